This design comes from an exercise in tuning for small area on the open sky130 flow, not from production work. Only simulation tests tie the RTL to the original design; equivalence was not proved. Runs are listed by start time; runs that overlapped did not see each other's results, and the first one shown may already differ from the original design. Some runs may be left out. An edit can pass the tests and still lose a function that they never use. Power figures rest on the tool's default switching activity, not on a simulated workload.

==> flow/run.sh <==
#!/bin/bash
# synth_recipe.tcl (not shown) runs the flow's synth.tcl, then flattens the netlist and writes it again
# the make line also repeats each setting of config.mk as NAME=value (left out here)
make -C /OpenROAD-flow-scripts/flow DESIGN_CONFIG=/design/flow/config.mk WORK_HOME=/design/flow/orfs CLKGATE_MAP_FILE= SYNTH_SCRIPT=/design/flow/synth_recipe.tcl finish
==> flow/config.mk <==
export PLATFORM = sky130hd
export DESIGN_NAME = SonarOnChip
export DESIGN_NICKNAME = SonarOnChip
export VERILOG_FILES = /design/flow/design.v
export SDC_FILE = /design/flow/constraint.sdc
export NUM_CORES = 4
export LEC_CHECK = 0
export CAP_MARGIN = 20
export CORE_MARGIN = 2
export CORE_UTILIZATION = 45
export PLACE_DENSITY = 0.6
export SLEW_MARGIN = 20
==> flow/constraint.sdc <==
create_clock -name core_clock -period 15.0 [get_ports {wb_clk_i}]
set_input_delay 3.0000 -clock core_clock [delete_from_list [all_inputs] [get_ports {wb_clk_i}]]
set_output_delay 3.0000 -clock core_clock [all_outputs]
set_load 0.01 [all_outputs]
==> flow/design.v <==
module SonarOnChip
   (
    input wire wb_clk_i,
    input wire wb_rst_i,
    input wire wb_valid_i,
    input wire  [3:0] wbs_adr_i,
    input wire  [16-1:0] wbs_dat_i,
    input  wire  wbs_strb_i,
    output                    wbs_ack_o,
    output   [16-1:0] wbs_dat_o,
    input wire  ce_pdm,
    input wire  ce_pcm,
    input wire  pdm_data_i,
    input wire  mclear,
    output wire  cmp
	);
  localparam  CONTROL_ADDR 		=  'd0;
  localparam  A0_ADDR 			=  'd1;
  localparam  A1_ADDR 			=  'd2; 
  localparam  A2_ADDR 			=  'd3; 
  localparam  B1_ADDR 			=  'd4; 
  localparam  B2_ADDR 			=  'd5; 
  localparam  AMP_ADDR 			=  'd6; 
  localparam  THRESHOLD_ADDR 	=  'd7;
  localparam  TIMER_ADDR 	    =  'd8;
  localparam  PCM_ADDR 	        =  'd9;
  localparam  PCM_LOAD_ADDR     =  'd10;
  localparam  FB0_ADDR 	 	    =  'd11;
  localparam  FB1_ADDR	    	=  'd12;
  wire clk;
  wire rst;
  wire we_pcm;  
  wire [16-1:0] maf_o;
  wire compare_out;
  wire [16-1:0] pcm_reg_i;
  wire [16-1:0] pcm_abs;
  wire [16-1:0] mul_o;
  reg wbs_done;
  wire wb_valid;
  wire [3:0] wstrb;
  reg [7:0] control;
  reg [7:0] amp;
  reg signed [16-1:0] pcm;
  reg signed [16-1:0] pcm_load;
  reg [16-1:0] timer;
  reg signed [16-1:0] a0;
  reg signed [16-1:0] a1;
  reg signed [16-1:0] a2;
  reg signed [16-1:0] b1;
  reg signed [16-1:0] b2;
  reg signed [16-1:0] fb0;
  reg signed [16-1:0] fb1;
  reg [16-1:0] threshold;
  wire timer_we;
  wire srlatchQ;
  wire srlatchQbar;
  reg [16-1:0] rdata;
  wire [11:0] cic_out;
  wire [16-1:0] fir_out;
  wire [16-1:0] fir_in;
  wire  [16-1:0] mul_i;
  wire  [16-1:0] iir_data;
  assign wbs_ack_o = wbs_done;
  assign wbs_dat_o =  rdata;
  assign clk = wb_clk_i;
  assign rst = wb_rst_i;
	always@(posedge clk) begin
		if(rst) begin
        wbs_done <= 0;
		a0 <= 16'h0000;
		a1 <= 16'h0000;
		a2 <= 16'h0000;
		b1 <= 16'h0000;
		b2 <= 16'h0000;
        fb0 <= 0;
        fb1 <= 0;
		fb0 <= 16'h0FFF;
		fb1 <= 16'h7FFF; 
        amp <= 8'h00;
        threshold <= 0;
        control   <= 0; 
        threshold <= 16'h0400;
        control   <= 16'h04; 
		pcm_load <= 16'h0000;
        rdata <= 16'h0000;
		end
		else begin
            wbs_done <= 0;
			if (wb_valid_i) begin     
				case(wbs_adr_i)   
					CONTROL_ADDR: 
 						begin
                  rdata <= control;
                   		if(wbs_strb_i)
       						      control <= wbs_dat_i;
                      end
					A0_ADDR:
 						begin
                  rdata <= a0;
                   	if(wbs_strb_i)
       						    a0 <= wbs_dat_i;
            end
					A1_ADDR:
 						begin
                  rdata <= a1;
                   	if(wbs_strb_i)
       						    a1 <= wbs_dat_i;
            end
					A2_ADDR:
 						begin
                  rdata <= a2;
                   		if(wbs_strb_i)
       						a2 <= wbs_dat_i;
                        end
					B1_ADDR:
 						begin
                  rdata <= b1;
                   	if(wbs_strb_i)
       						    b1 <= wbs_dat_i;
            end
					B2_ADDR:
 						begin
                  rdata <= b2;
                   		if(wbs_strb_i)
       						      b2 <= wbs_dat_i;
            end
					FB0_ADDR:
 						begin
                   	         rdata <= fb0;
                   		if(wbs_strb_i)
       						fb0 <= wbs_dat_i;
                        end
					FB1_ADDR:
 						begin
                   	         rdata <= fb1;
                   		if(wbs_strb_i)
       						fb1 <= wbs_dat_i;
                        end
					PCM_ADDR:
 						begin
                   	         rdata <= pcm;
                        end
					TIMER_ADDR:
 						begin
                   	         rdata <= timer;
                        end
					PCM_LOAD_ADDR:
 						begin
                   	         rdata <= pcm_load;
                   		if(wbs_strb_i)
       						 pcm_load <= wbs_dat_i;
                        end
					AMP_ADDR:
 						begin
                   	         rdata <= amp;
                   		if(wbs_strb_i)
       						amp <= wbs_dat_i;
                        end
					THRESHOLD_ADDR:
 						begin
                   	         rdata <= threshold;
                   		if(wbs_strb_i)
       						threshold <= wbs_dat_i;
                        end
                    default:   rdata <= 0; 
				endcase
                wbs_done  <= 1;
			end
		end
   end 
  always @(posedge clk)
    begin
      if (rst)
            timer <= 0;
        else if (mclear)
            timer <= 0;
        else if (timer_we)
            timer <= timer + 1'b1;
    end
   assign  timer_we = we_pcm & (srlatchQbar); 
  assign we_pcm = ce_pcm; 
  cic  cicmodule(clk, rst, ce_pdm, pdm_data_i, cic_out);
  assign fir_in = {{4{cic_out[11]}}, cic_out };
  assign pcm_reg_i = control[3] ? pcm_load :fir_out;
  always@(posedge clk) begin
  	if(rst) 
		pcm <= 0;
    else if (we_pcm)
        pcm <= pcm_reg_i;
  end
  assign mul_i = control[2] ? pcm : iir_data; 
  multiplier mul(mul_i, amp, mul_o);
  Abs  abs(mul_o, pcm_abs);
  comparator comp(maf_o, threshold, compare_out);
  SR_latch sr(clk, rst, mclear, compare_out, srlatchQ, srlatchQbar);
  assign cmp = srlatchQ;
 Filters  filt( .clk(clk),
                .rst(rst),
                .en(we_pcm),
                .X_fir(fir_in),
                .b0_fir(fb0),
                .b1_fir(fb1),
                .Y_fir(fir_out),  
                .X_iir(pcm), 
                .a0_iir(a0),
                .a1_iir(a1), 
                .a2_iir(a2), 
                .b1_iir(b1), 
                .b2_iir(b2), 
                .Y_iir(iir_data),
                .X_maf(pcm_abs),
                .Y_maf(maf_o)
);
endmodule
module cic #(parameter N =- 2)(
  input clk, rst, we,
  input                       data_in,
  output wire signed [11:0] data_out2
);
  integer i;
  wire signed [6:0] sum1; 
  wire signed [1:0] data_1_in;
  reg         [1:0] ff1[0:32-1];
  wire        [1:0] ff1_last;
  reg         [6:0] ff1out;
  wire        [6:0] dinext1;
  wire        [6:0] ffext1;
  wire signed [11:0] sum2;   
  reg         [6:0] ff2[0:32-1];
  wire        [6:0] ff2_last;
  reg         [11:0] ff2out;
  wire        [11:0] dinext2;
  wire        [11:0] ffext2;
   assign data_1_in = (data_in == 1'b0) ? 2'b11 : 2'b01;
   assign dinext1 =  {{6{data_1_in[1]}},data_1_in};
   assign ff1_last = ff1[32-1];
   assign ffext1 =  {{5{ff1_last[1]}}, ff1_last };
   assign sum1 = dinext1-ffext1;
   assign dinext2 =  {{5{ff1out[6]}},ff1out};
   assign ff2_last =ff2[32-1];
   assign ffext2 =  {{5{ff2_last[6]}}, ff2_last };
   assign sum2 = dinext2 - ffext2;
   assign data_out2 = ff2out;
   always @(posedge clk) begin
      if (rst) begin
         ff1out <=0;
         ff2out <=0;
		 for(i = 0; i<32; i=i+1 ) begin
		     ff1[i] <= 0;
		     ff2[i] <= 0;
		 end
      end  
      else if (we) begin
    	ff1[0] <= data_1_in;   
		ff2[0] <= ff1out; 	
		for(i = 1; i<32; i=i+1 ) begin
			ff1[i] <= ff1[i-1];       
            ff2[i] <= ff2[i-1];    
        end
        ff1out <= ff1out + sum1;
        ff2out <= ff2out + sum2;   
      end
   end
endmodule
module Filters  #(parameter N  = 16)
  ( 
    input         clk,
    input         rst,
    input          en,
    input signed [N-1:0] X_fir,
    input signed [N-1:0] b0_fir,
    input signed [N-1:0] b1_fir,
    output signed [N-1:0]   Y_fir,
    input signed [N-1:0] X_iir,
    input signed [N-1:0] a0_iir,
    input signed [N-1:0] a1_iir,
    input signed [N-1:0] a2_iir,
    input signed [N-1:0] b1_iir,
    input signed [N-1:0] b2_iir,
    output signed  [N-1:0] Y_iir,
    input [N-1:0] X_maf,
    output [N-1:0] Y_maf 
    );
reg signed [N-1:0] mux_coeff;
reg signed [N-1:0] mux_xy;
wire signed [2*N-1:0] product;
wire [N-1:0] aritmetic_shift;
reg signed [N-1:0] add1;
reg signed [N-1:0] result;
reg signed [N-1:0] X1_fir, X2_fir, X3_fir, Yt_fir;
reg signed [N-1:0] X1_iir, X2_iir;
reg signed [N-1:0] Yt_iir, Y1_iir, Y2_iir;
reg  [N-1:0] X1_maf, X2_maf, X3_maf, Yt_maf;
assign Y_fir = Yt_fir;
assign Y_iir = Yt_iir;
assign Y_maf = (Yt_maf >> 2);
always@(posedge clk) begin
    if(rst) begin
        Yt_fir <= 0;
        Yt_iir <= 0;
        Yt_maf <= 0;
        X1_fir <= 0;
        X2_fir <= 0;
        X3_fir <= 0;
        Y1_iir <= 0;
        Y2_iir <= 0;
        X1_iir <= 0;
        X2_iir <= 0;
        X1_maf <= 0;
        X2_maf <= 0;
        X3_maf <= 0;
    end
    else if(en == 1) begin
        X1_fir <= X_fir;
        X2_fir <= X1_fir;
        X3_fir <= X2_fir;
        Y1_iir <= Yt_iir; 
        Y2_iir <= Y1_iir;
        X1_iir <= X_iir;
        X2_iir <= X1_iir;
        X1_maf <= X_maf;
        X2_maf <= X1_maf;
        X3_maf <= X2_maf;
    end
   else if(phase == phase4)
        Yt_fir <= result;
   else if(phase == phase10)
        Yt_iir <= result;
   else if(phase == phase15)
        Yt_maf <= result; 
end
reg [4:0] phase;  
reg [4:0] next_phase;  
parameter phase0 = 0; parameter phase1 = 1;
parameter phase2 = 2; parameter phase3 = 3;
parameter phase4 = 4; parameter phase5 = 5;
parameter phase6 = 6; parameter phase7 = 7;
parameter phase8 = 8; parameter phase9 = 9;
parameter phase10 = 10; parameter phase11 = 11;
parameter phase12 = 12; parameter phase13 = 13;
parameter phase14 = 14;
parameter phase15 = 15;
parameter phase16 = 16;
always @(posedge clk) begin 
        if (rst) 
         phase <= phase0;
        else if(en == 1 )
           phase <= phase0;
        else 
           phase <= next_phase;
end
always @(*) begin
        mux_coeff = 0;
        mux_xy = 0;
        add1 = 0;
        next_phase = phase16;
        case(phase)
            phase0    : begin
                mux_coeff = b0_fir;
                mux_xy = X_fir;
                add1 = aritmetic_shift;
                next_phase = phase1;
            end
            phase1    : begin
                mux_coeff = b1_fir;
                mux_xy = X1_fir;
                add1 = aritmetic_shift; 
                next_phase = phase2;
            end
            phase2    : begin
                mux_coeff = b1_fir;
                mux_xy = X2_fir;
                add1 = aritmetic_shift;
                next_phase = phase3;   
            end
            phase3    : begin
                mux_coeff = b0_fir;
                mux_xy = X3_fir;
                add1 = aritmetic_shift;
                next_phase = phase4;
            end
            phase4    : begin 
                next_phase = phase5;
            end
            phase5    : begin
                mux_coeff = a0_iir;
                mux_xy = X_iir;
                add1 = aritmetic_shift; 
                next_phase = phase6;
            end
            phase6    : begin
                mux_coeff = a1_iir;
                mux_xy = X1_iir;
                add1 = aritmetic_shift;
                next_phase = phase7;
            end  	
            phase7     : begin
                mux_coeff = a2_iir;
                mux_xy = X2_iir;
                add1 = aritmetic_shift;
                next_phase = phase8;
            end
            phase8    : begin
                mux_coeff = b1_iir;
                mux_xy = -Y1_iir;
                add1 = aritmetic_shift;
                next_phase = phase9;
            end
            phase9    : begin
                mux_coeff = b2_iir;
                mux_xy = -Y2_iir;
                add1 = aritmetic_shift;
                next_phase = phase10; 
            end
            phase10    : begin
                next_phase = phase11; 
            end
            phase11    : begin
                add1 = X_maf;
                next_phase = phase12;
            end
            phase12    : begin
                add1 = X1_maf;
                next_phase = phase13;
            end
            phase13    : begin
                add1 = X2_maf;
                next_phase = phase14;
            end
            phase14    : begin
                add1 = X3_maf;
                next_phase = phase15;
            end
            phase15    : begin
                next_phase = phase16;
            end
             default : begin
                add1 = aritmetic_shift;                
             end  
        endcase
end
assign product = mux_coeff * mux_xy;
assign aritmetic_shift = product >>> 15;
always @(posedge clk) begin
    if(rst ==1'b1) 
        begin
            result <= 0;
        end
    else  if (en == 1)
            result <= 0;
    else  if (phase == phase4) 
            result <= 0;
    else  if (phase == phase10) 
            result <= 0;
    else
    	result <= result + add1;   
end
endmodule
module multiplier   #(parameter n =16)  (data_i, amplify, multiplier_o);
  input   wire [n-1:0]   data_i;
  input   wire [7:0]     amplify; 
  output  wire [n-1:0]   multiplier_o;
  assign multiplier_o = data_i <<< amplify; 
endmodule
module Abs
  #(  parameter n=16)( 
  input signed  [n-1:0] data_in,
  output        [n-1:0] data_out);
  assign data_out = ~data_in[n-1] ? data_in : ~data_in; 
endmodule
module comparator #(parameter n=16) (data_i,threshold,compare_o);
  input wire    [n-1:0] data_i, threshold;  
  output wire           compare_o;  
  assign compare_o = (data_i > threshold) ? 1'b1:1'b0;
endmodule
module SR_latch(
	input clk, 
	input rst, 
	input r, 
	input s, 
	output reg q, 
	output reg qbar); 
always@(posedge clk) begin
    if(rst)	begin
		q <= 0;
		qbar <= 1;
	end
	else if(s)	begin
		q <= 1;
		qbar <= 0;
	end
	else if(r) begin
		q <= 0;
		qbar <= 1;
	end
	else if(s == 0 & r == 0) begin
			q <= q;
			qbar <= qbar;
	end
	end
endmodule 
==> flow_summary.yaml, run 1 <==
power:
  p_sw_w: 0.00349
  power_frac_seq: 0.246
  clkPwrFrac: 0.239
  sw_frac_of_total: 0.418
  internal_power_w: 0.00486
  power.density_mw_per_mm2: 184
  p_leak_nw: 19.5
  ir_drop_v: 0.000276
  combPwrFrac: 0.515
global_route:
  grt_pass1_wl_um: 182000
  grt_use_total: 0.247
  grt_max_degree: 197
  antenna_found_initial: 1
  grt_pass1_vias: 30900
  grt_remaining_overflow: 0
placed_design:
  placed_area_mm2: 0.0425
  dp_worst_setup_slack_ns: 3.40
  gp_congestion: 0.973
  port_buffers: 45
  dpl.hpwl_um: 82300
setup_path:
  crit_top_cell: "fa_1"
  max_stage_delay_ns: 0.70
  arrival_ns: 11.99
  crit_start: "filt.phase[2]"
  cp-end-kind: "register"
  r2r_start: "filt.phase[2]"
  cp.required_ns: 15.55
  critical_path.max_fanout: 20
  slowest_stage: "dfxtp_1"
  startpoint_type: "register"
  worst-setup-path-type: "reg2reg"
timing:
  fin_crit_sh: 0.763
  max_slew_margin: 0.245
  fmax_mhz: 87.4
  setup_viol: 0
  tns_ns: 0
  min_period_ns: 11.45
  hold_viol: 0
  tightest_slew_ns: 1.13
  fin_skew_ns: 0.0357
  timing.final.ws_setup_ns: 3.55
  rsz0062_at_grt: "false"
  report.final.slew_viol_count: 0
job:
  maxCapViolations: 0
cells_and_area:
  nets: 4930
  final_util: 0.501
  drive_above_1_share: 0.0573
  finalInstanceArea_mm2: 0.0452
  diodes: 0
  syn_to_final_growth_pct: 10.0
clocking:
  post_cts_buffers: 0
  ctsResizeCount: 0
  cts_buffers: 79
  ctsHoldBuffers: 0
  tritoncts: "yes"
  max-clock-path-buffers: 3
  htreeDepth: 3
  clk_latency_ns: 0.66
  path_clk_slew_ns: 0.06
  cts-root-buf: "clkbuf_16"
  clkSinkCount: 730
synthesis:
  synth-seq-cells: 730
  synth_edf_count: 0
  syn_inst: 4613
  synth_area_per_cell_um2: 8.92
  syn_nets: 5036
  synth_warnings: 6
  yosys.area.top_type_share: 0.355
  synth_ff_type: "dfxtp_1"
  netlist_area_mm2: 0.0411
  synthDistinctLibCells: 79
  yosysTopAreaCell: "dfxtp_1"
  synth.area.top_cells: "dfxtp_1, fa_1, mux2i_1, nor2_1, nand2_1"
  yosysSeqAreaShare: 0.355
  async_flop_share: 0
min_path:
  worstHoldStart: "filt.Yt_fir[12]"
  hp-class: "reg2reg"
die:
  die_area_mm2: 0.0938
  rows: 110
  initial_core_util: 0.456
  die_y_um: 306
  pin_count: 46
  core_area_mm2: 0.0903
  die_w_um: 306
detailed_routing:
  ant_nets: 0
  via_per_inst: 5.56
  dr.pass1.iters: 14
  drtIter0Drc: 2895
  wl_per_cell_um: 20.2
  drt-total-wl_um: 116000
  route.detailed.drc: 0
  via_count: 31900
run_status:
  status: "complete, no violations"
-- synth_stat cells, types with 6 or more instances --
cell type	n
nor2_1	745
dfxtp_1	730
nand2_1	574
mux2i_1	500
inv_1	347
fa_1	259
a21oi_1	256
clkbuf_1	232
ha_1	136
xnor2_1	72
a22oi_1	64
buf_1	51
a221oi_1	47
xor2_1	42
o21ai_0	39
a211oi_1	36
nor3_1	36
nand2b_1	35
nor2b_1	31
a222oi_1	30
a22o_1	29
a211o_1	27
nand3_1	26
a21o_1	21
nand3b_1	20
a31oi_1	19
and2_1	19
and3_1	16
or2_2	14
mux2_2	12
nand4_1	12
o21a_1	12
buf_2	10
nor4_1	10
o21bai_1	10
a221o_1	9
and4_1	8
or3_1	7
mux4_2	6
-- power groups by stage --
stage | Sequential, W | Combinational (W) | Clock, W
floorplan | 0.00206 | 0.00298 | 0
global placement | 0.00210 | 0.00421 | 0
detailed placement | 0.00210 | 0.00424 | 0
CTS | 0.00205 | 0.00429 | 0.00203
global route | 0.00206 | 0.00482 | 0.00211
finish | 0.00206 | 0.00430 | 0.00199
-- placed cells by master (no fill, tap or decap), drive strengths merged, types with 49 or more instances in the layout --
| cell type | Yosys | routed |
|---|---|---|
| nor2 | 745 | 745 |
| a221oi | 49 | 49 |
| inv | 348 | 353 |
| buf | 63 | 66 |
| fa | 259 | 259 |
| xnor2 | 72 | 72 |
| a22oi | 64 | 64 |
| mux2i | 500 | 500 |
| dfxtp | 730 | 730 |
| ha | 136 | 136 |
| clkbuf | 232 | 118 |
| a21oi | 258 | 258 |
| nand2 | 574 | 574 |
-- flip-flops by register name, summed over array words and instances, names as in the netlist, 16 cells and up --
| register | flops |
|---|---|
| filt.Yt_fir | 16 |
| a2 | 16 |
| filt.Yt_iir | 16 |
| b1 | 16 |
| filt.X2_iir | 16 |
| threshold | 16 |
| filt.result | 16 |
| rdata | 16 |
| cicmodule.ff2 | 224 |
| fb1 | 16 |
| pcm_load | 16 |
| timer | 16 |
| filt.X1_iir | 16 |
| b2 | 16 |
| filt.Y2_iir | 16 |
| a0 | 16 |
| pcm | 16 |
| filt.Y1_iir | 16 |
| cicmodule.ff1 | 64 |
| fb0 | 16 |
| a1 | 16 |
-- layer usage --
metal  share of wire  GRT usage  routed length (um)
met1            0.43      0.332               50200
met2            0.45      0.386               51800
met3           0.068     0.0382                7950
met4           0.054      0.123                6230
met5               0          0                   0
-- through the flow --
stage | power (W) | hold slack, ns | cells
2_1_floorplan | 0.00505 | 0.433 | 4613
3_3_place_gp | 0.00631 | 0.440 | 5602
3_5_place_dp | 0.00634 | 0.447 | 5602
4_1_cts | 0.00838 | 0.456 | 5745
5_1_grt | 0.00899 | 0.475 | 5745
6_report | 0.00835 | 0.456 | 5745
-- logic make-up after synthesis --
logic type	Yosys count	share of synthesized area
AND/OR/NAND/NOR	1576	0.160
buffers and inverters	644	0.0593
multiplexers	518	0.128
XOR/XNOR	114	0.0243
adder cells (fa/ha/maj)	395	0.167
AO/OA/AOI/OAI	636	0.105
flip-flops	730	0.355
-- worst max-delay path: cells and delay by family, from the launching register on --
kind / cells / cell delay (ns)
adders and majority gates: 8 / 3.70
and+or+nand+nor: 8 / 1.45
AOI/OAI and AO/OA: 18 / 4.57
xor gates and xnor gates: 2 / 0.47
buffers and inverters: 5 / 0.41
DFF: 1 / 0.70
-- path summary, 6_finish.rpt --
check	slack [ns]	endpoint	depth (start not counted)
max	3.55	filt.result[14]	41
max reg2reg	3.55	filt.result[14]	41
min	0.46	filt.Yt_fir[12]	2
min reg2reg	0.46	filt.Yt_fir[12]	2
-- final cells by class --
| cell class | count | area, um2 |
|---|---|---|
| Fill cell | 8524 | 45000 |
| Multi-Input combinational cell | 3239 | 24200 |
| Sequential cell | 730 | 14600 |
| Clock buffer | 118 | 2360 |
| Tap cell | 1176 | 1470 |
| Inverter | 349 | 1310 |
| Timing Repair Buffer | 108 | 963 |
| Clock inverter | 25 | 328 |
==> run 2, diff against run 1 <==
==> flow/design.v (replaced) <==
module SonarOnChip (
    input  wire        wb_clk_i,
    input  wire        wb_rst_i,
    input  wire        wb_valid_i,
    input  wire [3:0]  wbs_adr_i,
    input  wire [15:0] wbs_dat_i,
    input  wire        wbs_strb_i,
    output             wbs_ack_o,
    output      [15:0] wbs_dat_o,
    input  wire        ce_pdm,
    input  wire        ce_pcm,
    input  wire        pdm_data_i,
    input  wire        mclear,
    output wire        cmp
);
  wire clk = wb_clk_i;
  wire rst = wb_rst_i;
  wire en  = ce_pcm;
  reg        ack;
  reg [15:0] rdata;
  reg [7:0]  control, amp;
  reg [15:0] a0, a1, a2, b1, b2, fb0, fb1, threshold, pcm_load;
  reg [15:0] timer, pcm;
  reg        q;
  assign wbs_ack_o = ack;
  assign wbs_dat_o = rdata;
  assign cmp = q;
  reg [15:0] rd;
  always @(*) begin
    case (wbs_adr_i)
      4'd0:  rd = {8'd0, control};
      4'd1:  rd = a0;
      4'd2:  rd = a1;
      4'd3:  rd = a2;
      4'd4:  rd = b1;
      4'd5:  rd = b2;
      4'd6:  rd = {8'd0, amp};
      4'd7:  rd = threshold;
      4'd8:  rd = timer;
      4'd9:  rd = pcm;
      4'd10: rd = pcm_load;
      4'd11: rd = fb0;
      4'd12: rd = fb1;
      default: rd = 16'd0;
    endcase
  end
  wire wr = wb_valid_i & wbs_strb_i;
  always @(posedge clk) begin
    if (rst) begin
      ack <= 1'b0;
      rdata <= 16'd0;
      control <= 8'h04;
      a0 <= 16'd0; a1 <= 16'd0; a2 <= 16'd0; b1 <= 16'd0; b2 <= 16'd0;
      amp <= 8'd0;
      threshold <= 16'h0400;
      pcm_load <= 16'd0;
      fb0 <= 16'h0FFF;
      fb1 <= 16'h7FFF;
    end else begin
      ack <= wb_valid_i;
      if (wb_valid_i) rdata <= rd;
      if (wr) begin
        case (wbs_adr_i)
          4'd0:  control <= wbs_dat_i[7:0];
          4'd1:  a0 <= wbs_dat_i;
          4'd2:  a1 <= wbs_dat_i;
          4'd3:  a2 <= wbs_dat_i;
          4'd4:  b1 <= wbs_dat_i;
          4'd5:  b2 <= wbs_dat_i;
          4'd6:  amp <= wbs_dat_i[7:0];
          4'd7:  threshold <= wbs_dat_i;
          4'd10: pcm_load <= wbs_dat_i;
          4'd11: fb0 <= wbs_dat_i;
          4'd12: fb1 <= wbs_dat_i;
          default: ;
        endcase
      end
    end
  end
  reg [63:0] h;
  reg [6:0]  cnt;
  reg signed [6:0]  sa, sc;
  reg signed [11:0] sb;
  wire v32 = cnt[6] | cnt[5];
  wire v64 = cnt[6];
  wire signed [6:0] xn  = pdm_data_i ? 7'sd1 : -7'sd1;
  wire signed [6:0] x32 = v32 ? (h[31] ? 7'sd1 : -7'sd1) : 7'sd0;
  wire signed [6:0] x64 = v64 ? (h[63] ? 7'sd1 : -7'sd1) : 7'sd0;
  always @(posedge clk) begin
    if (ce_pdm) h <= {h[62:0], pdm_data_i};
  end
  always @(posedge clk) begin
    if (rst) begin
      cnt <= 7'd0;
      sa <= 7'sd0;
      sc <= 7'sd0;
      sb <= 12'sd0;
    end else if (ce_pdm) begin
      if (!v64) cnt <= cnt + 7'd1;
      sa <= sa + xn - x32;
      sc <= sc + x32 - x64;
      sb <= sb + {{5{sa[6]}}, sa} - {{5{sc[6]}}, sc};
    end
  end
  reg [3:0]  ph;
  reg [15:0] acc;         
  reg [15:0] yfir;        
  reg [15:0] yiir;        
  reg [15:0] yprev;       
  reg [11:0] xf1, xf2, xf3;
  reg [15:0] xi1, xi2;
  reg [14:0] xm1, xm2, xm3;
  reg [13:0] ymaf;        
  wire [15:0] gin  = control[2] ? pcm : yiir;
  wire [15:0] gout = gin << amp;
  wire [14:0] xmaf = gout[15] ? ~gout[14:0] : gout[14:0];
  reg [15:0] mc, md;
  reg        neg;
  always @(*) begin
    mc = 16'd0;
    md = 16'd0;
    neg = 1'b0;
    case (ph)
      4'd0: begin mc = fb0; md = {{4{sb[11]}}, sb}; end
      4'd1: begin mc = fb1; md = {{4{xf1[11]}}, xf1}; end
      4'd2: begin mc = fb1; md = {{4{xf2[11]}}, xf2}; end
      4'd3: begin mc = fb0; md = {{4{xf3[11]}}, xf3}; end
      4'd5: begin mc = a0;  md = pcm; end
      4'd6: begin mc = a1;  md = xi1; end
      4'd7: begin mc = a2;  md = xi2; end
      4'd8: begin mc = b1;  md = -yiir; end
      4'd9: begin mc = b2;  md = -yprev; end
      default: ;
    endcase
  end
  wire signed [15:0] mcs = mc;
  wire signed [15:0] mds = md;
  wire signed [31:0] prod = mcs * mds;
  reg [15:0] addend;
  always @(*) begin
    case (ph)
      4'd11: addend = {1'b0, xmaf};
      4'd12: addend = {1'b0, xm1};
      4'd13: addend = {1'b0, xm2};
      4'd14: addend = {1'b0, xm3};
      default: addend = prod[30:15];
    endcase
  end
  always @(posedge clk) begin
    if (rst) begin
      ph <= 4'd0;
      acc <= 16'd0;
      yfir <= 16'd0;
      yiir <= 16'd0;
      yprev <= 16'd0;
      ymaf <= 14'd0;
      xf1 <= 12'd0; xf2 <= 12'd0; xf3 <= 12'd0;
      xi1 <= 16'd0; xi2 <= 16'd0;
      xm1 <= 15'd0; xm2 <= 15'd0; xm3 <= 15'd0;
      pcm <= 16'd0;
    end else if (en) begin
      ph <= 4'd0;
      acc <= 16'd0;
      xf1 <= sb; xf2 <= xf1; xf3 <= xf2;
      xi1 <= pcm; xi2 <= xi1;
      xm1 <= xmaf; xm2 <= xm1; xm3 <= xm2;
      pcm <= control[3] ? pcm_load : yfir;
    end else begin
      if (ph != 4'd15) ph <= ph + 4'd1;
      case (ph)
        4'd4:  begin yfir <= acc; acc <= 16'd0; end
        4'd10: begin yiir <= acc; yprev <= yiir; acc <= 16'd0; end
        4'd15: ymaf <= acc[15:2];
        default: acc <= acc + addend;
      endcase
    end
  end
  wire over = {2'b00, ymaf} > threshold;
  always @(posedge clk) begin
    if (rst) q <= 1'b0;
    else if (over) q <= 1'b1;
    else if (mclear) q <= 1'b0;
  end
  always @(posedge clk) begin
    if (rst | mclear) timer <= 16'd0;
    else if (en & ~q) timer <= timer + 16'd1;
  end
endmodule
==> run 2 against run 1 <==
Compared with the run above: flip-flop and latch count fell by 228; critical path depth is 4 lower; utilization decreased by 0.35 points; clock skew increased by 0.0098 ns; clock-buffer cell count shrank 39; sequential power shrank 27%; largest power group unchanged; clock power down 23%; setup slack gained 0.35 ns; highest routed layer unchanged; register-to-register slack improved by 0.35 ns; final cell count down 16%; largest cell class unchanged; via count decreased by 13%.
==> flow_summary.yaml, run 2 <==
run_status:
  status: "complete, no violations"
clocking:
  htreeDepth: 2
  clk_latency_ns: 0.65
  cts_buffers: 56
  post_cts_buffers: 0
  ctsHoldBuffers: 0
  tritoncts: "yes"
  cts-root-buf: "clkbuf_16"
  ctsResizeCount: 0
  max-clock-path-buffers: 3
  path_clk_slew_ns: 0.06
  clkSinkCount: 502
cells_and_area:
  diodes: 0
  largest_register_ffs: 64
  final_cell_mix: "nand2_1, dfxtp_1, nor2_1"
  syn_to_final_growth_pct: 9.87
  drive_above_1_share: 0.0544
  nets: 4246
  final_common_cell: "nand2_1"
  largest_register: "h"
timing:
  report.final.slew_viol_count: 0
  max_slew_margin: 0.176
  rsz0062_at_grt: "false"
  whs_ns: 0.418
  hold_viol: 0
  tightest_slew_ns: 1.23
  tns_ns: 0
  fin_crit_sh: 0.739
  fmax_mhz: 90.2
  fin_skew_ns: 0.0454
  min_period_ns: 11.09
  setup_viol: 0
setup_path:
  path_buf_inv: 6
  startpoint_type: "register"
  path_depth: 37
  reg2regPathDepth: 37
  critical_path.max_fanout: 16
  cp.required_ns: 15.58
  crit_family: "adder cells"
  arrival_ns: 11.67
  worst-setup-path-type: "reg2reg"
  max_stage_delay_ns: 0.83
  cp-end-kind: "register"
  slowest_stage: "nor3b_2"
power:
  clkPwrFrac: 0.199
  power.density_mw_per_mm2: 208
  internal_power_w: 0.00433
  combPwrFrac: 0.604
  power_frac_seq: 0.197
  ir_drop_v: 0.000305
  sw_frac_of_total: 0.437
  p_sw_w: 0.00337
  p_leak_nw: 15.6
synthesis:
  synth-seq-cells: 502
  yosys.area.top_type_share: 0.261
  netlist_area_mm2: 0.0336
  syn_nets: 4330
  synth.most_common_cell: "nand2_1"
  yosysSeqAreaShare: 0.318
  synth.area.top_cells: "dfxtp_1, fa_1, nand2_1, edfxtp_1, ha_1"
  synthDistinctLibCells: 78
  synth_ff_type: "dfxtp_1"
  synthAdderAreaFrac: 0.219
  yosys.area_share.xor_xnor: 0.0287
  synthMuxAreaShare: 0.0583
  synth_warnings: 1
  async_flop_share: 0
  synth_compound_area_frac: 0.135
  yosysTopAreaCell: "dfxtp_1"
  synthTopCellsByCount: "nand2_1, dfxtp_1, nor2_1"
  synth_top_family_by_area: "adder cells"
  synth_edf_count: 64
  synth-simple-area-share: 0.167
  syn_inst: 3881
  synth_area_per_cell_um2: 8.66
die:
  core_area_mm2: 0.0742
  die_w_um: 277
  pin_count: 46
  die_area_mm2: 0.0769
  die_y_um: 277
  initial_core_util: 0.453
  rows: 100
global_route:
  grt_pass1_wl_um: 166000
  grt_max_degree: 89
  grt_pass1_vias: 26800
  grt_use_total: 0.279
  antenna_found_initial: 0
  grt_remaining_overflow: 0
min_path:
  hp-class: "reg2reg"
  hold_depth: 0
detailed_routing:
  dr.pass1.iters: 10
  route.detailed.drc: 0
  via_count: 27600
  via_per_inst: 5.74
  drt-total-wl_um: 107000
  ant_nets: 0
  drtIter0Drc: 3182
  wl_per_cell_um: 22.3
placed_design:
  dpl.hpwl_um: 77800
  port_buffers: 45
  gp_congestion: 0.963
job:
  maxCapViolations: 0
run 2: cell types whose count changed after synthesis, moves of 57 or more:
cell,previous run,this run
dfxtp_1,730,438
mux2i_1,500,171
edfxtp_1,0,64
inv_1,347,404
nor2_1,745,419
nand2_1,574,647
run 2: power by group through the flow:
stage,registers [W],clock network [W],logic [W]
after CTS,0.00151,0.00155,0.00465
after detailed placement,0.00154,0,0.00461
final,0.00151,0.00153,0.00465
after global placement,0.00154,0,0.00456
after floorplan,0.00149,0,0.00348
after global routing,0.00152,0.00161,0.00532
run 2: worst paths after layout:
check,from,to,slack (ns)
worst min-delay path,h[14],h[15],0.42
worst min register to register,h[14],h[15],0.42
worst max-delay path,ph[0],acc[12],3.91
worst max register to register,ph[0],acc[12],3.91
run 2: routing by layer:
| layer | part of all wire | routed length [um] | GRT usage | vias to the layer above |
|---|---|---|---|---|
| met5 | 0 | 0 | 0 | - |
| met2 | 0.44 | 47100 | 0.429 | 1195 |
| met3 | 0.086 | 9210 | 0.0443 | 252 |
| met1 | 0.43 | 46100 | 0.391 | 13400 |
| li1 | - | - | - | 12700 |
| met4 | 0.046 | 4960 | 0.116 | 0 |
run 2: cell type report:
class | count | area (um2)
Multi-Input combinational cell | 2729 | 20600
Clock inverter | 26 | 423
Inverter | 408 | 1530
Sequential cell | 502 | 10700
Timing Repair Buffer | 100 | 867
Clock buffer | 79 | 1640
Fill cell | 6971 | 37300
Tap cell | 969 | 1210
run 2: cells by family after synthesis:
| family | after synthesis |
|---|---|
| and+or+nand+nor | 1323 |
| AOI/OAI and AO/OA | 687 |
| buffers and inverters | 650 |
| DFF | 502 |
| adders and majority gates | 421 |
| muxes | 186 |
| xor gates and xnor gates | 110 |
| other | 2 |
run 2: per-stage QoR:
| step | power, W | instance area, um2 | setup slack (ns) | instances | util |
|---|---|---|---|---|---|
| after detailed placement | 0.00615 | 34900 | 4.16 | 4708 | 0.470 |
| after global placement | 0.00610 | 34900 | 4.34 | 4708 | 0.470 |
| after floorplan | 0.00498 | 33600 | 5.47 | 3881 | - |
| after global routing | 0.00845 | 36900 | 3.34 | 4813 | 0.498 |
| final | 0.00770 | 36900 | 3.91 | 4813 | 0.498 |
| after CTS | 0.00772 | 36900 | 4.12 | 4813 | 0.498 |
==> run 3, diff against run 2 <==
--- a/flow/design.v
+++ b/flow/design.v
@@ -46,8 +46,8 @@
   end
   wire wr = wb_valid_i & wbs_strb_i;
+  always @(posedge clk) rdata <= rd;
   always @(posedge clk) begin
     if (rst) begin
       ack <= 1'b0;
-      rdata <= 16'd0;
       control <= 8'h04;
       a0 <= 16'd0; a1 <= 16'd0; a2 <= 16'd0; b1 <= 16'd0; b2 <= 16'd0;
@@ -59,5 +59,4 @@
     end else begin
       ack <= wb_valid_i;
-      if (wb_valid_i) rdata <= rd;
       if (wr) begin
         case (wbs_adr_i)
@@ -115,41 +114,34 @@
   wire [15:0] gout = gin << amp;
   wire [14:0] xmaf = gout[15] ? ~gout[14:0] : gout[14:0];
-  reg [15:0] mc, md;
-  reg        neg;
+  reg [15:0] me, mm;
+  reg        mng;
   always @(*) begin
-    mc = 16'd0;
-    md = 16'd0;
-    neg = 1'b0;
+    me = 16'd0;
+    mm = 16'd0;
+    mng = 1'b0;
     case (ph)
-      4'd0: begin mc = fb0; md = {{4{sb[11]}}, sb}; end
-      4'd1: begin mc = fb1; md = {{4{xf1[11]}}, xf1}; end
-      4'd2: begin mc = fb1; md = {{4{xf2[11]}}, xf2}; end
-      4'd3: begin mc = fb0; md = {{4{xf3[11]}}, xf3}; end
-      4'd5: begin mc = a0;  md = pcm; end
-      4'd6: begin mc = a1;  md = xi1; end
-      4'd7: begin mc = a2;  md = xi2; end
-      4'd8: begin mc = b1;  md = -yiir; end
-      4'd9: begin mc = b2;  md = -yprev; end
+      4'd0:  begin me = fb0; mm = {{4{sb[11]}}, sb}; end
+      4'd1:  begin me = fb1; mm = {{4{xf1[11]}}, xf1}; end
+      4'd2:  begin me = fb1; mm = {{4{xf2[11]}}, xf2}; end
+      4'd3:  begin me = fb0; mm = {{4{xf3[11]}}, xf3}; end
+      4'd5:  begin me = a0;  mm = pcm; end
+      4'd6:  begin me = a1;  mm = xi1; end
+      4'd7:  begin me = a2;  mm = xi2; end
+      4'd8:  begin me = b1;  mm = yiir;  mng = (yiir != 16'h8000); end
+      4'd9:  begin me = b2;  mm = yprev; mng = (yprev != 16'h8000); end
+      4'd11: begin me = 16'h8000; mm = {1'b0, xmaf}; mng = 1'b1; end
+      4'd12: begin me = 16'h8000; mm = {1'b0, xm1};  mng = 1'b1; end
+      4'd13: begin me = 16'h8000; mm = {1'b0, xm2};  mng = 1'b1; end
+      4'd14: begin me = 16'h8000; mm = {1'b0, xm3};  mng = 1'b1; end
       default: ;
     endcase
   end
-  wire signed [15:0] mcs = mc;
-  wire signed [15:0] mds = md;
-  wire signed [31:0] prod = mcs * mds;
-  reg [15:0] addend;
-  always @(*) begin
-    case (ph)
-      4'd11: addend = {1'b0, xmaf};
-      4'd12: addend = {1'b0, xm1};
-      4'd13: addend = {1'b0, xm2};
-      4'd14: addend = {1'b0, xm3};
-      default: addend = prod[30:15];
-    endcase
-  end
+  wire [15:0] macc;
+  mac u_mac (.e(me), .m(mm), .ng(mng), .a(acc), .y(macc));
+  always @(posedge clk) if (!en && ph == 4'd4) yfir <= acc;
   always @(posedge clk) begin
     if (rst) begin
       ph <= 4'd0;
       acc <= 16'd0;
-      yfir <= 16'd0;
       yiir <= 16'd0;
       yprev <= 16'd0;
@@ -168,10 +160,7 @@
     end else begin
       if (ph != 4'd15) ph <= ph + 4'd1;
-      case (ph)
-        4'd4:  begin yfir <= acc; acc <= 16'd0; end
-        4'd10: begin yiir <= acc; yprev <= yiir; acc <= 16'd0; end
-        4'd15: ymaf <= acc[15:2];
-        default: acc <= acc + addend;
-      endcase
+      acc <= (ph == 4'd4 || ph == 4'd10) ? 16'd0 : macc;
+      if (ph == 4'd10) begin yiir <= acc; yprev <= yiir; end
+      if (ph == 4'd15) ymaf <= acc[15:2];
     end
   end
@@ -187,2 +176,917 @@
   end
 endmodule
+module mac (
+  input  wire [15:0] e,
+  input  wire [15:0] m,
+  input  wire        ng,
+  input  wire [15:0] a,
+  output wire [15:0] y
+);
+  wire bo1;
+  wire bt2;
+  wire bn3;
+  wire pp4;
+  wire pp5;
+  wire pp6;
+  wire pp7;
+  wire pp8;
+  wire pp9;
+  wire pp10;
+  wire pp11;
+  wire pp12;
+  wire pp13;
+  wire pp14;
+  wire pp15;
+  wire pp16;
+  wire pp17;
+  wire pp18;
+  wire pp19;
+  wire pp20;
+  wire bo21;
+  wire bt22;
+  wire bn23;
+  wire pp24;
+  wire pp25;
+  wire pp26;
+  wire pp27;
+  wire pp28;
+  wire pp29;
+  wire pp30;
+  wire pp31;
+  wire pp32;
+  wire pp33;
+  wire pp34;
+  wire pp35;
+  wire pp36;
+  wire pp37;
+  wire pp38;
+  wire pp39;
+  wire pp40;
+  wire bo41;
+  wire bt42;
+  wire bn43;
+  wire pp44;
+  wire pp45;
+  wire pp46;
+  wire pp47;
+  wire pp48;
+  wire pp49;
+  wire pp50;
+  wire pp51;
+  wire pp52;
+  wire pp53;
+  wire pp54;
+  wire pp55;
+  wire pp56;
+  wire pp57;
+  wire pp58;
+  wire pp59;
+  wire pp60;
+  wire bo61;
+  wire bt62;
+  wire bn63;
+  wire pp64;
+  wire pp65;
+  wire pp66;
+  wire pp67;
+  wire pp68;
+  wire pp69;
+  wire pp70;
+  wire pp71;
+  wire pp72;
+  wire pp73;
+  wire pp74;
+  wire pp75;
+  wire pp76;
+  wire pp77;
+  wire pp78;
+  wire pp79;
+  wire pp80;
+  wire bo81;
+  wire bt82;
+  wire bn83;
+  wire pp84;
+  wire pp85;
+  wire pp86;
+  wire pp87;
+  wire pp88;
+  wire pp89;
+  wire pp90;
+  wire pp91;
+  wire pp92;
+  wire pp93;
+  wire pp94;
+  wire pp95;
+  wire pp96;
+  wire pp97;
+  wire pp98;
+  wire pp99;
+  wire pp100;
+  wire bo101;
+  wire bt102;
+  wire bn103;
+  wire pp104;
+  wire pp105;
+  wire pp106;
+  wire pp107;
+  wire pp108;
+  wire pp109;
+  wire pp110;
+  wire pp111;
+  wire pp112;
+  wire pp113;
+  wire pp114;
+  wire pp115;
+  wire pp116;
+  wire pp117;
+  wire pp118;
+  wire pp119;
+  wire pp120;
+  wire bo121;
+  wire bt122;
+  wire bn123;
+  wire pp124;
+  wire pp125;
+  wire pp126;
+  wire pp127;
+  wire pp128;
+  wire pp129;
+  wire pp130;
+  wire pp131;
+  wire pp132;
+  wire pp133;
+  wire pp134;
+  wire pp135;
+  wire pp136;
+  wire pp137;
+  wire pp138;
+  wire pp139;
+  wire pp140;
+  wire bo141;
+  wire bt142;
+  wire bn143;
+  wire pp144;
+  wire pp145;
+  wire pp146;
+  wire pp147;
+  wire pp148;
+  wire pp149;
+  wire pp150;
+  wire pp151;
+  wire pp152;
+  wire pp153;
+  wire pp154;
+  wire pp155;
+  wire pp156;
+  wire pp157;
+  wire pp158;
+  wire pp159;
+  wire pp160;
+  wire nk161;
+  wire nk162;
+  wire nk163;
+  wire nk164;
+  wire nk165;
+  wire nk166;
+  wire nk167;
+  wire nk168;
+  wire s169;
+  wire c170;
+  wire s171;
+  wire c172;
+  wire s173;
+  wire c174;
+  wire s175;
+  wire c176;
+  wire s177;
+  wire c178;
+  wire s179;
+  wire c180;
+  wire s181;
+  wire c182;
+  wire s183;
+  wire c184;
+  wire s185;
+  wire c186;
+  wire s187;
+  wire c188;
+  wire s189;
+  wire c190;
+  wire s191;
+  wire c192;
+  wire s193;
+  wire c194;
+  wire s195;
+  wire c196;
+  wire s197;
+  wire c198;
+  wire s199;
+  wire c200;
+  wire s201;
+  wire c202;
+  wire s203;
+  wire c204;
+  wire s205;
+  wire c206;
+  wire s207;
+  wire c208;
+  wire s209;
+  wire c210;
+  wire s211;
+  wire c212;
+  wire s213;
+  wire c214;
+  wire s215;
+  wire c216;
+  wire s217;
+  wire c218;
+  wire s219;
+  wire c220;
+  wire s221;
+  wire c222;
+  wire s223;
+  wire c224;
+  wire s225;
+  wire c226;
+  wire s227;
+  wire c228;
+  wire s229;
+  wire c230;
+  wire s231;
+  wire c232;
+  wire s233;
+  wire c234;
+  wire s235;
+  wire c236;
+  wire s237;
+  wire c238;
+  wire s239;
+  wire c240;
+  wire s241;
+  wire c242;
+  wire s243;
+  wire c244;
+  wire s245;
+  wire c246;
+  wire s247;
+  wire c248;
+  wire s249;
+  wire c250;
+  wire s251;
+  wire c252;
+  wire s253;
+  wire c254;
+  wire s255;
+  wire c256;
+  wire s257;
+  wire c258;
+  wire s259;
+  wire c260;
+  wire s261;
+  wire c262;
+  wire s263;
+  wire c264;
+  wire s265;
+  wire c266;
+  wire s267;
+  wire c268;
+  wire s269;
+  wire c270;
+  wire s271;
+  wire c272;
+  wire s273;
+  wire c274;
+  wire s275;
+  wire c276;
+  wire s277;
+  wire c278;
+  wire s279;
+  wire c280;
+  wire s281;
+  wire c282;
+  wire s283;
+  wire c284;
+  wire s285;
+  wire c286;
+  wire s287;
+  wire c288;
+  wire s289;
+  wire c290;
+  wire s291;
+  wire c292;
+  wire s293;
+  wire c294;
+  wire s295;
+  wire c296;
+  wire s297;
+  wire c298;
+  wire s299;
+  wire c300;
+  wire s301;
+  wire c302;
+  wire s303;
+  wire c304;
+  wire s305;
+  wire c306;
+  wire s307;
+  wire c308;
+  wire s309;
+  wire c310;
+  wire s311;
+  wire c312;
+  wire s313;
+  wire c314;
+  wire s315;
+  wire c316;
+  wire s317;
+  wire c318;
+  wire s319;
+  wire c320;
+  wire s321;
+  wire c322;
+  wire s323;
+  wire c324;
+  wire s325;
+  wire c326;
+  wire s327;
+  wire c328;
+  wire s329;
+  wire c330;
+  wire s331;
+  wire c332;
+  wire s333;
+  wire c334;
+  wire s335;
+  wire c336;
+  wire s337;
+  wire c338;
+  wire s339;
+  wire c340;
+  wire s341;
+  wire c342;
+  wire s343;
+  wire c344;
+  wire s345;
+  wire c346;
+  wire s347;
+  wire c348;
+  wire s349;
+  wire c350;
+  wire s351;
+  wire c352;
+  wire s353;
+  wire c354;
+  wire s355;
+  wire c356;
+  wire s357;
+  wire c358;
+  wire s359;
+  wire c360;
+  wire s361;
+  wire c362;
+  wire s363;
+  wire c364;
+  wire s365;
+  wire c366;
+  wire s367;
+  wire c368;
+  wire s369;
+  wire c370;
+  wire s371;
+  wire c372;
+  wire s373;
+  wire c374;
+  wire s375;
+  wire c376;
+  wire s377;
+  wire c378;
+  wire s379;
+  wire c380;
+  wire s381;
+  wire c382;
+  wire s383;
+  wire c384;
+  wire s385;
+  wire c386;
+  wire s387;
+  wire c388;
+  wire s389;
+  wire c390;
+  wire s391;
+  wire c392;
+  wire s393;
+  wire c394;
+  wire s395;
+  wire c396;
+  wire s397;
+  wire c398;
+  wire s399;
+  wire c400;
+  wire s401;
+  wire c402;
+  wire s403;
+  wire c404;
+  wire s405;
+  wire c406;
+  wire c407;
+  wire c408;
+  wire c409;
+  wire c410;
+  wire c411;
+  wire c412;
+  wire c413;
+  wire c414;
+  wire c415;
+  wire c416;
+  wire c417;
+  wire c418;
+  wire c419;
+  wire c420;
+  wire c421;
+  wire s422;
+  wire c423;
+  wire s424;
+  wire c425;
+  wire s426;
+  wire c427;
+  wire s428;
+  wire c429;
+  wire s430;
+  wire c431;
+  wire s432;
+  wire c433;
+  wire s434;
+  wire c435;
+  wire s436;
+  wire c437;
+  wire s438;
+  wire c439;
+  wire s440;
+  wire c441;
+  wire s442;
+  wire c443;
+  wire s444;
+  wire c445;
+  wire s446;
+  wire c447;
+  wire s448;
+  wire c449;
+  wire s450;
+  wire c451;
+  wire s452;
+  wire c453;
+  assign bo1 = e[0] ^ 1'b0;
+  assign bt2 = (e[1] & ~e[0] & ~1'b0) | (~e[1] & e[0] & 1'b0);
+  assign bn3 = e[1] ^ ng;
+  assign pp4 = ((bo1 & m[0]) | (bt2 & 1'b0)) ^ bn3;
+  assign pp5 = ((bo1 & m[1]) | (bt2 & m[0])) ^ bn3;
+  assign pp6 = ((bo1 & m[2]) | (bt2 & m[1])) ^ bn3;
+  assign pp7 = ((bo1 & m[3]) | (bt2 & m[2])) ^ bn3;
+  assign pp8 = ((bo1 & m[4]) | (bt2 & m[3])) ^ bn3;
+  assign pp9 = ((bo1 & m[5]) | (bt2 & m[4])) ^ bn3;
+  assign pp10 = ((bo1 & m[6]) | (bt2 & m[5])) ^ bn3;
+  assign pp11 = ((bo1 & m[7]) | (bt2 & m[6])) ^ bn3;
+  assign pp12 = ((bo1 & m[8]) | (bt2 & m[7])) ^ bn3;
+  assign pp13 = ((bo1 & m[9]) | (bt2 & m[8])) ^ bn3;
+  assign pp14 = ((bo1 & m[10]) | (bt2 & m[9])) ^ bn3;
+  assign pp15 = ((bo1 & m[11]) | (bt2 & m[10])) ^ bn3;
+  assign pp16 = ((bo1 & m[12]) | (bt2 & m[11])) ^ bn3;
+  assign pp17 = ((bo1 & m[13]) | (bt2 & m[12])) ^ bn3;
+  assign pp18 = ((bo1 & m[14]) | (bt2 & m[13])) ^ bn3;
+  assign pp19 = ((bo1 & m[15]) | (bt2 & m[14])) ^ bn3;
+  assign pp20 = ~(((bo1 & m[15]) | (bt2 & m[15])) ^ bn3);
+  assign bo21 = e[2] ^ e[1];
+  assign bt22 = (e[3] & ~e[2] & ~e[1]) | (~e[3] & e[2] & e[1]);
+  assign bn23 = e[3] ^ ng;
+  assign pp24 = ((bo21 & m[0]) | (bt22 & 1'b0)) ^ bn23;
+  assign pp25 = ((bo21 & m[1]) | (bt22 & m[0])) ^ bn23;
+  assign pp26 = ((bo21 & m[2]) | (bt22 & m[1])) ^ bn23;
+  assign pp27 = ((bo21 & m[3]) | (bt22 & m[2])) ^ bn23;
+  assign pp28 = ((bo21 & m[4]) | (bt22 & m[3])) ^ bn23;
+  assign pp29 = ((bo21 & m[5]) | (bt22 & m[4])) ^ bn23;
+  assign pp30 = ((bo21 & m[6]) | (bt22 & m[5])) ^ bn23;
+  assign pp31 = ((bo21 & m[7]) | (bt22 & m[6])) ^ bn23;
+  assign pp32 = ((bo21 & m[8]) | (bt22 & m[7])) ^ bn23;
+  assign pp33 = ((bo21 & m[9]) | (bt22 & m[8])) ^ bn23;
+  assign pp34 = ((bo21 & m[10]) | (bt22 & m[9])) ^ bn23;
+  assign pp35 = ((bo21 & m[11]) | (bt22 & m[10])) ^ bn23;
+  assign pp36 = ((bo21 & m[12]) | (bt22 & m[11])) ^ bn23;
+  assign pp37 = ((bo21 & m[13]) | (bt22 & m[12])) ^ bn23;
+  assign pp38 = ((bo21 & m[14]) | (bt22 & m[13])) ^ bn23;
+  assign pp39 = ((bo21 & m[15]) | (bt22 & m[14])) ^ bn23;
+  assign pp40 = ~(((bo21 & m[15]) | (bt22 & m[15])) ^ bn23);
+  assign bo41 = e[4] ^ e[3];
+  assign bt42 = (e[5] & ~e[4] & ~e[3]) | (~e[5] & e[4] & e[3]);
+  assign bn43 = e[5] ^ ng;
+  assign pp44 = ((bo41 & m[0]) | (bt42 & 1'b0)) ^ bn43;
+  assign pp45 = ((bo41 & m[1]) | (bt42 & m[0])) ^ bn43;
+  assign pp46 = ((bo41 & m[2]) | (bt42 & m[1])) ^ bn43;
+  assign pp47 = ((bo41 & m[3]) | (bt42 & m[2])) ^ bn43;
+  assign pp48 = ((bo41 & m[4]) | (bt42 & m[3])) ^ bn43;
+  assign pp49 = ((bo41 & m[5]) | (bt42 & m[4])) ^ bn43;
+  assign pp50 = ((bo41 & m[6]) | (bt42 & m[5])) ^ bn43;
+  assign pp51 = ((bo41 & m[7]) | (bt42 & m[6])) ^ bn43;
+  assign pp52 = ((bo41 & m[8]) | (bt42 & m[7])) ^ bn43;
+  assign pp53 = ((bo41 & m[9]) | (bt42 & m[8])) ^ bn43;
+  assign pp54 = ((bo41 & m[10]) | (bt42 & m[9])) ^ bn43;
+  assign pp55 = ((bo41 & m[11]) | (bt42 & m[10])) ^ bn43;
+  assign pp56 = ((bo41 & m[12]) | (bt42 & m[11])) ^ bn43;
+  assign pp57 = ((bo41 & m[13]) | (bt42 & m[12])) ^ bn43;
+  assign pp58 = ((bo41 & m[14]) | (bt42 & m[13])) ^ bn43;
+  assign pp59 = ((bo41 & m[15]) | (bt42 & m[14])) ^ bn43;
+  assign pp60 = ~(((bo41 & m[15]) | (bt42 & m[15])) ^ bn43);
+  assign bo61 = e[6] ^ e[5];
+  assign bt62 = (e[7] & ~e[6] & ~e[5]) | (~e[7] & e[6] & e[5]);
+  assign bn63 = e[7] ^ ng;
+  assign pp64 = ((bo61 & m[0]) | (bt62 & 1'b0)) ^ bn63;
+  assign pp65 = ((bo61 & m[1]) | (bt62 & m[0])) ^ bn63;
+  assign pp66 = ((bo61 & m[2]) | (bt62 & m[1])) ^ bn63;
+  assign pp67 = ((bo61 & m[3]) | (bt62 & m[2])) ^ bn63;
+  assign pp68 = ((bo61 & m[4]) | (bt62 & m[3])) ^ bn63;
+  assign pp69 = ((bo61 & m[5]) | (bt62 & m[4])) ^ bn63;
+  assign pp70 = ((bo61 & m[6]) | (bt62 & m[5])) ^ bn63;
+  assign pp71 = ((bo61 & m[7]) | (bt62 & m[6])) ^ bn63;
+  assign pp72 = ((bo61 & m[8]) | (bt62 & m[7])) ^ bn63;
+  assign pp73 = ((bo61 & m[9]) | (bt62 & m[8])) ^ bn63;
+  assign pp74 = ((bo61 & m[10]) | (bt62 & m[9])) ^ bn63;
+  assign pp75 = ((bo61 & m[11]) | (bt62 & m[10])) ^ bn63;
+  assign pp76 = ((bo61 & m[12]) | (bt62 & m[11])) ^ bn63;
+  assign pp77 = ((bo61 & m[13]) | (bt62 & m[12])) ^ bn63;
+  assign pp78 = ((bo61 & m[14]) | (bt62 & m[13])) ^ bn63;
+  assign pp79 = ((bo61 & m[15]) | (bt62 & m[14])) ^ bn63;
+  assign pp80 = ~(((bo61 & m[15]) | (bt62 & m[15])) ^ bn63);
+  assign bo81 = e[8] ^ e[7];
+  assign bt82 = (e[9] & ~e[8] & ~e[7]) | (~e[9] & e[8] & e[7]);
+  assign bn83 = e[9] ^ ng;
+  assign pp84 = ((bo81 & m[0]) | (bt82 & 1'b0)) ^ bn83;
+  assign pp85 = ((bo81 & m[1]) | (bt82 & m[0])) ^ bn83;
+  assign pp86 = ((bo81 & m[2]) | (bt82 & m[1])) ^ bn83;
+  assign pp87 = ((bo81 & m[3]) | (bt82 & m[2])) ^ bn83;
+  assign pp88 = ((bo81 & m[4]) | (bt82 & m[3])) ^ bn83;
+  assign pp89 = ((bo81 & m[5]) | (bt82 & m[4])) ^ bn83;
+  assign pp90 = ((bo81 & m[6]) | (bt82 & m[5])) ^ bn83;
+  assign pp91 = ((bo81 & m[7]) | (bt82 & m[6])) ^ bn83;
+  assign pp92 = ((bo81 & m[8]) | (bt82 & m[7])) ^ bn83;
+  assign pp93 = ((bo81 & m[9]) | (bt82 & m[8])) ^ bn83;
+  assign pp94 = ((bo81 & m[10]) | (bt82 & m[9])) ^ bn83;
+  assign pp95 = ((bo81 & m[11]) | (bt82 & m[10])) ^ bn83;
+  assign pp96 = ((bo81 & m[12]) | (bt82 & m[11])) ^ bn83;
+  assign pp97 = ((bo81 & m[13]) | (bt82 & m[12])) ^ bn83;
+  assign pp98 = ((bo81 & m[14]) | (bt82 & m[13])) ^ bn83;
+  assign pp99 = ((bo81 & m[15]) | (bt82 & m[14])) ^ bn83;
+  assign pp100 = ~(((bo81 & m[15]) | (bt82 & m[15])) ^ bn83);
+  assign bo101 = e[10] ^ e[9];
+  assign bt102 = (e[11] & ~e[10] & ~e[9]) | (~e[11] & e[10] & e[9]);
+  assign bn103 = e[11] ^ ng;
+  assign pp104 = ((bo101 & m[0]) | (bt102 & 1'b0)) ^ bn103;
+  assign pp105 = ((bo101 & m[1]) | (bt102 & m[0])) ^ bn103;
+  assign pp106 = ((bo101 & m[2]) | (bt102 & m[1])) ^ bn103;
+  assign pp107 = ((bo101 & m[3]) | (bt102 & m[2])) ^ bn103;
+  assign pp108 = ((bo101 & m[4]) | (bt102 & m[3])) ^ bn103;
+  assign pp109 = ((bo101 & m[5]) | (bt102 & m[4])) ^ bn103;
+  assign pp110 = ((bo101 & m[6]) | (bt102 & m[5])) ^ bn103;
+  assign pp111 = ((bo101 & m[7]) | (bt102 & m[6])) ^ bn103;
+  assign pp112 = ((bo101 & m[8]) | (bt102 & m[7])) ^ bn103;
+  assign pp113 = ((bo101 & m[9]) | (bt102 & m[8])) ^ bn103;
+  assign pp114 = ((bo101 & m[10]) | (bt102 & m[9])) ^ bn103;
+  assign pp115 = ((bo101 & m[11]) | (bt102 & m[10])) ^ bn103;
+  assign pp116 = ((bo101 & m[12]) | (bt102 & m[11])) ^ bn103;
+  assign pp117 = ((bo101 & m[13]) | (bt102 & m[12])) ^ bn103;
+  assign pp118 = ((bo101 & m[14]) | (bt102 & m[13])) ^ bn103;
+  assign pp119 = ((bo101 & m[15]) | (bt102 & m[14])) ^ bn103;
+  assign pp120 = ~(((bo101 & m[15]) | (bt102 & m[15])) ^ bn103);
+  assign bo121 = e[12] ^ e[11];
+  assign bt122 = (e[13] & ~e[12] & ~e[11]) | (~e[13] & e[12] & e[11]);
+  assign bn123 = e[13] ^ ng;
+  assign pp124 = ((bo121 & m[0]) | (bt122 & 1'b0)) ^ bn123;
+  assign pp125 = ((bo121 & m[1]) | (bt122 & m[0])) ^ bn123;
+  assign pp126 = ((bo121 & m[2]) | (bt122 & m[1])) ^ bn123;
+  assign pp127 = ((bo121 & m[3]) | (bt122 & m[2])) ^ bn123;
+  assign pp128 = ((bo121 & m[4]) | (bt122 & m[3])) ^ bn123;
+  assign pp129 = ((bo121 & m[5]) | (bt122 & m[4])) ^ bn123;
+  assign pp130 = ((bo121 & m[6]) | (bt122 & m[5])) ^ bn123;
+  assign pp131 = ((bo121 & m[7]) | (bt122 & m[6])) ^ bn123;
+  assign pp132 = ((bo121 & m[8]) | (bt122 & m[7])) ^ bn123;
+  assign pp133 = ((bo121 & m[9]) | (bt122 & m[8])) ^ bn123;
+  assign pp134 = ((bo121 & m[10]) | (bt122 & m[9])) ^ bn123;
+  assign pp135 = ((bo121 & m[11]) | (bt122 & m[10])) ^ bn123;
+  assign pp136 = ((bo121 & m[12]) | (bt122 & m[11])) ^ bn123;
+  assign pp137 = ((bo121 & m[13]) | (bt122 & m[12])) ^ bn123;
+  assign pp138 = ((bo121 & m[14]) | (bt122 & m[13])) ^ bn123;
+  assign pp139 = ((bo121 & m[15]) | (bt122 & m[14])) ^ bn123;
+  assign pp140 = ~(((bo121 & m[15]) | (bt122 & m[15])) ^ bn123);
+  assign bo141 = e[14] ^ e[13];
+  assign bt142 = (e[15] & ~e[14] & ~e[13]) | (~e[15] & e[14] & e[13]);
+  assign bn143 = e[15] ^ ng;
+  assign pp144 = ((bo141 & m[0]) | (bt142 & 1'b0)) ^ bn143;
+  assign pp145 = ((bo141 & m[1]) | (bt142 & m[0])) ^ bn143;
+  assign pp146 = ((bo141 & m[2]) | (bt142 & m[1])) ^ bn143;
+  assign pp147 = ((bo141 & m[3]) | (bt142 & m[2])) ^ bn143;
+  assign pp148 = ((bo141 & m[4]) | (bt142 & m[3])) ^ bn143;
+  assign pp149 = ((bo141 & m[5]) | (bt142 & m[4])) ^ bn143;
+  assign pp150 = ((bo141 & m[6]) | (bt142 & m[5])) ^ bn143;
+  assign pp151 = ((bo141 & m[7]) | (bt142 & m[6])) ^ bn143;
+  assign pp152 = ((bo141 & m[8]) | (bt142 & m[7])) ^ bn143;
+  assign pp153 = ((bo141 & m[9]) | (bt142 & m[8])) ^ bn143;
+  assign pp154 = ((bo141 & m[10]) | (bt142 & m[9])) ^ bn143;
+  assign pp155 = ((bo141 & m[11]) | (bt142 & m[10])) ^ bn143;
+  assign pp156 = ((bo141 & m[12]) | (bt142 & m[11])) ^ bn143;
+  assign pp157 = ((bo141 & m[13]) | (bt142 & m[12])) ^ bn143;
+  assign pp158 = ((bo141 & m[14]) | (bt142 & m[13])) ^ bn143;
+  assign pp159 = ((bo141 & m[15]) | (bt142 & m[14])) ^ bn143;
+  assign pp160 = ~(((bo141 & m[15]) | (bt142 & m[15])) ^ bn143);
+  assign nk161 = ~pp20;
+  assign nk162 = ~pp39;
+  assign nk163 = ~pp59;
+  assign nk164 = ~pp79;
+  assign nk165 = ~pp99;
+  assign nk166 = ~pp119;
+  assign nk167 = ~pp139;
+  assign nk168 = ~pp159;
+  assign s169 = pp14 ^ pp32;
+  assign c170 = pp14 & pp32;
+  assign s171 = pp15 ^ pp33;
+  assign c172 = pp15 & pp33;
+  assign s173 = pp16 ^ pp34 ^ pp52;
+  assign c174 = (pp16 & pp34) | (pp16 & pp52) | (pp34 & pp52);
+  assign s175 = pp70 ^ pp88;
+  assign c176 = pp70 & pp88;
+  assign s177 = pp17 ^ pp35 ^ pp53;
+  assign c178 = (pp17 & pp35) | (pp17 & pp53) | (pp35 & pp53);
+  assign s179 = pp71 ^ pp89;
+  assign c180 = pp71 & pp89;
+  assign s181 = pp18 ^ pp36 ^ pp54;
+  assign c182 = (pp18 & pp36) | (pp18 & pp54) | (pp36 & pp54);
+  assign s183 = pp72 ^ pp90 ^ pp108;
+  assign c184 = (pp72 & pp90) | (pp72 & pp108) | (pp90 & pp108);
+  assign s185 = pp126 ^ pp144;
+  assign c186 = pp126 & pp144;
+  assign s187 = pp19 ^ pp37 ^ pp55;
+  assign c188 = (pp19 & pp37) | (pp19 & pp55) | (pp37 & pp55);
+  assign s189 = pp73 ^ pp91 ^ pp109;
+  assign c190 = (pp73 & pp91) | (pp73 & pp109) | (pp91 & pp109);
+  assign s191 = pp127 ^ pp145 ^ a[0];
+  assign c192 = (pp127 & pp145) | (pp127 & a[0]) | (pp145 & a[0]);
+  assign s193 = pp38 ^ pp56 ^ pp74;
+  assign c194 = (pp38 & pp56) | (pp38 & pp74) | (pp56 & pp74);
+  assign s195 = pp92 ^ pp110 ^ pp128;
+  assign c196 = (pp92 & pp110) | (pp92 & pp128) | (pp110 & pp128);
+  assign s197 = pp146 ^ a[1] ^ nk161;
+  assign c198 = (pp146 & a[1]) | (pp146 & nk161) | (a[1] & nk161);
+  assign s199 = pp57 ^ pp75 ^ pp93;
+  assign c200 = (pp57 & pp75) | (pp57 & pp93) | (pp75 & pp93);
+  assign s201 = pp111 ^ pp129 ^ pp147;
+  assign c202 = (pp111 & pp129) | (pp111 & pp147) | (pp129 & pp147);
+  assign s203 = a[2] ^ pp20 ^ nk162;
+  assign c204 = (a[2] & pp20) | (a[2] & nk162) | (pp20 & nk162);
+  assign s205 = pp40 ^ pp58 ^ pp76;
+  assign c206 = (pp40 & pp58) | (pp40 & pp76) | (pp58 & pp76);
+  assign s207 = pp94 ^ pp112 ^ pp130;
+  assign c208 = (pp94 & pp112) | (pp94 & pp130) | (pp112 & pp130);
+  assign s209 = pp148 ^ a[3] ^ pp39;
+  assign c210 = (pp148 & a[3]) | (pp148 & pp39) | (a[3] & pp39);
+  assign s211 = pp77 ^ pp95 ^ pp113;
+  assign c212 = (pp77 & pp95) | (pp77 & pp113) | (pp95 & pp113);
+  assign s213 = pp131 ^ pp149 ^ a[4];
+  assign c214 = (pp131 & pp149) | (pp131 & a[4]) | (pp149 & a[4]);
+  assign s215 = pp60 ^ pp78 ^ pp96;
+  assign c216 = (pp60 & pp78) | (pp60 & pp96) | (pp78 & pp96);
+  assign s217 = pp114 ^ pp132 ^ pp150;
+  assign c218 = (pp114 & pp132) | (pp114 & pp150) | (pp132 & pp150);
+  assign s219 = pp97 ^ pp115 ^ pp133;
+  assign c220 = (pp97 & pp115) | (pp97 & pp133) | (pp115 & pp133);
+  assign s221 = pp80 ^ pp98 ^ pp116;
+  assign c222 = (pp80 & pp98) | (pp80 & pp116) | (pp98 & pp116);
+  assign s223 = pp10 ^ pp28;
+  assign c224 = pp10 & pp28;
+  assign s225 = pp11 ^ pp29;
+  assign c226 = pp11 & pp29;
+  assign s227 = pp12 ^ pp30 ^ pp48;
+  assign c228 = (pp12 & pp30) | (pp12 & pp48) | (pp30 & pp48);
+  assign s229 = pp66 ^ pp84;
+  assign c230 = pp66 & pp84;
+  assign s231 = pp13 ^ pp31 ^ pp49;
+  assign c232 = (pp13 & pp31) | (pp13 & pp49) | (pp31 & pp49);
+  assign s233 = pp67 ^ pp85;
+  assign c234 = pp67 & pp85;
+  assign s235 = pp50 ^ pp68 ^ pp86;
+  assign c236 = (pp50 & pp68) | (pp50 & pp86) | (pp68 & pp86);
+  assign s237 = pp104 ^ bn103 ^ s169;
+  assign c238 = (pp104 & bn103) | (pp104 & s169) | (bn103 & s169);
+  assign s239 = pp51 ^ pp69 ^ pp87;
+  assign c240 = (pp51 & pp69) | (pp51 & pp87) | (pp69 & pp87);
+  assign s241 = pp105 ^ c170 ^ s171;
+  assign c242 = (pp105 & c170) | (pp105 & s171) | (c170 & s171);
+  assign s243 = pp106 ^ pp124 ^ bn123;
+  assign c244 = (pp106 & pp124) | (pp106 & bn123) | (pp124 & bn123);
+  assign s245 = c172 ^ s173 ^ s175;
+  assign c246 = (c172 & s173) | (c172 & s175) | (s173 & s175);
+  assign s247 = pp107 ^ pp125 ^ c174;
+  assign c248 = (pp107 & pp125) | (pp107 & c174) | (pp125 & c174);
+  assign s249 = c176 ^ s177 ^ s179;
+  assign c250 = (c176 & s177) | (c176 & s179) | (s177 & s179);
+  assign s251 = bn143 ^ c178 ^ c180;
+  assign c252 = (bn143 & c178) | (bn143 & c180) | (c178 & c180);
+  assign s253 = s181 ^ s183 ^ s185;
+  assign c254 = (s181 & s183) | (s181 & s185) | (s183 & s185);
+  assign s255 = c182 ^ c184 ^ c186;
+  assign c256 = (c182 & c184) | (c182 & c186) | (c184 & c186);
+  assign s257 = s187 ^ s189 ^ s191;
+  assign c258 = (s187 & s189) | (s187 & s191) | (s189 & s191);
+  assign s259 = c188 ^ c190 ^ c192;
+  assign c260 = (c188 & c190) | (c188 & c192) | (c190 & c192);
+  assign s261 = s193 ^ s195 ^ s197;
+  assign c262 = (s193 & s195) | (s193 & s197) | (s195 & s197);
+  assign s263 = c194 ^ c196 ^ c198;
+  assign c264 = (c194 & c196) | (c194 & c198) | (c196 & c198);
+  assign s265 = s199 ^ s201 ^ s203;
+  assign c266 = (s199 & s201) | (s199 & s203) | (s201 & s203);
+  assign s267 = c200 ^ c202 ^ c204;
+  assign c268 = (c200 & c202) | (c200 & c204) | (c202 & c204);
+  assign s269 = s205 ^ s207 ^ s209;
+  assign c270 = (s205 & s207) | (s205 & s209) | (s207 & s209);
+  assign s271 = nk163 ^ c206 ^ c208;
+  assign c272 = (nk163 & c206) | (nk163 & c208) | (c206 & c208);
+  assign s273 = c210 ^ s211 ^ s213;
+  assign c274 = (c210 & s211) | (c210 & s213) | (s211 & s213);
+  assign s275 = a[5] ^ pp59 ^ c212;
+  assign c276 = (a[5] & pp59) | (a[5] & c212) | (pp59 & c212);
+  assign s277 = c214 ^ s215 ^ s217;
+  assign c278 = (c214 & s215) | (c214 & s217) | (s215 & s217);
+  assign s279 = pp151 ^ a[6] ^ nk164;
+  assign c280 = (pp151 & a[6]) | (pp151 & nk164) | (a[6] & nk164);
+  assign s281 = c216 ^ c218 ^ s219;
+  assign c282 = (c216 & c218) | (c216 & s219) | (c218 & s219);
+  assign s283 = pp134 ^ pp152 ^ a[7];
+  assign c284 = (pp134 & pp152) | (pp134 & a[7]) | (pp152 & a[7]);
+  assign s285 = pp79 ^ c220 ^ s221;
+  assign c286 = (pp79 & c220) | (pp79 & s221) | (c220 & s221);
+  assign s287 = pp117 ^ pp135 ^ pp153;
+  assign c288 = (pp117 & pp135) | (pp117 & pp153) | (pp135 & pp153);
+  assign s289 = a[8] ^ nk165 ^ c222;
+  assign c290 = (a[8] & nk165) | (a[8] & c222) | (nk165 & c222);
+  assign s291 = pp100 ^ pp118 ^ pp136;
+  assign c292 = (pp100 & pp118) | (pp100 & pp136) | (pp118 & pp136);
+  assign s293 = pp154 ^ a[9] ^ pp99;
+  assign c294 = (pp154 & a[9]) | (pp154 & pp99) | (a[9] & pp99);
+  assign s295 = pp137 ^ pp155 ^ a[10];
+  assign c296 = (pp137 & pp155) | (pp137 & a[10]) | (pp155 & a[10]);
+  assign s297 = pp120 ^ pp138 ^ pp156;
+  assign c298 = (pp120 & pp138) | (pp120 & pp156) | (pp138 & pp156);
+  assign s299 = pp8 ^ pp26;
+  assign c300 = pp8 & pp26;
+  assign s301 = pp9 ^ pp27;
+  assign c302 = pp9 & pp27;
+  assign s303 = pp46 ^ pp64 ^ bn63;
+  assign c304 = (pp46 & pp64) | (pp46 & bn63) | (pp64 & bn63);
+  assign s305 = pp47 ^ pp65 ^ c224;
+  assign c306 = (pp47 & pp65) | (pp47 & c224) | (pp65 & c224);
+  assign s307 = bn83 ^ c226 ^ s227;
+  assign c308 = (bn83 & c226) | (bn83 & s227) | (c226 & s227);
+  assign s309 = c228 ^ c230 ^ s231;
+  assign c310 = (c228 & c230) | (c228 & s231) | (c230 & s231);
+  assign s311 = c232 ^ c234 ^ s235;
+  assign c312 = (c232 & c234) | (c232 & s235) | (c234 & s235);
+  assign s313 = c236 ^ c238 ^ s239;
+  assign c314 = (c236 & c238) | (c236 & s239) | (c238 & s239);
+  assign s315 = c240 ^ c242 ^ s243;
+  assign c316 = (c240 & c242) | (c240 & s243) | (c242 & s243);
+  assign s317 = c244 ^ c246 ^ s247;
+  assign c318 = (c244 & c246) | (c244 & s247) | (c246 & s247);
+  assign s319 = c248 ^ c250 ^ s251;
+  assign c320 = (c248 & c250) | (c248 & s251) | (c250 & s251);
+  assign s321 = c252 ^ c254 ^ s255;
+  assign c322 = (c252 & c254) | (c252 & s255) | (c254 & s255);
+  assign s323 = c256 ^ c258 ^ s259;
+  assign c324 = (c256 & c258) | (c256 & s259) | (c258 & s259);
+  assign s325 = c260 ^ c262 ^ s263;
+  assign c326 = (c260 & c262) | (c260 & s263) | (c262 & s263);
+  assign s327 = c264 ^ c266 ^ s267;
+  assign c328 = (c264 & c266) | (c264 & s267) | (c266 & s267);
+  assign s329 = c268 ^ c270 ^ s271;
+  assign c330 = (c268 & c270) | (c268 & s271) | (c270 & s271);
+  assign s331 = c272 ^ c274 ^ s275;
+  assign c332 = (c272 & c274) | (c272 & s275) | (c274 & s275);
+  assign s333 = c276 ^ c278 ^ s279;
+  assign c334 = (c276 & c278) | (c276 & s279) | (c278 & s279);
+  assign s335 = c280 ^ c282 ^ s283;
+  assign c336 = (c280 & c282) | (c280 & s283) | (c282 & s283);
+  assign s337 = c284 ^ c286 ^ s287;
+  assign c338 = (c284 & c286) | (c284 & s287) | (c286 & s287);
+  assign s339 = c288 ^ c290 ^ s291;
+  assign c340 = (c288 & c290) | (c288 & s291) | (c290 & s291);
+  assign s341 = nk166 ^ c292 ^ c294;
+  assign c342 = (nk166 & c292) | (nk166 & c294) | (c292 & c294);
+  assign s343 = a[11] ^ pp119 ^ c296;
+  assign c344 = (a[11] & pp119) | (a[11] & c296) | (pp119 & c296);
+  assign s345 = pp157 ^ a[12] ^ nk167;
+  assign c346 = (pp157 & a[12]) | (pp157 & nk167) | (a[12] & nk167);
+  assign s347 = pp140 ^ pp158 ^ a[13];
+  assign c348 = (pp140 & pp158) | (pp140 & a[13]) | (pp158 & a[13]);
+  assign s349 = pp6 ^ pp24;
+  assign c350 = pp6 & pp24;
+  assign s351 = pp7 ^ pp25;
+  assign c352 = pp7 & pp25;
+  assign s353 = pp44 ^ bn43 ^ s299;
+  assign c354 = (pp44 & bn43) | (pp44 & s299) | (bn43 & s299);
+  assign s355 = pp45 ^ c300 ^ s301;
+  assign c356 = (pp45 & c300) | (pp45 & s301) | (c300 & s301);
+  assign s357 = s223 ^ c302 ^ s303;
+  assign c358 = (s223 & c302) | (s223 & s303) | (c302 & s303);
+  assign s359 = s225 ^ c304 ^ s305;
+  assign c360 = (s225 & c304) | (s225 & s305) | (c304 & s305);
+  assign s361 = s229 ^ c306 ^ s307;
+  assign c362 = (s229 & c306) | (s229 & s307) | (c306 & s307);
+  assign s363 = s233 ^ c308 ^ s309;
+  assign c364 = (s233 & c308) | (s233 & s309) | (c308 & s309);
+  assign s365 = s237 ^ c310 ^ s311;
+  assign c366 = (s237 & c310) | (s237 & s311) | (c310 & s311);
+  assign s367 = s241 ^ c312 ^ s313;
+  assign c368 = (s241 & c312) | (s241 & s313) | (c312 & s313);
+  assign s369 = s245 ^ c314 ^ s315;
+  assign c370 = (s245 & c314) | (s245 & s315) | (c314 & s315);
+  assign s371 = s249 ^ c316 ^ s317;
+  assign c372 = (s249 & c316) | (s249 & s317) | (c316 & s317);
+  assign s373 = s253 ^ c318 ^ s319;
+  assign c374 = (s253 & c318) | (s253 & s319) | (c318 & s319);
+  assign s375 = s257 ^ c320 ^ s321;
+  assign c376 = (s257 & c320) | (s257 & s321) | (c320 & s321);
+  assign s377 = s261 ^ c322 ^ s323;
+  assign c378 = (s261 & c322) | (s261 & s323) | (c322 & s323);
+  assign s379 = s265 ^ c324 ^ s325;
+  assign c380 = (s265 & c324) | (s265 & s325) | (c324 & s325);
+  assign s381 = s269 ^ c326 ^ s327;
+  assign c382 = (s269 & c326) | (s269 & s327) | (c326 & s327);
+  assign s383 = s273 ^ c328 ^ s329;
+  assign c384 = (s273 & c328) | (s273 & s329) | (c328 & s329);
+  assign s385 = s277 ^ c330 ^ s331;
+  assign c386 = (s277 & c330) | (s277 & s331) | (c330 & s331);
+  assign s387 = s281 ^ c332 ^ s333;
+  assign c388 = (s281 & c332) | (s281 & s333) | (c332 & s333);
+  assign s389 = s285 ^ c334 ^ s335;
+  assign c390 = (s285 & c334) | (s285 & s335) | (c334 & s335);
+  assign s391 = s289 ^ c336 ^ s337;
+  assign c392 = (s289 & c336) | (s289 & s337) | (c336 & s337);
+  assign s393 = s293 ^ c338 ^ s339;
+  assign c394 = (s293 & c338) | (s293 & s339) | (c338 & s339);
+  assign s395 = s295 ^ c340 ^ s341;
+  assign c396 = (s295 & c340) | (s295 & s341) | (c340 & s341);
+  assign s397 = s297 ^ c342 ^ s343;
+  assign c398 = (s297 & c342) | (s297 & s343) | (c342 & s343);
+  assign s399 = c298 ^ c344 ^ s345;
+  assign c400 = (c298 & c344) | (c298 & s345) | (c344 & s345);
+  assign s401 = pp139 ^ c346 ^ s347;
+  assign c402 = (pp139 & c346) | (pp139 & s347) | (c346 & s347);
+  assign s403 = a[14] ^ nk168 ^ c348;
+  assign c404 = (a[14] & nk168) | (a[14] & c348) | (nk168 & c348);
+  assign s405 = pp160 ^ a[15] ^ pp159;
+  assign c406 = (pp160 & a[15]) | (pp160 & pp159) | (a[15] & pp159);
+  assign c407 = pp4 & bn3;
+  assign c408 = pp5 & c407;
+  assign c409 = (bn23 & s349) | (bn23 & c408) | (s349 & c408);
+  assign c410 = (c350 & s351) | (c350 & c409) | (s351 & c409);
+  assign c411 = (c352 & s353) | (c352 & c410) | (s353 & c410);
+  assign c412 = (c354 & s355) | (c354 & c411) | (s355 & c411);
+  assign c413 = (c356 & s357) | (c356 & c412) | (s357 & c412);
+  assign c414 = (c358 & s359) | (c358 & c413) | (s359 & c413);
+  assign c415 = (c360 & s361) | (c360 & c414) | (s361 & c414);
+  assign c416 = (c362 & s363) | (c362 & c415) | (s363 & c415);
+  assign c417 = (c364 & s365) | (c364 & c416) | (s365 & c416);
+  assign c418 = (c366 & s367) | (c366 & c417) | (s367 & c417);
+  assign c419 = (c368 & s369) | (c368 & c418) | (s369 & c418);
+  assign c420 = (c370 & s371) | (c370 & c419) | (s371 & c419);
+  assign c421 = (c372 & s373) | (c372 & c420) | (s373 & c420);
+  assign s422 = c374 ^ s375 ^ c421;
+  assign c423 = (c374 & s375) | (c374 & c421) | (s375 & c421);
+  assign s424 = c376 ^ s377 ^ c423;
+  assign c425 = (c376 & s377) | (c376 & c423) | (s377 & c423);
+  assign s426 = c378 ^ s379 ^ c425;
+  assign c427 = (c378 & s379) | (c378 & c425) | (s379 & c425);
+  assign s428 = c380 ^ s381 ^ c427;
+  assign c429 = (c380 & s381) | (c380 & c427) | (s381 & c427);
+  assign s430 = c382 ^ s383 ^ c429;
+  assign c431 = (c382 & s383) | (c382 & c429) | (s383 & c429);
+  assign s432 = c384 ^ s385 ^ c431;
+  assign c433 = (c384 & s385) | (c384 & c431) | (s385 & c431);
+  assign s434 = c386 ^ s387 ^ c433;
+  assign c435 = (c386 & s387) | (c386 & c433) | (s387 & c433);
+  assign s436 = c388 ^ s389 ^ c435;
+  assign c437 = (c388 & s389) | (c388 & c435) | (s389 & c435);
+  assign s438 = c390 ^ s391 ^ c437;
+  assign c439 = (c390 & s391) | (c390 & c437) | (s391 & c437);
+  assign s440 = c392 ^ s393 ^ c439;
+  assign c441 = (c392 & s393) | (c392 & c439) | (s393 & c439);
+  assign s442 = c394 ^ s395 ^ c441;
+  assign c443 = (c394 & s395) | (c394 & c441) | (s395 & c441);
+  assign s444 = c396 ^ s397 ^ c443;
+  assign c445 = (c396 & s397) | (c396 & c443) | (s397 & c443);
+  assign s446 = c398 ^ s399 ^ c445;
+  assign c447 = (c398 & s399) | (c398 & c445) | (s399 & c445);
+  assign s448 = c400 ^ s401 ^ c447;
+  assign c449 = (c400 & s401) | (c400 & c447) | (s401 & c447);
+  assign s450 = c402 ^ s403 ^ c449;
+  assign c451 = (c402 & s403) | (c402 & c449) | (s403 & c449);
+  assign s452 = c404 ^ s405 ^ c451;
+  assign c453 = (c404 & s405) | (c404 & c451) | (s405 & c451);
+  assign y = {s452, s450, s448, s446, s444, s442, s440, s438, s436, s434, s432, s430, s428, s426, s424, s422};
+endmodule
==> run 3 against run 2 <==
Compared with the run above: still clean; area after synthesis fell by 12%; hold slack got worse by 0.0076 ns; sequential share of layout area rose by 4.2 points; clock skew fell by 0.0058 ns; register-to-register slack got worse by 1.5 ns; combinational power fell by 39%; die area fell by 12%; setup slack got worse by 1.5 ns; critical path type unchanged; largest cell class unchanged; largest power group unchanged.
==> flow_summary.yaml, run 3 <==
detailed_routing:
  via_count: 25300
  wl_per_cell_um: 25.1
  dr.pass1.iters: 8
  ant_nets: 0
  drt-total-wl_um: 103000
  via_per_inst: 6.14
  route.detailed.drc: 0
  drtIter0Drc: 3030
synthesis:
  synthTopCellsByCount: "nand2_1, dfxtp_1, nor2_1"
  yosys.area.top_type_share: 0.285
  yosys.area_share.xor_xnor: 0.0645
  synthAdderAreaFrac: 0.120
  async_flop_share: 0
  synth.most_common_cell: "nand2_1"
  synth_top_family_by_area: "compound AO/OA/AOI/OAI gates"
  netlist_area_mm2: 0.0296
  synth_ff_type: "dfxtp_1"
  synth_warnings: 1
  synth-seq-cells: 502
  syn_nets: 3498
  synth.area.top_cells: "dfxtp_1, fa_1, edfxtp_1, nand2_1, mux2i_1"
  synthDistinctLibCells: 87
  synthMuxAreaShare: 0.0744
  yosysTopAreaCell: "dfxtp_1"
  synth_edf_count: 80
  yosysSeqAreaShare: 0.366
  synth-simple-area-share: 0.147
  syn_inst: 3271
  synth_compound_area_frac: 0.168
  synth_area_per_cell_um2: 9.05
power:
  power.density_mw_per_mm2: 178
  p_leak_nw: 12.3
  ir_drop_v: 0.000338
timing:
  tightest_slew_ns: 1.17
  max_slew_margin: 0.220
  fin_skew_ns: 0.0397
  report.final.slew_viol_count: 0
  fin_crit_sh: 0.839
  setup_viol: 0
  rsz0062_at_grt: "false"
  fmax_mhz: 79.5
  min_period_ns: 12.58
  hold_viol: 0
  tns_ns: 0
cells_and_area:
  final_cell_mix: "nand2_1, dfxtp_1, nor2_1"
  nets: 3433
  final_cell_count_no_fill: 4118
  diodes: 0
  fillers: 6020
  syn_to_final_growth_pct: 10.7
  largest_register: "h"
  drive_above_1_share: 0.0765
  largest_register_ffs: 64
  final_common_cell: "nand2_1"
placed_design:
  dp_cells: 4012
  dpl.hpwl_um: 72300
  port_buffers: 45
  gp_congestion: 0.996
clocking:
  tritoncts: "yes"
  max-clock-path-buffers: 3
  clkSinkCount: 502
  ctsHoldBuffers: 0
  htreeDepth: 2
  cts-root-buf: "clkbuf_16"
  clk_latency_ns: 0.65
  path_clk_slew_ns: 0.07
  ctsResizeCount: 0
  post_cts_buffers: 0
  cts_buffers: 56
global_route:
  grt_pass1_vias: 24900
  antenna_found_initial: 0
  grt_pass1_wl_um: 156000
  grt_use_total: 0.302
  grt_remaining_overflow: 0
  grt_max_degree: 135
setup_path:
  critical_path.max_fanout: 23
  startpoint_type: "register"
  cp.required_ns: 15.49
  arrival_ns: 13.07
  cp-end-kind: "register"
  crit_top_cell: "fa_1"
  path_buf_inv: 11
  slowest_stage: "o2111ai_2"
  worst-setup-path-type: "reg2reg"
  crit_family: "adder cells"
  max_stage_delay_ns: 0.83
die:
  rows: 94
  die_area_mm2: 0.0679
  die_w_um: 261
  initial_core_util: 0.452
  pin_count: 46
  die_y_um: 261
  core_area_mm2: 0.0655
min_path:
  hp-class: "reg2reg"
run_status:
  status: "complete, no violations"
job:
  maxCapViolations: 0
-- run 3: cell count changes in the layout (fill, tap and decap cells not counted), sizes merged, moves of 59 or more --
cell,change
inv,-197
ha,-82
xnor2,+59
nor2,-169
nand2,-175
a21oi,-79
fa,-140
a22oi,+89
-- run 3: kinds of logic after synthesis --
| kind of cell | count (synthesis) |
|---|---|
| simple gates | 992 |
| compound gates | 719 |
| flops | 502 |
| buf+inv | 445 |
| xor+xnor | 216 |
| fa+ha+maj | 201 |
| mux | 194 |
| other cells | 2 |
-- run 3: cell type report --
cell class | instances | area [um2] | area share
Tap cell | 864 | 1080 | 0.0330
Sequential cell | 502 | 10900 | 0.331
Timing Repair Buffer | 116 | 987 | 0.0301
Inverter | 206 | 773 | 0.0236
Multi-Input combinational cell | 2324 | 17100 | 0.523
Clock buffer | 71 | 1530 | 0.0467
Clock inverter | 35 | 424 | 0.0129
-- run 3: layer usage --
metal	vias up	GRT usage	part of all wire
met5	-	0	0
met4	0	0.0995	0.034
met3	253	0.0689	0.10
met2	1327	0.466	0.44
met1	12500	0.418	0.43
li1	11200	-	-
-- run 3: worst paths after layout --
kind,cells after the start,endpoint,slack [ns],startpoint
hold / removal,0,h[23],0.41,h[22]
hold reg to reg,0,h[23],0.41,h[22]
setup / recovery,49,acc[15],2.42,amp[1]
setup reg to reg,49,acc[15],2.42,amp[1]
-- run 3: metrics by stage --
stage	power [W]	hold WS (ns)	area [um2]	worst slack (ns)	util
2_1_floorplan	0.00362	0.400	29600	4.17	-
3_3_place_gp	0.00433	0.401	30800	2.59	0.470
3_5_place_dp	0.00438	0.405	30800	2.48	0.470
4_1_cts	0.00587	0.403	32800	2.44	0.500
5_1_grt	0.00636	0.422	32800	1.79	0.500
6_report	0.00582	0.410	32800	2.42	0.500
-- run 3: power by group --
group / internal (W) / switching, W / leakage (nW)
registers: 0.00145 / 0.0000896 / 4.20
logic: 0.00122 / 0.00161 / 7.19
clock network: 0.000836 / 0.000620 / 0.914
==> run 4, diff against run 3 <==
--- a/flow/design.v
+++ b/flow/design.v
@@ -111,4 +111,5 @@
   reg [14:0] xm1, xm2, xm3;
   reg [13:0] ymaf;        
+  reg        v1, v2, v3;
   wire [15:0] gin  = control[2] ? pcm : yiir;
   wire [15:0] gout = gin << amp;
@@ -122,16 +123,16 @@
     case (ph)
       4'd0:  begin me = fb0; mm = {{4{sb[11]}}, sb}; end
-      4'd1:  begin me = fb1; mm = {{4{xf1[11]}}, xf1}; end
-      4'd2:  begin me = fb1; mm = {{4{xf2[11]}}, xf2}; end
-      4'd3:  begin me = fb0; mm = {{4{xf3[11]}}, xf3}; end
+      4'd1:  begin me = fb1; if (v1) mm = {{4{xf1[11]}}, xf1}; end
+      4'd2:  begin me = fb1; if (v2) mm = {{4{xf2[11]}}, xf2}; end
+      4'd3:  begin me = fb0; if (v3) mm = {{4{xf3[11]}}, xf3}; end
       4'd5:  begin me = a0;  mm = pcm; end
-      4'd6:  begin me = a1;  mm = xi1; end
-      4'd7:  begin me = a2;  mm = xi2; end
-      4'd8:  begin me = b1;  mm = yiir;  mng = (yiir != 16'h8000); end
-      4'd9:  begin me = b2;  mm = yprev; mng = (yprev != 16'h8000); end
+      4'd6:  begin me = a1;  if (v1) mm = xi1; end
+      4'd7:  begin me = a2;  if (v2) mm = xi2; end
+      4'd8:  begin me = b1;  if (v1) mm = yiir;  mng = (yiir != 16'h8000); end
+      4'd9:  begin me = b2;  if (v2) mm = yprev; mng = (yprev != 16'h8000); end
       4'd11: begin me = 16'h8000; mm = {1'b0, xmaf}; mng = 1'b1; end
-      4'd12: begin me = 16'h8000; mm = {1'b0, xm1};  mng = 1'b1; end
-      4'd13: begin me = 16'h8000; mm = {1'b0, xm2};  mng = 1'b1; end
-      4'd14: begin me = 16'h8000; mm = {1'b0, xm3};  mng = 1'b1; end
+      4'd12: begin me = 16'h8000; if (v1) mm = {1'b0, xm1}; mng = 1'b1; end
+      4'd13: begin me = 16'h8000; if (v2) mm = {1'b0, xm2}; mng = 1'b1; end
+      4'd14: begin me = 16'h8000; if (v3) mm = {1'b0, xm3}; mng = 1'b1; end
       default: ;
     endcase
@@ -142,24 +143,30 @@
   always @(posedge clk) begin
     if (rst) begin
+      v1 <= 1'b0; v2 <= 1'b0; v3 <= 1'b0;
+    end else if (en) begin
+      v1 <= 1'b1; v2 <= v1; v3 <= v2;
+    end
+  end
+  always @(posedge clk) begin
+    if (en) begin
+      xf1 <= sb; xf2 <= xf1; xf3 <= xf2;
+      xi1 <= pcm; xi2 <= xi1;
+      xm1 <= xmaf; xm2 <= xm1; xm3 <= xm2;
+    end
+    if (!en && ph == 4'd10) begin yiir <= acc; yprev <= yiir; end
+  end
+  always @(posedge clk) begin
+    if (rst) begin
       ph <= 4'd0;
       acc <= 16'd0;
-      yiir <= 16'd0;
-      yprev <= 16'd0;
       ymaf <= 14'd0;
-      xf1 <= 12'd0; xf2 <= 12'd0; xf3 <= 12'd0;
-      xi1 <= 16'd0; xi2 <= 16'd0;
-      xm1 <= 15'd0; xm2 <= 15'd0; xm3 <= 15'd0;
       pcm <= 16'd0;
     end else if (en) begin
       ph <= 4'd0;
       acc <= 16'd0;
-      xf1 <= sb; xf2 <= xf1; xf3 <= xf2;
-      xi1 <= pcm; xi2 <= xi1;
-      xm1 <= xmaf; xm2 <= xm1; xm3 <= xm2;
       pcm <= control[3] ? pcm_load : yfir;
     end else begin
       if (ph != 4'd15) ph <= ph + 4'd1;
       acc <= (ph == 4'd4 || ph == 4'd10) ? 16'd0 : macc;
-      if (ph == 4'd10) begin yiir <= acc; yprev <= yiir; end
       if (ph == 4'd15) ymaf <= acc[15:2];
     end
--- a/flow/config.mk
+++ b/flow/config.mk
@@ -9,4 +9,5 @@
 export CORE_MARGIN = 2
 export CORE_UTILIZATION = 45
+export CTS_BUF_LIST = sky130_fd_sc_hd__clkbuf_4
 export PLACE_DENSITY = 0.6
 export SLEW_MARGIN = 20
==> run 4 against run 3 <==
Compared with the run above: critical endpoint unchanged; power down 1.2%; highest routed layer is now met5; wire length down 3.4%; maximum frequency fell by 0.66%; largest cell class unchanged; final cell count is 4.5% lower; die area shrank 3.1%.
==> flow_summary.yaml, run 4 <==
run_status:
  status: "complete, no violations"
setup_path:
  slowest_stage: "and3b_1"
  cp-end-kind: "register"
  crit_top_cell: "fa_1"
  r2r_slack_ns: 2.34
  startpoint_type: "register"
  max_stage_delay_ns: 0.65
  cp.required_ns: 15.91
  arrival_ns: 13.57
  critical_path.max_fanout: 13
  worst-setup-path-type: "reg2reg"
cells_and_area:
  syn_to_final_growth_pct: 11.4
  final_common_cell: "nand2_1"
  largest_register: "h"
  drive_above_1_share: 0.124
  largest_register_ffs: 64
  nets: 3202
  finalInstanceArea_mm2: 0.0320
  final_cell_mix: "nand2_1, dfxtp_1, edfxtp_1"
  final_util: 0.507
detailed_routing:
  route.detailed.drc: 0
  via_per_inst: 6.09
  ant_nets: 0
  drt-total-wl_um: 99700
  drtIter0Drc: 3023
  wl_per_cell_um: 25.4
  dr.pass1.iters: 8
  via_count: 23900
placed_design:
  port_buffers: 45
  dpl.hpwl_um: 68700
  gp_congestion: 0.974
  placed_area_mm2: 0.0302
timing:
  report.final.slew_viol_count: 0
  rsz0062_at_grt: "false"
  setup_viol: 0
  fin_crit_sh: 0.844
  min_period_ns: 12.66
  tns_ns: 0
  hold_viol: 0
  tightest_slew_ns: 1.19
  max_slew_margin: 0.205
  fmax_mhz: 79.0
  whs_ns: 0.390
  fin_skew_ns: 0.0738
power:
  ir_drop_v: 0.000260
  p_leak_nw: 11.8
  power.density_mw_per_mm2: 180
synthesis:
  synthTopCellsByCount: "nand2_1, dfxtp_1, edfxtp_1"
  synth_warnings: 1
  yosys.area.top_type_share: 0.235
  syn_inst: 2918
  netlist_area_mm2: 0.0287
  synth_area_per_cell_um2: 9.83
  synth_edf_count: 225
  yosysTopAreaCell: "edfxtp_1"
  async_flop_share: 0
  synth.most_common_cell: "nand2_1"
  synth.area.top_cells: "edfxtp_1, dfxtp_1, fa_1, nand2_1, a22oi_1"
  synth-seq-cells: 505
  synth_ff_type: "dfxtp_1"
  synthDistinctLibCells: 76
  syn_nets: 3145
  yosysSeqAreaShare: 0.431
die:
  rows: 92
  die_area_mm2: 0.0658
  pin_count: 46
  core_area_mm2: 0.0631
  die_y_um: 257
  die_w_um: 257
  initial_core_util: 0.455
clocking:
  path_clk_slew_ns: 0.07
  cts-root-buf: "clkbuf_4"
  clk_latency_ns: 1.02
  cts_buffers: 137
  max-clock-path-buffers: 3
  htreeDepth: 4
  ctsHoldBuffers: 0
  tritoncts: "yes"
  post_cts_buffers: 0
  ctsResizeCount: 0
  clkSinkCount: 505
job:
  maxCapViolations: 0
global_route:
  grt_pass1_wl_um: 150000
  grt_remaining_overflow: 0
  grt_max_degree: 101
  grt_pass1_vias: 23900
  grt_use_total: 0.302
  antenna_found_initial: 6
min_path:
  hp-class: "reg2reg"
-- run 4: cell count changes in the layout (fill, tap and decap cells not counted), sizes merged, moves of 29 or more --
cell and change:
dfxtp -142, edfxtp +145, o22ai +35, nor2 -107, a21oi -34, clkbuf +138, mux2i -105, nand2 -29
-- run 4: final timing paths --
kind	start	end	cells past startpoint
setup / recovery	ph[0]	acc[15]	53
hold / removal	h[28]	h[29]	0
setup reg to reg	ph[0]	acc[15]	53
hold reg to reg	h[28]	h[29]	0
-- run 4: area by class of cell --
type	instances	area, um2
Antenna cell	5	12.5
Timing Repair Buffer	125	1050
Sequential cell	505	12400
Multi-Input combinational cell	2005	14900
Inverter	201	754
Clock buffer	209	1570
Tap cell	846	1060
Fill cell	5843	31100
Clock inverter	35	211
-- run 4: worst max-delay path, delay by kind of cell (launching register included) --
kind,cells,cell delay [ns]
AOI/OAI and AO/OA,10,1.17
xor gates and xnor gates,3,0.39
adders and majority gates,22,7.30
buffers and inverters,13,1.75
DFF,1,0.36
and+or+nand+nor,5,1.58
-- run 4: metrics by stage --
stage | power (W) | std cells | worst slack (ns)
2_1_floorplan | 0.00371 | 2918 | 3.64
3_3_place_gp | 0.00449 | 3682 | 2.47
3_5_place_dp | 0.00448 | 3682 | 2.34
4_1_cts | 0.00581 | 3926 | 2.41
5_1_grt | 0.00633 | 3929 | 1.50
6_report | 0.00575 | 3931 | 2.34
-- run 4: where the power goes --
group          internal (W)  total, W  switching [W]
sequential          0.00154   0.00163      0.0000895
clock              0.000646   0.00128       0.000631
combinational       0.00123   0.00284        0.00161
total               0.00342   0.00575        0.00233
-- run 4: routing by layer --
layer	GRT usage	routed length (um)	vias to the layer above
met3	0.0693	10200	319
met4	0.174	5710	2
met1	0.397	39500	11700
li1	-	-	10500
met2	0.457	44200	1428
met5	0	13	-
-- run 4: logic make-up after synthesis --
group / Yosys count / share of synthesized area
muxes: 85 / 0.0362
and+or+nand+nor: 823 / 0.127
xor gates and xnor gates: 210 / 0.0641
DFF: 505 / 0.431
AOI/OAI and AO/OA: 682 / 0.163
other: 2 / 0.000262
buffers and inverters: 408 / 0.0543
adders and majority gates: 203 / 0.124
==> run 5, diff against run 4 <==
--- a/flow/config.mk
+++ b/flow/config.mk
@@ -8,6 +8,8 @@
 export CAP_MARGIN = 20
 export CORE_MARGIN = 2
-export CORE_UTILIZATION = 45
-export CTS_BUF_LIST = sky130_fd_sc_hd__clkbuf_4
-export PLACE_DENSITY = 0.6
+export CORE_UTILIZATION = 70
+export CTS_BUF_LIST = sky130_fd_sc_hd__clkbuf_8
+export CTS_CLUSTER_DIAMETER = 50
+export CTS_CLUSTER_SIZE = 15
+export PLACE_DENSITY = 0.8
 export SLEW_MARGIN = 20
==> run 5 against run 4 <==
Compared with the run above: hold slack better by 0.023 ns; setup slack worse by 0.59 ns; highest routed layer unchanged; register-to-register slack worse by 0.59 ns; clock skew up 0.020 ns; via count down 0.80%.
==> flow_summary.yaml, run 5 <==
synthesis:
  async_flop_share: 0
  netlist_area_mm2: 0.0287
  synth_edf_count: 225
  syn_inst: 2918
  synth_area_per_cell_um2: 9.83
  synthMuxAreaShare: 0.0362
  synth_top_family_by_area: "compound AO/OA/AOI/OAI gates"
  synth.area.top_cells: "edfxtp_1, dfxtp_1, fa_1, nand2_1, a22oi_1"
  yosys.area.top_type_share: 0.235
  yosysTopAreaCell: "edfxtp_1"
  syn_nets: 3145
  synth.most_common_cell: "nand2_1"
  yosysSeqAreaShare: 0.431
  synth-simple-area-share: 0.127
  synth_warnings: 1
  synth-seq-cells: 505
  synth_compound_area_frac: 0.163
  synthTopCellsByCount: "nand2_1, dfxtp_1, edfxtp_1"
  synthDistinctLibCells: 76
  synthAdderAreaFrac: 0.124
  synth_ff_type: "dfxtp_1"
  yosys.area_share.xor_xnor: 0.0641
detailed_routing:
  wl_per_cell_um: 26.1
  route.met2.wl_um: 38900
  wirelength_met1_um: 32800
  dr_wl_met3_um: 13200
  dr.pass1.iters: 10
  via_per_inst: 6.88
  ant_nets: 0
  drt-total-wl_um: 89900
  drtIter0Drc: 3800
  via_count: 23700
  routed.top_layer: "met5"
  route.detailed.drc: 0
timing:
  max_slew_margin: 0.231
  tightest_slew_ns: 1.15
  fin_crit_sh: 0.884
  tns_ns: 0
  hold_viol: 0
  setup_viol: 0
  rsz0062_at_grt: "false"
  fin_skew_ns: 0.0940
  whs_ns: 0.413
  fmax_mhz: 75.4
  report.final.slew_viol_count: 0
  min_period_ns: 13.26
clocking:
  ctsHoldBuffers: 0
  cts_buffers: 49
  max-clock-path-buffers: 3
  tritoncts: "yes"
  htreeDepth: 2
  cts-root-buf: "clkbuf_8"
  post_cts_buffers: 0
  ctsResizeCount: 0
  clk_latency_ns: 0.71
  clkSinkCount: 505
  path_clk_slew_ns: 0.09
global_route:
  grt_use_total: 0.425
  grt_pass1_wl_um: 135000
  grt_remaining_overflow: 0
  grt_max_degree: 95
  antenna_found_initial: 5
  grt_pass1_vias: 22900
setup_path:
  cp.required_ns: 15.60
  crit_top_cell: "fa_1"
  slowest_stage: "nor3_2"
  max_stage_delay_ns: 0.82
  startpoint_type: "register"
  arrival_ns: 13.86
  worst-setup-path-type: "reg2reg"
  cp-end-kind: "register"
  critical_path.max_fanout: 25
die:
  die_y_um: 206
  pin_count: 46
  rows: 74
  die_w_um: 206
  core_area_mm2: 0.0406
  die_area_mm2: 0.0426
  initial_core_util: 0.706
power:
  ir_drop_v: 0.000396
  p_leak_nw: 11.3
  power.density_mw_per_mm2: 175
placed_design:
  dpl.hpwl_um: 63500
  gp_congestion: 0.997
  placed_area_mm2: 0.0297
  port_buffers: 45
cells_and_area:
  drive_above_1_share: 0.0745
  final_common_cell: "nand2_1"
  final_util: 0.756
  final_cell_mix: "nand2_1, dfxtp_1, edfxtp_1"
  largest_register: "h"
  nets: 3106
  fillers: 2772
  syn_to_final_growth_pct: 7.10
  finalInstanceArea_mm2: 0.0307
  multi_input_comb_area_mm2: 0.0149
  seq_area_mm2: 0.0124
  largest_register_ffs: 64
min_path:
  hp-class: "reg2reg"
job:
  maxCapViolations: 0
run_status:
  status: "complete, no violations"
==> run 5: changes by cell type in the layout (fill, tap and decap cells not counted), moves of 5 or more <==
cell | before | now
buf_4 | 81 | 72
clkinv_1 | 21 | 2
clkbuf_8 | 0 | 52
clkinv_8 | 0 | 5
clkbuf_4 | 209 | 0
inv_1 | 198 | 211
==> run 5: power breakdown <==
group | switching (W) | internal [W] | total (W)
Clock | 0.000523 | 0.000391 | 0.000915
Sequential | 0.0000827 | 0.00154 | 0.00163
Combinational | 0.00160 | 0.00123 | 0.00283
Total | 0.00220 | 0.00317 | 0.00537
==> run 5: metal layers <==
metal | vias to the layer above | track usage
met5 | - | 0.00595
met1 | 11400 | 0.561
li1 | 10200 | -
met3 | 403 | 0.139
met2 | 1759 | 0.639
met4 | 8 | 0.192
==> run 5: cell type report <==
class	count	share of cell area
Antenna cell	2	0.000163
Timing Repair Buffer	117	0.0329
Sequential cell	505	0.402
Multi-Input combinational cell	2005	0.485
Tap cell	532	0.0217
Inverter	201	0.0245
Clock inverter	34	0.0106
Clock buffer	52	0.0233
==> run 5: kinds of logic after synthesis <==
logic type | count (synthesis)
buf+inv | 408
mux | 85
simple gates | 823
xor+xnor | 210
fa+ha+maj | 203
compound gates | 682
other cells | 2
flops | 505
==> run 5: stage by stage <==
step	cells	worst slack, ns	power [W]
finish	3448	1.74	0.00537
global route	3446	1.11	0.00585
CTS	3445	1.92	0.00538
detailed placement	3359	2.00	0.00444
global placement	3358	2.13	0.00431
floorplan	2918	3.64	0.00371
==> run 5: final timing paths <==
check,from,endpoint,slack [ns],cells after the start
hold reg to reg,h[61],h[62],0.41,0
setup reg to reg,control[2],acc[15],1.74,51
setup / recovery,control[2],acc[15],1.74,51
hold / removal,h[61],h[62],0.41,0
==> run 5: critical path: cells and delay by family (launching register included) <==
family	cells	cell delay (ns)
adders and majority gates	21	6.80
muxes	2	0.88
and+or+nand+nor	7	2.10
AOI/OAI and AO/OA	7	0.85
buffers and inverters	10	1.38
DFF	1	0.33
xor gates and xnor gates	4	0.77
==> run 6, diff against run 5 <==
--- a/flow/design.v
+++ b/flow/design.v
@@ -47,43 +47,30 @@
   wire wr = wb_valid_i & wbs_strb_i;
   always @(posedge clk) rdata <= rd;
+  always @(posedge clk) ack <= wb_valid_i & ~rst;
+  wire [15:0] wz = wbs_dat_i & {16{~rst}};
+  wire [15:0] wo = wbs_dat_i | {16{rst}};
+  wire [15:0] we = {16{wr}} & (16'd1 << wbs_adr_i);
   always @(posedge clk) begin
-    if (rst) begin
-      ack <= 1'b0;
-      control <= 8'h04;
-      a0 <= 16'd0; a1 <= 16'd0; a2 <= 16'd0; b1 <= 16'd0; b2 <= 16'd0;
-      amp <= 8'd0;
-      threshold <= 16'h0400;
-      pcm_load <= 16'd0;
-      fb0 <= 16'h0FFF;
-      fb1 <= 16'h7FFF;
-    end else begin
-      ack <= wb_valid_i;
-      if (wr) begin
-        case (wbs_adr_i)
-          4'd0:  control <= wbs_dat_i[7:0];
-          4'd1:  a0 <= wbs_dat_i;
-          4'd2:  a1 <= wbs_dat_i;
-          4'd3:  a2 <= wbs_dat_i;
-          4'd4:  b1 <= wbs_dat_i;
-          4'd5:  b2 <= wbs_dat_i;
-          4'd6:  amp <= wbs_dat_i[7:0];
-          4'd7:  threshold <= wbs_dat_i;
-          4'd10: pcm_load <= wbs_dat_i;
-          4'd11: fb0 <= wbs_dat_i;
-          4'd12: fb1 <= wbs_dat_i;
-          default: ;
-        endcase
-      end
-    end
+    if (we[0]  | rst) control   <= {wz[7:3], wo[2], wz[1:0]};
+    if (we[1]  | rst) a0        <= wz;
+    if (we[2]  | rst) a1        <= wz;
+    if (we[3]  | rst) a2        <= wz;
+    if (we[4]  | rst) b1        <= wz;
+    if (we[5]  | rst) b2        <= wz;
+    if (we[6]  | rst) amp       <= wz[7:0];
+    if (we[7]  | rst) threshold <= {wz[15:11], wo[10], wz[9:0]};
+    if (we[10] | rst) pcm_load  <= wz;
+    if (we[11] | rst) fb0       <= {wz[15:12], wo[11:0]};
+    if (we[12] | rst) fb1       <= {wz[15], wo[14:0]};
   end
   reg [63:0] h;
   reg [6:0]  cnt;
-  reg signed [6:0]  sa, sc;
+  reg signed [7:0]  sd;
   reg signed [11:0] sb;
   wire v32 = cnt[6] | cnt[5];
   wire v64 = cnt[6];
-  wire signed [6:0] xn  = pdm_data_i ? 7'sd1 : -7'sd1;
-  wire signed [6:0] x32 = v32 ? (h[31] ? 7'sd1 : -7'sd1) : 7'sd0;
-  wire signed [6:0] x64 = v64 ? (h[63] ? 7'sd1 : -7'sd1) : 7'sd0;
+  wire signed [7:0] xn  = pdm_data_i ? 8'sd1 : -8'sd1;
+  wire signed [7:0] x32 = v32 ? (h[31] ? 8'sd2 : -8'sd2) : 8'sd0;
+  wire signed [7:0] x64 = v64 ? (h[63] ? 8'sd1 : -8'sd1) : 8'sd0;
   always @(posedge clk) begin
     if (ce_pdm) h <= {h[62:0], pdm_data_i};
@@ -92,12 +79,10 @@
     if (rst) begin
       cnt <= 7'd0;
-      sa <= 7'sd0;
-      sc <= 7'sd0;
+      sd <= 8'sd0;
       sb <= 12'sd0;
     end else if (ce_pdm) begin
       if (!v64) cnt <= cnt + 7'd1;
-      sa <= sa + xn - x32;
-      sc <= sc + x32 - x64;
-      sb <= sb + {{5{sa[6]}}, sa} - {{5{sc[6]}}, sc};
+      sd <= sd + xn - x32 + x64;
+      sb <= sb + {{4{sd[7]}}, sd};
     end
   end
@@ -129,6 +114,6 @@
       4'd6:  begin me = a1;  if (v1) mm = xi1; end
       4'd7:  begin me = a2;  if (v2) mm = xi2; end
-      4'd8:  begin me = b1;  if (v1) mm = yiir;  mng = (yiir != 16'h8000); end
-      4'd9:  begin me = b2;  if (v2) mm = yprev; mng = (yprev != 16'h8000); end
+      4'd8:  begin me = b1;  if (v1) begin mm = yiir;  mng = (yiir != 16'h8000); end end
+      4'd9:  begin me = b2;  if (v2) begin mm = yprev; mng = (yprev != 16'h8000); end end
       4'd11: begin me = 16'h8000; mm = {1'b0, xmaf}; mng = 1'b1; end
       4'd12: begin me = 16'h8000; if (v1) mm = {1'b0, xm1}; mng = 1'b1; end
--- a/flow/config.mk
+++ b/flow/config.mk
@@ -8,8 +8,8 @@
 export CAP_MARGIN = 20
 export CORE_MARGIN = 2
-export CORE_UTILIZATION = 70
+export CORE_UTILIZATION = 60
 export CTS_BUF_LIST = sky130_fd_sc_hd__clkbuf_8
 export CTS_CLUSTER_DIAMETER = 50
 export CTS_CLUSTER_SIZE = 15
-export PLACE_DENSITY = 0.8
+export PLACE_DENSITY = 0.7
 export SLEW_MARGIN = 20
==> run 6 against run 5 <==
Compared with the run above: sequential share of layout area up 6.7 points; via count shrank 18%; clock skew is 0.029 ns lower; sequential power rose by 7%; critical path depth decreased by 5; non-clock buffer count shrank 26; still clean; first-iteration DRC count is 39% lower; global-route usage decreased by 8.1 points; maximum frequency increased by 2.7%; die area is 11% higher; clock power up 3.6%; largest cell class is now flip-flops and latches.
==> flow_summary.yaml, run 6 <==
synthesis:
  synthDistinctLibCells: 80
  synthTopCellsByCount: "edfxtp_1, a22oi_1, inv_1"
  syn_inst: 2246
  yosys.area.top_type_share: 0.423
  synth.area.top_cells: "edfxtp_1, fa_1, dfxtp_1, a22oi_1, xnor2_1"
  synth-seq-cells: 499
  synth_edf_count: 385
  netlist_area_mm2: 0.0273
  synth_ff_type: "edfxtp_1"
  async_flop_share: 0
  synth_warnings: 1
  syn_nets: 2455
  yosysTopAreaCell: "edfxtp_1"
  yosysSeqAreaShare: 0.507
  synth.most_common_cell: "edfxtp_1"
  synth_area_per_cell_um2: 12.2
timing:
  max_slew_margin: 0.184
  min_period_ns: 12.91
  fin_crit_sh: 0.860
  setup_viol: 0
  rsz0062_at_grt: "false"
  hold_viol: 0
  whs_ns: 0.417
  report.final.slew_viol_count: 0
  fmax_mhz: 77.5
  tightest_slew_ns: 1.22
  fin_skew_ns: 0.0654
  tns_ns: 0
setup_path:
  slowest_stage: "dfxtp_1"
  arrival_ns: 13.44
  critical_path.max_fanout: 31
  r2r-end: "acc[15]"
  crit_start: "ph[3]"
  worst-setup-path-type: "reg2reg"
  crit_top_cell: "fa_1"
  cp.required_ns: 15.54
  startpoint_type: "register"
  r2r_start: "ph[3]"
  worstSetupEndpoint: "acc[15]"
  max_stage_delay_ns: 1.03
  reg2regPathDepth: 46
  cp-end-kind: "register"
  r2r_slack_ns: 2.09
clocking:
  tritoncts: "yes"
  ctsHoldBuffers: 0
  cts_buffers: 48
  cts-root-buf: "clkbuf_8"
  max-clock-path-buffers: 3
  clkSinkCount: 499
  htreeDepth: 2
  path_clk_slew_ns: 0.10
  ctsResizeCount: 0
  clk_latency_ns: 0.70
  post_cts_buffers: 0
die:
  die_w_um: 217
  initial_core_util: 0.605
  pin_count: 46
  core_area_mm2: 0.0452
  rows: 78
  die_y_um: 217
  die_area_mm2: 0.0473
global_route:
  grt_max_degree: 77
  grt_pass1_vias: 19400
  grt_use_total: 0.344
  grt_remaining_overflow: 0
  grt_pass1_wl_um: 121000
  antenna_found_initial: 1
detailed_routing:
  via_count: 19500
  ant_nets: 0
  dr.pass1.iters: 7
  drtIter0Drc: 2322
  wl_per_cell_um: 27.8
  via_per_inst: 6.75
  route.detailed.drc: 0
  drt-total-wl_um: 80100
cells_and_area:
  nets: 2452
  seq_area_mm2: 0.0138
  multi_input_comb_area_mm2: 0.0125
  final_cell_mix: "edfxtp_1, a22oi_1, inv_1"
  diodes: 0
  syn_to_final_growth_pct: 8.01
  final_common_cell: "edfxtp_1"
  largest_register: "h"
  fillers: 3475
  drive_above_1_share: 0.0955
  largest_register_ffs: 64
  final_util: 0.653
power:
  power.density_mw_per_mm2: 185
  p_leak_nw: 10.8
  ir_drop_v: 0.000360
min_path:
  hp-class: "reg2reg"
  worstHoldStart: "h[32]"
placed_design:
  gp_congestion: 0.931
  dpl.hpwl_um: 54800
  port_buffers: 45
job:
  maxCapViolations: 0
run_status:
  status: "complete, no violations"
## run 6: worst max-delay path, delay by kind of cell (launching register included)
| kind | cells | cell delay [ns] |
|---|---|---|
| AOI/OAI and AO/OA | 8 | 1.38 |
| xor gates and xnor gates | 3 | 0.50 |
| adders and majority gates | 19 | 6.22 |
| buffers and inverters | 9 | 0.89 |
| DFF | 1 | 1.03 |
| muxes | 1 | 0.29 |
| and+or+nand+nor | 6 | 2.46 |
## run 6: area by class of cell
type | instances | share of cell area
Inverter | 149 | 0.0190
Timing Repair Buffer | 91 | 0.0270
Tap cell | 600 | 0.0254
Clock inverter | 40 | 0.0141
Sequential cell | 499 | 0.469
Multi-Input combinational cell | 1454 | 0.422
Clock buffer | 50 | 0.0233
## run 6: kinds of logic after synthesis
kind of cell / Yosys count / share of synthesized area
xor+xnor: 199 / 0.0638
mux: 91 / 0.0398
buf+inv: 293 / 0.0433
fa+ha+maj: 183 / 0.119
simple gates: 462 / 0.0832
compound gates: 519 / 0.144
flops: 499 / 0.507
## run 6: how the worst min path moves through the flow
stage	end	slack, ns	depth (start not counted)
6_report	h[33]	0.42	0
5_1_grt	h[58]	0.43	0
3_5_place_dp	h[21]	0.40	0
2_1_floorplan	h[10]	0.40	0
4_1_cts	h[53]	0.42	0
3_3_place_gp	h[19]	0.40	0
## run 6: stage by stage
stage	worst slack (ns)	total power, W	cells	area (um2)
6_report	2.09	0.00547	2883	29500
5_1_grt	1.32	0.00604	2883	29500
2_1_floorplan	3.68	0.00390	2246	27300
3_3_place_gp	2.23	0.00451	2792	28400
4_1_cts	2.16	0.00552	2883	29500
3_5_place_dp	2.14	0.00456	2793	28400
## run 6: where the power goes
part	total, W	internal [W]	leakage, nW	switching, W
clock	0.000948	0.000434	0.610	0.000514
combinational	0.00277	0.00123	5.50	0.00154
sequential	0.00175	0.00163	4.69	0.000123
total	0.00547	0.00329	10.8	0.00218
## run 6: metal layers
| layer | up-vias | routed length [um] | global-route usage |
|---|---|---|---|
| li1 | 8347 | - | - |
| met1 | 9620 | 31200 | 0.472 |
| met2 | 1271 | 36100 | 0.532 |
| met3 | 234 | 8620 | 0.0647 |
| met4 | 2 | 4210 | 0.162 |
| met5 | - | 12 | 0 |
==> run 7, diff against run 6 <==
--- a/flow/design.v
+++ b/flow/design.v
@@ -76,4 +76,30 @@
     if (ce_pdm) h <= {h[62:0], pdm_data_i};
   end
+  wire [7:0] dx = xn - x32 + x64;
+  wire [7:0] sd_n;
+  wire [8:0] sd_c;
+  assign sd_c[0] = 1'b0;
+  wire [11:0] sb_a = {{4{sd[7]}}, sd};
+  wire [11:0] sb_n;
+  wire [12:0] sb_c;
+  assign sb_c[0] = 1'b0;
+  wire [6:0] cnt_n;
+  wire [7:0] cnt_c;
+  assign cnt_c[0] = 1'b1;
+  genvar gi;
+  generate
+    for (gi = 0; gi < 8; gi = gi + 1) begin : g_sd
+      assign sd_n[gi] = sd[gi] ^ dx[gi] ^ sd_c[gi];
+      assign sd_c[gi+1] = (sd[gi] & dx[gi]) | (sd[gi] & sd_c[gi]) | (dx[gi] & sd_c[gi]);
+    end
+    for (gi = 0; gi < 12; gi = gi + 1) begin : g_sb
+      assign sb_n[gi] = sb[gi] ^ sb_a[gi] ^ sb_c[gi];
+      assign sb_c[gi+1] = (sb[gi] & sb_a[gi]) | (sb[gi] & sb_c[gi]) | (sb_a[gi] & sb_c[gi]);
+    end
+    for (gi = 0; gi < 7; gi = gi + 1) begin : g_cnt
+      assign cnt_n[gi] = cnt[gi] ^ cnt_c[gi];
+      assign cnt_c[gi+1] = cnt[gi] & cnt_c[gi];
+    end
+  endgenerate
   always @(posedge clk) begin
     if (rst) begin
@@ -82,7 +108,7 @@
       sb <= 12'sd0;
     end else if (ce_pdm) begin
-      if (!v64) cnt <= cnt + 7'd1;
-      sd <= sd + xn - x32 + x64;
-      sb <= sb + {{4{sd[7]}}, sd};
+      if (!v64) cnt <= cnt_n;
+      sd <= sd_n;
+      sb <= sb_n;
     end
   end
@@ -157,5 +183,20 @@
     end
   end
-  wire over = {2'b00, ymaf} > threshold;
+  wire [15:0] cmp_a = {2'b00, ymaf};
+  wire [16:0] gt_c;
+  assign gt_c[0] = 1'b0;
+  wire [15:0] timer_n;
+  wire [16:0] timer_c;
+  assign timer_c[0] = en & ~q;
+  generate
+    for (gi = 0; gi < 16; gi = gi + 1) begin : g_cmp
+      assign gt_c[gi+1] = (cmp_a[gi] & ~threshold[gi]) | (cmp_a[gi] & gt_c[gi]) | (~threshold[gi] & gt_c[gi]);
+    end
+    for (gi = 0; gi < 16; gi = gi + 1) begin : g_timer
+      assign timer_n[gi] = timer[gi] ^ timer_c[gi];
+      assign timer_c[gi+1] = timer[gi] & timer_c[gi];
+    end
+  endgenerate
+  wire over = gt_c[16];
   always @(posedge clk) begin
     if (rst) q <= 1'b0;
@@ -165,5 +206,5 @@
   always @(posedge clk) begin
     if (rst | mclear) timer <= 16'd0;
-    else if (en & ~q) timer <= timer + 16'd1;
+    else timer <= timer_n;
   end
 endmodule
==> run 7 against run 6 <==
Compared with the run above: still clean; power decreased by 13%; final cell count decreased by 1.5%; critical path depth increased by 1; clock skew decreased by 0.022 ns; die area decreased by 2.0%; largest cell class unchanged; largest power group unchanged.
==> flow_summary.yaml, run 7 <==
run_status:
  status: "complete, no violations"
synthesis:
  synth_top_family_by_area: "compound AO/OA/AOI/OAI gates"
  synth_ff_type: "edfxtp_1"
  synthTopCellsByCount: "edfxtp_1, inv_1, fa_1"
  synth-seq-cells: 499
  yosys.area.top_type_share: 0.432
  netlist_area_mm2: 0.0268
  syn_inst: 2208
  async_flop_share: 0
  synth_compound_area_frac: 0.141
  syn_nets: 2414
  synthDistinctLibCells: 72
  synth_warnings: 1
  synthAdderAreaFrac: 0.128
  synth_area_per_cell_um2: 12.1
  yosysSeqAreaShare: 0.517
  yosys.area_share.xor_xnor: 0.0589
  synthMuxAreaShare: 0.0315
  yosysTopAreaCell: "edfxtp_1"
  synth.most_common_cell: "edfxtp_1"
  synth_edf_count: 385
  synth.area.top_cells: "edfxtp_1, fa_1, dfxtp_1, xnor2_1, a22oi_1"
  synth-simple-area-share: 0.0817
cells_and_area:
  largest_register: "h"
  largest_register_ffs: 64
  seq_area_mm2: 0.0138
  fillers: 3410
  multi_input_comb_area_mm2: 0.0120
  syn_to_final_growth_pct: 8.34
  nets: 2418
  final_common_cell: "edfxtp_1"
  final_cell_mix: "edfxtp_1, inv_1, fa_1"
  final_cell_count_no_fill: 2841
  drive_above_1_share: 0.103
setup_path:
  worst-setup-path-type: "reg2reg"
  critical_path.max_fanout: 22
  max_stage_delay_ns: 0.91
  crit_family: "adder cells"
  path_buf_inv: 11
  startpoint_type: "register"
  slowest_stage: "edfxtp_1"
  cp.required_ns: 15.61
  crit_top_cell: "fa_1"
  arrival_ns: 13.32
  cp-end-kind: "register"
detailed_routing:
  drtIter0Drc: 2909
  via_per_inst: 6.69
  via_count: 19000
  route.detailed.drc: 0
  wl_per_cell_um: 27.0
  ant_nets: 0
  dr.pass1.iters: 9
  drt-total-wl_um: 76800
placed_design:
  dp_cells: 2755
  port_buffers: 45
  gp_congestion: 0.942
  dp_worst_setup_slack_ns: 2.18
  dpl.hpwl_um: 53800
timing:
  max_slew_margin: 0.140
  tightest_slew_ns: 1.29
  tns_ns: 0
  hold_viol: 0
  rsz0062_at_grt: "false"
  fin_crit_sh: 0.847
  min_period_ns: 12.71
  timing.final.ws_setup_ns: 2.29
  whs_ns: 0.408
  fin_skew_ns: 0.0437
  fmax_mhz: 78.7
  report.final.slew_viol_count: 0
  setup_viol: 0
clocking:
  post_cts_buffers: 0
  ctsResizeCount: 0
  clk_latency_ns: 0.68
  path_clk_slew_ns: 0.09
  htreeDepth: 2
  cts-root-buf: "clkbuf_8"
  ctsHoldBuffers: 0
  tritoncts: "yes"
  clkSinkCount: 499
  max-clock-path-buffers: 3
  cts_buffers: 46
min_path:
  hp-class: "reg2reg"
global_route:
  antenna_found_initial: 2
  grt_remaining_overflow: 0
  grt_util_met3: 0.0769
  top_usage_layer: "met2"
  grt_pass1_vias: 18900
  grt_use_total: 0.335
  grt_pass1_wl_um: 116000
  groute.layer.met2.usage: 0.498
  grt_max_degree: 93
  met1_usage: 0.483
die:
  rows: 77
  die_w_um: 215
  core_area_mm2: 0.0441
  die_y_um: 215
  pin_count: 46
  initial_core_util: 0.607
  die_area_mm2: 0.0463
power:
  p_sw_w: 0.00183
  internal_power_w: 0.00293
  combPwrFrac: 0.464
  sw_frac_of_total: 0.384
  clkPwrFrac: 0.176
  power_frac_seq: 0.360
  power.density_mw_per_mm2: 164
  ir_drop_v: 0.000327
  p_leak_nw: 10.6
job:
  maxCapViolations: 0
-- run 7: path summary, 6_finish.rpt --
path          start  endpoint  cells past startpoint  slack [ns]
max          amp[1]   acc[15]                     47        2.29
min           h[27]     h[28]                      0        0.41
max reg2reg  amp[1]   acc[15]                     47        2.29
min reg2reg   h[27]     h[28]                      0        0.41
-- run 7: cells by family (layout without fill, tap and decap cells) --
group | Yosys count | count (layout)
AOI/OAI and AO/OA | 508 | 508
other | 0 | 1
and+or+nand+nor | 448 | 448
muxes | 76 | 76
adders and majority gates | 194 | 194
xor gates and xnor gates | 180 | 180
buffers and inverters | 303 | 343
DFF | 499 | 499
-- run 7: power groups by stage --
stage                     registers, W  logic [W]  clock network, W
final                          0.00171    0.00221          0.000838
after floorplan                0.00169    0.00168                 0
after detailed placement       0.00174    0.00222                 0
after CTS                      0.00171    0.00224          0.000852
after global routing           0.00172    0.00257          0.000906
after global placement         0.00174    0.00214                 0
-- run 7: worst reg2reg max path: cells and delay by family, from the launching register on --
family	cells	cell delay, ns
AND/OR/NAND/NOR	4	0.55
flip-flops	1	0.91
multiplexers	2	0.64
AO/OA/AOI/OAI	7	2.14
buffers and inverters	11	1.58
adder cells (fa/ha/maj)	19	6.09
XOR/XNOR	4	0.70
-- run 7: final cells by class --
class,count,share of cell area
flip-flops and latches,499,0.477
multi-input cells,1406,0.413
clock buffers,49,0.0233
diodes,1,0.0000863
repair buffers,105,0.0318
inverters,154,0.0199
well taps,592,0.0255
clock inverters,35,0.00927
-- run 7: routing by layer --
| layer | wire, um | share of wire |
|---|---|---|
| met5 | 0 | 0 |
| met1 | 30500 | 0.40 |
| met2 | 34000 | 0.44 |
| met3 | 9120 | 0.12 |
| met4 | 3160 | 0.041 |
-- run 7: per-stage QoR --
step                      power, W  area [um2]   util
after floorplan            0.00337       26800      -
after global placement     0.00387       28000  0.635
after detailed placement   0.00396       28000  0.635
after CTS                  0.00480       29000  0.656
after global routing       0.00520       29000  0.657
final                      0.00476       29000  0.657

-- afterwards: timing with drivers on the ports --
The results above use ideal ports. As a check the final layouts listed here were re-extracted and re-timed, cells and wires unchanged. Step 1 sets driving cells, clkbuf_16 on the clock port and buf_2 on the other inputs (assumed; they add their load-dependent delay and slew). Step 2 moves the port delays by t, midway between the first and last clock arrival at a register: inputs arrive t later, outputs are due t later. That takes back most of the time a late clock gives input paths. a / b / c = no drivers / after step 1 / after step 2; a / b = the first two.
| run | t (ns) | setup WS [ns] | worst setup path after step 2 |
|---|---|---|---|
| run 1 | 0.712 | 3.553 / 3.553 / 3.553 | register to register |
| run 2 | 0.695 | 3.908 / 3.908 / 3.908 | register to register |
| run 3 | 0.694 | 2.420 / 2.420 / 2.420 | register to register |
| run 4 | 1.047 | 2.336 / 2.336 / 2.336 | register to register |
| run 5 | 0.721 | 1.741 / 1.741 / 1.741 | register to register |
| run 6 | 0.722 | 2.093 / 2.093 / 2.093 | register to register |
| run 7 | 0.718 | 2.289 / 2.289 / 2.289 | register to register |
After both steps setup and hold are still met in every run listed.
